This is an optimization exercise on Yosys and OpenROAD, whose aim is small area, not a production implementation. RTL that was checked went through simulation tests only; none was proved equivalent to the original. The runs stand in the order in which they began. Some may have run side by side, so a run need not build on the results above it, and the first need not be the original design. The series may have gaps, and a smaller design here may also do less where the tests do not look. Function not checked in run 6: the RTL went through the layout flow alone.

File: design/flow/config.mk
export PLATFORM = sky130hd
export DESIGN_NAME = top
export DESIGN_NICKNAME = top
export VERILOG_FILES = /design/flow/design.v
export SDC_FILE = /design/flow/constraint.sdc
export NUM_CORES = 4
export LEC_CHECK = 0
export CAP_MARGIN = 20
export CORE_MARGIN = 2
export CORE_UTILIZATION = 40
export SLEW_MARGIN = 20
File: design/flow/run.sh
#!/bin/bash
# synth_recipe.tcl (not shown) runs the flow's synth.tcl, then flattens the netlist and writes it again
# the make line also repeats each setting of config.mk as NAME=value (left out here)
make -C /OpenROAD-flow-scripts/flow DESIGN_CONFIG=/design/flow/config.mk WORK_HOME=/design/flow/orfs CLKGATE_MAP_FILE= SYNTH_SCRIPT=/design/flow/synth_recipe.tcl finish
File: design/flow/design.v
module clock_divider #(
    parameter WIDTH = 27,
    parameter BIT   = 26
)(
    input  wire        clk,
    input  wire        reset,
    output wire        slow_clk,
    output wire        tick
);
    reg [WIDTH-1:0] cnt;
    always @(posedge clk or posedge reset) begin
        if (reset)   cnt <= {WIDTH{1'b0}};
        else         cnt <= cnt + 1'b1;
    end
    assign slow_clk = cnt[BIT];
    assign tick     = ~cnt[BIT] & (&cnt[BIT-1:0]);
endmodule
module debounced #(parameter N = 19)(   
    input  wire clk,
    input  wire rst,
    input  wire raw,    
    output reg  q       
);
    reg [N-1:0] cnt;
    reg state;
    always @(posedge clk or posedge rst) begin
        if (rst) begin cnt<=0; state<=0; q<=0; end
        else begin
            if (raw==state) cnt<=0;
            else if (cnt==(1<<N)-1) begin
                state <= raw;
                q     <= raw;
                cnt   <= 0;
            end else cnt <= cnt + 1;
        end
    end
endmodule
`timescale 1ns/1ps
module simon_fsm_hard #(
    parameter N        = 10,     
    parameter LED_HOLD = 96      
)(
    input  wire        clk,
    input  wire        tick,         
    input  wire        reset,
    input  wire        btn_valid,
    input  wire [1:0]  btn_val,
    output reg  [3:0]  led,
    output reg         error_led,
    output reg  [2:0]  state,
    output wire [3:0]  init_cnt
);
    localparam [2:0]
        S_INIT  = 3'd0,
        S_PLAY  = 3'd1,
        S_WAIT  = 3'd2,
        S_CHECK = 3'd3,
        S_ERROR = 3'd4;
    reg [3:0] init_idx, play_idx, input_idx, round_cnt;
    reg [6:0] hold_cnt;                 
    reg [1:0] latched_btn;              
    localparam [19:0] PATTERN = {2'd3, 2'd1, 2'd0, 2'd3, 2'd2,
                                 2'd0, 2'd1, 2'd3, 2'd1, 2'd2};
    wire [1:0] play_pat  = PATTERN[2*play_idx  +: 2];
    wire [1:0] input_pat = PATTERN[2*input_idx +: 2];
    assign init_cnt = init_idx;         
    always @(posedge clk or posedge reset) begin
        if (reset) begin
            state       <= S_INIT;
            init_idx    <= 0;
            play_idx    <= 0;
            input_idx   <= 0;
            round_cnt   <= 0;
            hold_cnt    <= 0;
            latched_btn <= 0;
            led         <= 0;
            error_led   <= 0;
        end
        else if (tick) begin
            case (state)
            S_INIT : begin
                if (init_idx < N)
                    init_idx <= init_idx + 1;             
                else begin
                    round_cnt <= 1;
                    play_idx  <= 0;
                    hold_cnt  <= 0;
                    state     <= S_PLAY;
                end
            end
            S_PLAY : begin
                if (hold_cnt != 0) begin                  
                    hold_cnt <= hold_cnt - 1;
                end
                else if (play_idx < round_cnt) begin
                    led      <= 4'b0001 << play_pat;
                    play_idx <= play_idx + 1;
                    hold_cnt <= LED_HOLD - 1;
                end
                else begin
                    led       <= 0;
                    input_idx <= 0;
                    state     <= S_WAIT;
                end
            end
            S_WAIT : begin
                led <= 0;
                if (btn_valid) begin
                    latched_btn <= btn_val;               
                    state       <= S_CHECK;
                end
            end
            S_CHECK : begin
                if (latched_btn == input_pat) begin
                    input_idx <= input_idx + 1;
                    if (input_idx + 1 == round_cnt) begin
                        if (round_cnt < N) begin          
                            round_cnt <= round_cnt + 1;
                            play_idx  <= 0;
                            hold_cnt  <= 0;
                            state     <= S_PLAY;
                        end else begin                    
                            state <= S_INIT;
                        end
                    end else begin
                        state <= S_WAIT;                  
                    end
                end else begin
                    error_led <= 1;
                    led       <= 0;
                    state     <= S_ERROR;
                end
            end
            S_ERROR : begin
                led <= 0;
                if (btn_valid) begin                      
                    error_led   <= 0;
                    round_cnt   <= 1;
                    play_idx    <= 0;
                    hold_cnt    <= 0;
                    state       <= S_PLAY;
                end
            end
            default: state <= S_INIT;
            endcase
        end  
    end  
endmodule
`timescale 1ns/1ps
module debug_display(
    input  wire [3:0] hex,   
    output reg  [6:0] seg,   
    output wire [3:0] an     
);
  assign an = 4'b1110;
  always @(*) begin
    case (hex)
      4'h0: seg = 7'b1000000;  
      4'h1: seg = 7'b1111001;  
      4'h2: seg = 7'b0100100;  
      4'h3: seg = 7'b0110000;  
      4'h4: seg = 7'b0011001;  
      4'h5: seg = 7'b0010010;  
      4'h6: seg = 7'b0000010;  
      4'h7: seg = 7'b1111000;  
      4'h8: seg = 7'b0000000;  
      4'h9: seg = 7'b0010000;  
      4'hA: seg = 7'b0001000;  
      4'hB: seg = 7'b0000011;  
      4'hC: seg = 7'b1000110;  
      4'hD: seg = 7'b0100001;  
      4'hE: seg = 7'b0000110;  
      4'hF: seg = 7'b0001110;  
      default: seg = 7'b1111111;  
    endcase
  end
endmodule
`timescale 1ns/1ps
module top(
    input  wire       clk,         
    input  wire       reset,       
    input  wire [3:0] btn,         
    output wire [3:0] led,         
    output wire       error_led,   
    output wire [6:0] seg,         
    output wire [3:0] an           
);
  wire        btn_valid;
  wire [1:0]  btn_val;
  wire [2:0]  fsm_state;
  wire [3:0]  init_cnt;
  wire btn_clk;    
  wire btn_tick;   
  clock_divider #(.WIDTH(8), .BIT(7)) btn_clk_gen (
    .clk      (clk),
    .reset    (reset),
    .slow_clk (btn_clk),
    .tick     (btn_tick)
  );
  wire [3:0] clean_btn;       
  genvar k;
  generate
    for (k=0; k<4; k=k+1) begin : DEB
        debounced #(.N(7)) db (
            .clk (clk),
            .rst (reset),
            .raw (btn[k]),
            .q   (clean_btn[k])
        );
    end
  endgenerate
  reg  [3:0] btn_s1, btn_s2;
  always @(posedge clk or posedge reset) begin
     if (reset) begin btn_s1<=0; btn_s2<=0; end
     else if (btn_tick) begin btn_s1<=clean_btn; btn_s2<=btn_s1; end
  end
  wire [3:0] btn_rise = btn_s1 & ~btn_s2;    
  reg       btn_valid_r;
  reg [1:0] btn_val_r;
  always @(*) begin
      casex (btn_rise)
          4'b0001: begin btn_valid_r = 1'b1; btn_val_r = 2'd0; end    
          4'b0010: begin btn_valid_r = 1'b1; btn_val_r = 2'd1; end    
          4'b0100: begin btn_valid_r = 1'b1; btn_val_r = 2'd2; end    
          4'b1000: begin btn_valid_r = 1'b1; btn_val_r = 2'd3; end    
          default: begin btn_valid_r = 1'b0; btn_val_r = 2'd0; end
      endcase
  end
  assign btn_valid = btn_valid_r;
  assign btn_val   = btn_val_r;
  simon_fsm_hard #(.N(10)) fsm (
    .clk       (clk),
    .tick      (btn_tick),
    .reset     (reset),
    .btn_valid (btn_valid),
    .btn_val   (btn_val),
    .led       (led),
    .error_led (error_led),
    .state     (fsm_state),
    .init_cnt  (init_cnt)
  );
  wire [3:0] debug_nibble = (fsm_state == 3'd0)
                            ? init_cnt
                            : {1'b0, fsm_state};
  debug_display dbg (
    .hex(debug_nibble),
    .seg(seg),
    .an (an )
  );
endmodule
File: design/flow/constraint.sdc
create_clock -name core_clock -period 10.0 [get_ports {clk}]
set_input_delay 2.0000 -clock core_clock [delete_from_list [all_inputs] [get_ports {clk}]]
set_output_delay 2.0000 -clock core_clock [all_outputs]
set_load 0.01 [all_outputs]
==> metrics.cfg, run 1 <==
[outcome]
status=no timing/DRC/antenna violations

[floorplanning]
placementRows=39
die_w_um=111
core_area_um2=11400
fp.dieH_um=111
ios=22
start_util_pct=40.7
die_area_um2=12400

[synthesis]
post_synth.cell_area_avg_um2=9.45
synth_cell_types=68
synth_area_leader_cell=dfrtp_1
async_flop_share_pct=100
synthCells=489
synth-edff-count=0
synth_top_area_share_pct=43.9
synth_seq_cells=81
synthFlopType=dfrtp_1
netlist_area_um2=4620
yosysWarnings=5
seq_area_frac_synth_pct=43.9
synth_area_leaders=dfrtp_1 44%, ha_1 6.2%, nand2_1 5.1%

[timing]
skew_ns=0.00812
fin_worst_hold_slack_ns=0.465
rsz0062_at_grt=false
finalSetupViolCount=0
maxSlewHeadroom_pct=41.4
fin_crit_sh_pct=50.5
slew_viol_final=0
min_period_ns=5.05
setup_slack_ns=4.95
hold_viol_final=0
max_freq_mhz=198
tightest_slew_ns=0.876
tns_ns=0

[route]
viasPerCell=5.36
first_iter_violations=171
route.vias.total=3498
dr_wl_met3_um=194
top_layer=met4
antenna_left=0
wl_per_cell_um=13.9
wl_met2_um=4460
wirelength_um=9100
wl_met1_um=4380
first_pass_iters=4
drc=0

[clock_network]
postCtsHoldBufs=0
path_clk_slew_ns=0.06
cts_root_buf=clkbuf_16
cts_max_level=3
clockBufferDepth=2
cts-buffers-inserted=9
post_cts_buffers=0
cts_sinks=81
cts_resized=0
clkLatencyLatePin_ns=0.34
tritoncts=yes

[worst_hold_path]
min_from=DEB[0].db.cnt[0]
hold_class=flip-flop to flip-flop

[global_routing]
grt_usage_pct=15.8
overflow=0
grt_pass1_wl_um=16300
grt_pass1_vias=3444
antenna_found_initial=0
grt_max_degree=82

[layout]
final_cell_mix=81 x dfrtp_1, 63 x nand2_1, 61 x nor2_1, 23 x xnor2_1, 23 x ha_1
area_growth_pct=13.2
final.fill_count=1098
diodes=0
drive_gt1_share_pct=8.04
final_common_cell=dfrtp_1
finalNetCount=534

[critical_path]
arrival_ns=3.05
crit_start=fsm.state[1]
critPathCaptureType=output pin
critPathRequiredTime_ns=8.00
critPathLaunchType=flip-flop
r2r_start=fsm.input_idx[0]
path_max_fanout=16
worst-setup-path-type=flip-flop to output pin

[placed_design]
globalplace.congestion=0.827
port_buffers=17
dp_slack_ns=5.30
dp_hpwl_um=6460

[run]
max_cap_viol_count=0

[worst max-delay path, cell delays in order, from the launching register on]
cell and delay [ns]:
dfrtp_1 0.64, nor2_1 0.18, a21oi_1 0.53, inv_1 0.13, ha_1 0.26, mux4_2 0.47
clkdlybuf4s50_1 0.49
[layout make-up]
type	count	area, um^2	area share, %
clock inverters	6	73.8	1.41
flip-flops and latches	81	2030	38.8
multi-input cells	376	2460	47.0
repair buffers	18	181	3.47
inverters	19	72.6	1.39
well taps	143	179	3.42
clock buffers	10	239	4.57
[cells by family (layout without fill, tap and decap cells)]
kind of cell / Yosys count / after routing / share of synthesized area, %
AO/OA/AOI/OAI: 85 / 85 / 13.4
other: 2 / 4 / 0.162
flip-flops: 81 / 81 / 43.9
buffers and inverters: 34 / 53 / 3.14
multiplexers: 16 / 16 / 4.09
XOR/XNOR: 39 / 39 / 7.39
AND/OR/NAND/NOR: 209 / 209 / 21.8
adder cells (fa/ha/maj): 23 / 23 / 6.23
[worst paths after layout]
kind | endpoint | slack [ns] | cells past startpoint
min in group asynchronous | DEB[2].db.cnt[3] | 2.17 | 3
setup / recovery | seg[3] | 4.95 | 6
max in group asynchronous | DEB[0].db.cnt[3] | 7.33 | 3
setup reg to reg | fsm.round_cnt[0] | 7.26 | 8
hold reg to reg | DEB[0].db.cnt[0] | 0.46 | 1
hold / removal | DEB[0].db.cnt[0] | 0.46 | 1
[metrics by stage]
stage	cells	cell area (um^2)	util, %
after global placement	637	4910	43.2
after detailed placement	637	4910	43.2
final	653	5230	46.0
after global routing	653	5230	46.0
after CTS	653	5230	46.0
after floorplan	491	4630	-
[per-layer routing]
metal	GRT usage [%]	up-vias
met5	0	-
met4	5.19	0
met3	2.89	6
met2	26.4	34
met1	21.0	1706
li1	-	1752
[cell usage after synthesis (all sizes together) (5+ instances only)]
cell type,count
nor3,11
mux2i,5
a21oi,12
nand2b,9
nand3,22
inv,19
or3,8
xor2,16
xnor2,23
dfrtp,81
o21ai,22
nor2,61
mux2,10
o31ai,7
clkbuf,8
and3,6
nand2,63
buf,7
ha,23
[registers in the layout, indices dropped and copies added (netlist names)]
name	flops
DEB.db.cnt	28
btn_clk_gen.cnt	8
fsm.hold_cnt	7
DEB.db.q	4
btn_s1	4
btn_s2	4
fsm.init_idx	4
fsm.input_idx	4
fsm.led	4
fsm.play_idx	4
fsm.round_cnt	4
fsm.state	3
fsm.latched_btn	2
fsm.error_led	1
Power of run 1 is not shown: the default activity estimate is doubtful for this run.
==> inputs of run 2 (changes only) <==
==> design/flow/design.v (replaced) <==
module clock_divider (
    input  wire clk,
    input  wire reset,
    output wire tick
);
    reg [7:0] cnt;
    always @(posedge clk or posedge reset) begin
        if (reset) cnt <= 8'd0;
        else       cnt <= cnt + 1'b1;
    end
    assign tick = ~cnt[7] & (&cnt[6:0]);
endmodule
module debounced (
    input  wire clk,
    input  wire rst,
    input  wire raw,    
    output reg  q       
);
    reg  [6:0] c;
    wire       d    = raw ^ q;            
    wire       z    = ~|c[5:0];
    wire       fb   = c[6] ^ c[5] ^ z;
    always @(posedge clk or posedge rst) begin
        if (rst) begin
            c <= 7'd0;
            q <= 1'b0;
        end else begin
            c <= d ? {c[5:0], fb} : 7'd0;
            if (d & c[6] & z) q <= raw;
        end
    end
endmodule
module simon_fsm_hard (
    input  wire        clk,
    input  wire        tick,
    input  wire        reset,
    input  wire [3:0]  rise,       
    output wire [3:0]  led,
    output wire        error_led,
    output wire [6:0]  seg
);
    localparam [2:0]
        S_INIT  = 3'd0,
        S_PLAY  = 3'd1,
        S_WAIT  = 3'd2,
        S_CKOK  = 3'd3,
        S_ERROR = 3'd4,
        S_CKBAD = 3'd7;
    reg [2:0] st;
    reg [6:0] hc;
    reg [3:0] idx, rnd;
    reg [3:0] pat;
    always @(*) begin
        case (idx)
          4'd0: pat = 4'b0100;
          4'd1: pat = 4'b0010;
          4'd2: pat = 4'b1000;
          4'd3: pat = 4'b0010;
          4'd4: pat = 4'b0001;
          4'd5: pat = 4'b0100;
          4'd6: pat = 4'b1000;
          4'd7: pat = 4'b0001;
          4'd8: pat = 4'b0010;
          4'd9: pat = 4'b1000;
          default: pat = 4'b0000;
        endcase
    end
    wire valid = (rise == 4'b0001) | (rise == 4'b0010) |
                 (rise == 4'b0100) | (rise == 4'b1000);
    wire ok    = |(rise & pat);
    wire [3:0] inc  = idx + 1'b1;
    wire       last = (inc == rnd);
    wire       hcz  = (hc == 7'd0);
    always @(posedge clk or posedge reset) begin
        if (reset) begin
            st <= S_INIT;
            hc <= 7'd10;
        end else if (tick) begin
            case (st)
            S_INIT:  if (hcz) st <= S_PLAY;
                     else     hc <= hc - 1'b1;
            S_PLAY:  if (!hcz)     hc <= hc - 1'b1;
                     else if (last) st <= S_WAIT;
                     else           hc <= 7'd95;
            S_WAIT:  if (valid) st <= ok ? S_CKOK : S_CKBAD;
            S_CKOK:  if (!last)          st <= S_WAIT;
                     else if (rnd == 4'd10) st <= S_INIT;
                     else                 st <= S_PLAY;
            S_CKBAD: st <= S_ERROR;
            S_ERROR: if (valid) st <= S_PLAY;
            default: st <= S_INIT;
            endcase
        end
    end
    always @(posedge clk) begin
        if (tick) begin
            case (st)
            S_INIT:  begin idx <= 4'd15; rnd <= 4'd1; end
            S_PLAY:  if (hcz) idx <= last ? 4'd0 : inc;
            S_CKOK:  if (!last) idx <= inc;
                     else begin idx <= 4'd15; rnd <= rnd + 1'b1; end
            S_ERROR: begin idx <= 4'd15; rnd <= 4'd1; end
            default: ;
            endcase
        end
    end
    assign led       = (st == S_PLAY) ? pat : 4'b0000;
    assign error_led = (st == S_ERROR);
    debug_display dbg (
        .in_init (st == S_INIT),
        .cnt     (hc[3:0]),
        .num     (st),
        .seg     (seg)
    );
endmodule
module debug_display (
    input  wire       in_init,
    input  wire [3:0] cnt,     
    input  wire [2:0] num,     
    output reg  [6:0] seg
);
    always @(*) begin
        if (in_init) begin
            case (cnt)
              4'd10: seg = 7'b1000000;  
              4'd9:  seg = 7'b1111001;  
              4'd8:  seg = 7'b0100100;  
              4'd7:  seg = 7'b0110000;  
              4'd6:  seg = 7'b0011001;  
              4'd5:  seg = 7'b0010010;  
              4'd4:  seg = 7'b0000010;  
              4'd3:  seg = 7'b1111000;  
              4'd2:  seg = 7'b0000000;  
              4'd1:  seg = 7'b0010000;  
              default: seg = 7'b0001000;  
            endcase
        end else begin
            case (num)
              3'd1:    seg = 7'b1111001;  
              3'd2:    seg = 7'b0100100;  
              3'd4:    seg = 7'b0011001;  
              default: seg = 7'b0110000;  
            endcase
        end
    end
endmodule
`timescale 1ns/1ps
module top(
    input  wire       clk,         
    input  wire       reset,       
    input  wire [3:0] btn,         
    output wire [3:0] led,         
    output wire       error_led,   
    output wire [6:0] seg,         
    output wire [3:0] an           
);
  wire tick;
  clock_divider btn_clk_gen (.clk(clk), .reset(reset), .tick(tick));
  wire [3:0] clean_btn;
  genvar k;
  generate
    for (k = 0; k < 4; k = k + 1) begin : DEB
      debounced db (.clk(clk), .rst(reset), .raw(btn[k]), .q(clean_btn[k]));
    end
  endgenerate
  reg [3:0] btn_s1, btn_s2;
  always @(posedge clk) begin
    if (tick) begin btn_s1 <= clean_btn; btn_s2 <= btn_s1; end
  end
  simon_fsm_hard fsm (
    .clk       (clk),
    .tick      (tick),
    .reset     (reset),
    .rise      (btn_s1 & ~btn_s2),
    .led       (led),
    .error_led (error_led),
    .seg       (seg)
  );
  assign an = 4'b1110;
endmodule
==> run 2 against run 1 <==
Still clean on timing, DRC and antenna. Synthesized area fell by 23%. Sequential cell count is 11 lower. Maximum frequency increased by 18%. Synthesized cell count decreased by 31%. Cell area shrank 23%. Global-route usage is 1.8 points lower. Die area shrank 23%. Routed wire length shrank 30%. Worst setup slack improved by 0.76 ns. Clock-buffer cell count rose by 3. Critical path type unchanged.
==> metrics.cfg, run 2 <==
[clock_network]
postCtsHoldBufs=0  ; unchanged
post_cts_buffers=0  ; unchanged
cts_resized=0  ; unchanged
cts_sinks=70  ; -14%
path_clk_slew_ns=0.07  ; about the same
clockBufferDepth=2  ; unchanged
tritoncts=yes
cts-buffers-inserted=9  ; unchanged
clkLatencyLatePin_ns=0.34  ; about the same
cts_max_level=3  ; unchanged
cts_root_buf=clkbuf_8

[timing]
hold_viol_final=0  ; unchanged
tns_ns=0  ; unchanged
finalSetupViolCount=0  ; unchanged
tightest_slew_ns=0.838  ; -0.0381 ns
min_period_ns=4.29  ; -0.763 ns
fin_crit_sh_pct=42.9  ; -7.6 points
rsz0062_at_grt=false
skew_ns=0.00804  ; -0.0000808 ns
maxSlewHeadroom_pct=44.0  ; +2.7 points
slew_viol_final=0  ; unchanged
max_freq_mhz=233  ; +18%

[synthesis]
post_synth.cell_area_avg_um2=10.5  ; +11%
synth-edff-count=16  ; +16
async_flop_share_pct=71.4  ; -29 points
netlist_area_um2=3540  ; -23%
synthFlopType=dfrtp_1
synth_cell_types=55  ; -19%
yosysMostFrequentCell=dfrtp_1
synth_top_area_share_pct=33.9  ; -10 points
synth_area_leaders=dfrtp_1 34%, edfxtp_1 14%, ha_1 4.6%
synthCells=337  ; -31%
yosysWarnings=5  ; unchanged
netlist_top_cells_count=48 x dfrtp_1, 26 x nor2_1, 24 x and2_1
synth_seq_cells=70  ; -14%
seq_area_frac_synth_pct=51.2  ; +7.3 points
synth_area_leader_cell=dfrtp_1

[critical_path]
cpPeakStageDelay_ns=0.58  ; -0.06 ns
crit_chain=inv_1 > ha_1 > mux2_2 > a21oi_1 > nor3_1 > clkdlybuf4s50_1
r2r_start=fsm.hc[0]
crit_start=fsm.hc[1]
critPathCaptureType=output pin
path_max_fanout=6  ; -10
critPathRequiredTime_ns=8.00  ; about the same
critPathBufInv=2  ; unchanged
arrival_ns=2.29  ; -0.76 ns
cpMaxStageDelayCell=dfstp_2
critPathLaunchType=flip-flop
worst-setup-path-type=flip-flop to output pin
crit_family=flip-flops

[layout]
final.fill_count=823  ; -25%
area_growth_pct=13.0
largest_register_ffs=28  ; unchanged
final_cell_mix=48 x dfrtp_1, 26 x nor2_1, 24 x and2_1, 23 x nand2_1, 17 x clkdlybuf4s50_1
regMostFlops=DEB.db.c
drive_gt1_share_pct=8.89  ; +0.85 points
final_common_cell=dfrtp_1
finalNetCount=374  ; -30%
reg_top3=DEB.db.c x28, btn_clk_gen.cnt x8, fsm.hc x7
diodes=0  ; unchanged

[route]
wirelength_um=6330  ; -30%
antenna_left=0  ; unchanged
route.vias.total=2414  ; -31%
wl_per_cell_um=13.5  ; -2.9%
first_iter_violations=71  ; -58%
viasPerCell=5.16  ; -3.7%
first_pass_iters=5  ; +1
drc=0  ; unchanged

[global_routing]
grt_max_degree=51  ; -38%
grt_pass1_wl_um=11000  ; -33%
overflow=0  ; unchanged
grt_usage_pct=14.1  ; -1.8 points
grt_pass1_vias=2322  ; -33%
antenna_found_initial=0  ; unchanged

[floorplanning]
placementRows=34  ; -13%
start_util_pct=41.0  ; +0.38 points
die_w_um=98.1  ; -12%
die_area_um2=9630  ; -23%
fp.dieH_um=98.1  ; -12%
ios=22  ; unchanged
core_area_um2=8640  ; -24%

[placed_design]
port_buffers=17  ; unchanged
dp_hpwl_um=4500  ; -30%
globalplace.congestion=0.826  ; -0.15%

[worst_hold_path]
hold_class=flip-flop to flip-flop
min_from=btn_s1[3]

[run]
max_cap_viol_count=0  ; unchanged

[outcome]
status=no timing/DRC/antenna violations

==> run 2: cell count changes after synthesis, moves of 13 or more <==
cell / change
nand3_1: -13
nor2_1: -35
dfrtp_1: -33
nand2_1: -40
edfxtp_1: +16
and2_1: +21
==> run 2: layer usage <==
metal	vias up	global-route usage, %	wire, um
li1	1206	-	-
met1	1150	18.5	2960
met5	-	0	0
met2	52	22.3	3030
met4	0	3.95	44
met3	6	4.72	302
==> run 2: path summary, 6_finish.rpt <==
path | to | cells after the start | slack, ns
setup / recovery | seg[6] | 6 | 5.71
hold / removal | btn_s2[3] | 0 | 0.45
setup reg to reg | fsm.pat[2] | 8 | 6.98
hold reg to reg | btn_s2[3] | 0 | 0.45
max in group asynchronous | fsm.hc[4] | 2 | 7.38
min in group asynchronous | DEB[0].db.c[2] | 2 | 2.12
==> run 2: cell type report <==
type / instances / area [um^2] / share of cell area, %
Multi-Input combinational cell: 238 / 1590 / 39.8
Sequential cell: 70 / 1810 / 45.3
Clock inverter: 3 / 22.5 / 0.563
Tap cell: 108 / 135 / 3.38
Clock buffer: 13 / 190 / 4.75
Inverter: 18 / 68.8 / 1.72
Timing Repair Buffer: 18 / 178 / 4.44
==> run 2: cells by family (layout without fill, tap and decap cells) <==
| family | Yosys count | count (layout) | share of synthesized area, % |
|---|---|---|---|
| and+or+nand+nor | 132 | 132 | 20.4 |
| DFF | 70 | 70 | 51.2 |
| other | 2 | 4 | 0.212 |
| AOI/OAI and AO/OA | 56 | 56 | 10.5 |
| muxes | 9 | 9 | 2.75 |
| buffers and inverters | 31 | 52 | 4.03 |
| adders and majority gates | 13 | 13 | 4.59 |
| xor gates and xnor gates | 24 | 24 | 6.36 |
==> run 2: stage by stage <==
| step | hold WS [ns] | instances | instance area [um^2] | util (%) | setup slack (ns) |
|---|---|---|---|---|---|
| global route | 0.472 | 468 | 4000 | 46.3 | 5.53 |
| finish | 0.448 | 468 | 4000 | 46.3 | 5.71 |
| global placement | 0.431 | 452 | 3790 | 43.9 | 6.09 |
| floorplan | 0.418 | 339 | 3550 | - | 6.53 |
| CTS | 0.454 | 468 | 4000 | 46.3 | 5.69 |
| detailed placement | 0.436 | 452 | 3790 | 43.9 | 6.07 |
Power of run 2 is not shown: the default activity estimate is doubtful for this run.
==> inputs of run 3 (changes only) <==
--- a/design/flow/config.mk
+++ b/design/flow/config.mk
@@ -7,5 +7,8 @@
 export LEC_CHECK = 0
 export CAP_MARGIN = 20
 export CORE_MARGIN = 2
-export CORE_UTILIZATION = 40
+export CORE_UTILIZATION = 70
+export CTS_BUF_LIST = sky130_fd_sc_hd__clkbuf_4
+export CTS_CLUSTER_DIAMETER = 100
+export CTS_CLUSTER_SIZE = 30
 export SLEW_MARGIN = 20
==> run 3 against run 2 <==
Sequential share of layout area up 1.9 points. Clock skew up 0.013 ns. Core utilization up 33 points. Final cell count down 9.0%. Still clean on timing, DRC and antenna. Non-clock buffer count down 1. Worst hold slack better by 0.0073 ns. Critical path depth unchanged. Register-to-register slack better by 0.05 ns. Critical path type unchanged. Die area down 41%.
==> metrics.cfg, run 3 <==
[timing]
finalSetupViolCount=0  ; unchanged
tns_ns=0  ; unchanged
min_period_ns=4.42  ; +0.131 ns
slew_viol_final=0  ; unchanged
skew_ns=0.0213  ; +0.0132 ns
hold_viol_final=0  ; unchanged
rsz0062_at_grt=false
maxSlewHeadroom_pct=42.5  ; -1.6 points
max_freq_mhz=226  ; -3.0%
tightest_slew_ns=0.856  ; +0.0179 ns
fin_crit_sh_pct=44.2  ; +1.3 points

[route]
wl_per_cell_um=14.2  ; +5.2%
first_iter_violations=162  ; +130%
viasPerCell=5.74  ; +11%
drc=0  ; unchanged
antenna_left=0  ; unchanged
first_pass_iters=4  ; -1
wirelength_um=6060  ; -4.2%
route.vias.total=2444  ; +1.2%

[floorplanning]
placementRows=25  ; -26%
fp.dieH_um=75.1  ; -23%
die_w_um=75.1  ; -23%
start_util_pct=73.6  ; +33 points
core_area_um2=4820  ; -44%
ios=22  ; unchanged
die_area_um2=5650  ; -41%

[synthesis]
synthMuxAreaShare_pct=2.75  ; unchanged
synth_xor_area_share_pct=6.36  ; unchanged
seq_area_frac_synth_pct=51.2  ; unchanged
synthAdderAreaFrac_pct=4.59  ; unchanged
synth_simple_gate_area_share_pct=20.4  ; unchanged
synth-edff-count=16  ; unchanged
synth_top_family_by_area=simple AND/OR/NAND/NOR gates
synth_seq_cells=70  ; unchanged
async_flop_share_pct=71.4  ; unchanged
netlist_top_cells_count=48 x dfrtp_1, 26 x nor2_1, 24 x and2_1
post_synth.cell_area_avg_um2=10.5  ; unchanged
yosysMostFrequentCell=dfrtp_1
synth_area_leader_cell=dfrtp_1
synthCells=337  ; unchanged
synth_top_area_share_pct=33.9  ; unchanged
yosysWarnings=5  ; unchanged
synthFlopType=dfrtp_1
synth_compound_area_share_pct=10.5  ; unchanged
netlist_area_um2=3540  ; unchanged
synth_area_leaders=dfrtp_1 34%, edfxtp_1 14%, ha_1 4.6%
synth_cell_types=55  ; unchanged

[global_routing]
antenna_found_initial=0  ; unchanged
grtUsageMet2_pct=40.4  ; +18 points
grt_max_degree=51  ; unchanged
use_met3_pct=6.96  ; +2.2 points
met1_usage_pct=30.3  ; +12 points
overflow=0  ; unchanged
grt-busiest-layer=met2
grt_pass1_vias=2309  ; -0.56%
grt_usage_pct=24.5  ; +10 points
grt_pass1_wl_um=10100  ; -7.9%

[critical_path]
worst-setup-path-type=flip-flop to output pin
arrival_ns=2.42  ; +0.13 ns
path_max_fanout=6  ; unchanged
critPathLaunchType=flip-flop
critPathCaptureType=output pin
critPathRequiredTime_ns=8.00  ; about the same
reg2reg_depth=10  ; +2

[clock_network]
tritoncts=yes
path_clk_slew_ns=0.12  ; +0.05 ns
cts_max_level=3  ; unchanged
postCtsHoldBufs=0  ; unchanged
cts_sinks=70  ; unchanged
cts_root_buf=clkbuf_4
cts_resized=0  ; unchanged
post_cts_buffers=0  ; unchanged
cts-buffers-inserted=9  ; unchanged
clkLatencyLatePin_ns=0.42  ; +0.08 ns
clockBufferDepth=2  ; unchanged

[layout]
final_cell_mix=48 x dfrtp_1, 26 x nor2_1, 24 x and2_1, 23 x nand2_1, 17 x clkdlybuf4s50_1
finalNetCount=373  ; -0.27%
drive_gt1_share_pct=8.08  ; -0.81 points
multiInputGateArea_um2=1590  ; unchanged
regMostFlops=DEB.db.c
final_common_cell=dfrtp_1
area_growth_pct=8.37
diodes=0  ; unchanged
area.sequential_um2=1810  ; unchanged
final.fill_count=352  ; -57%
reg_top3=DEB.db.c x28, btn_clk_gen.cnt x8, fsm.hc x7
largest_register_ffs=28  ; unchanged

[outcome]
status=no timing/DRC/antenna violations

[run]
max_cap_viol_count=0  ; unchanged

[placed_design]
globalplace.congestion=0.861  ; +4.3%
dp_hpwl_um=4350  ; -3.3%
port_buffers=17  ; unchanged

[worst_hold_path]
min_path_cells=0  ; unchanged
hold_class=flip-flop to flip-flop

run 3: worst max-delay path, cell delays in order, from the launching register on:
cell and delay [ns]:
dfstp_2 0.60, inv_1 0.10, ha_1 0.32, mux2_2 0.15, a21oi_1 0.06, nor3_1 0.20, clkdlybuf4s50_1 0.58
run 3: cells by family (layout without fill, tap and decap cells):
family                   Yosys count  after routing
AND/OR/NAND/NOR                  132            132
flip-flops                        70             70
AO/OA/AOI/OAI                     56             56
buffers and inverters             31             51
XOR/XNOR                          24             24
adder cells (fa/ha/maj)           13             13
multiplexers                       9              9
other                              2              4
run 3: layout make-up:
type,instances,area share (%)
Clock buffer,11,2.15
Multi-Input combinational cell,238,41.5
Sequential cell,70,47.2
Tap cell,67,2.18
Clock inverter,5,0.684
Inverter,18,1.79
Timing Repair Buffer,17,4.43
run 3: worst paths after layout:
path,from,to,slack (ns)
min reg2reg,btn_s1[0],btn_s2[0],0.46
min,btn_s1[0],btn_s2[0],0.46
min in group asynchronous,reset,btn_clk_gen.cnt[5],2.04
max,fsm.hc[1],seg[6],5.58
max reg2reg,fsm.idx[0],fsm.pat[2],7.03
max in group asynchronous,reset,DEB[0].db.c[4],7.46
run 3: metal layers:
metal | up-vias | part of all wire, % | wire length (um)
li1 | 1215 | - | -
met1 | 1166 | 46 | 2780
met2 | 52 | 49 | 2950
met3 | 11 | 3.7 | 227
met4 | 0 | 1.8 | 110
met5 | - | 0 | 0
run 3: through the flow:
stage	std cells	hold WS (ns)	area (um^2)	worst slack [ns]	util [%]
3_3_place_gp	410	0.433	3730	6.10	77.4
4_1_cts	426	0.461	3840	5.56	79.7
2_1_floorplan	339	0.418	3550	6.53	-
6_report	426	0.456	3840	5.58	79.7
5_1_grt	426	0.478	3840	5.46	79.7
3_5_place_dp	410	0.436	3730	6.04	77.4
Power of run 3 is not shown: the default activity estimate is doubtful for this run.
==> inputs of run 4 (changes only) <==
==> design/flow/design.v (replaced) <==
module clock_divider (
    input  wire clk,
    input  wire reset,
    output wire tick
);
    reg [7:0] cnt;
    always @(posedge clk or posedge reset) begin
        if (reset) cnt <= 8'd0;
        else       cnt <= cnt + 1'b1;
    end
    assign tick = ~cnt[7] & (&cnt[6:0]);
endmodule
module debounced (
    input  wire clk,
    input  wire rst,
    input  wire raw,
    output reg  q
);
    localparam [6:0] INV = 7'b0101010;
    reg  [6:0] s;
    wire [6:0] c  = s ^ INV;
    wire       d  = (raw ^ q) & ~rst;
    wire       z  = ~|c[5:0];
    wire       fb = c[6] ^ c[5] ^ z;
    always @(posedge clk) s <= (d ? {c[5:0], fb} : 7'd0) ^ INV;
    always @(posedge clk or posedge rst) begin
        if (rst) q <= 1'b0;
        else if (d & c[6] & z) q <= raw;
    end
endmodule
module simon_fsm_hard (
    input  wire        clk,
    input  wire        tick,
    input  wire        reset,
    input  wire [3:0]  rise,       
    output wire [3:0]  led,
    output wire        error_led,
    output wire [3:0]  digit       
);
    reg [2:0] st;
    reg [6:0] hc;
    reg [3:0] idx, rnd;
    wire s_init  = ~(st[2] | st[1] | st[0]);
    wire s_play  = ~st[1] & st[0];
    wire s_wait  = st[1] & ~st[0];
    wire s_ckok  = ~st[2] & st[1] & st[0];
    wire s_ckbad = st[2] & st[1];
    wire s_error = st[2] & ~st[1];
    wire [3:0] pat;
    assign pat[0] = (~idx[0] & idx[1] & ~idx[3]) | (~idx[0] & idx[2] & ~idx[3]);
    assign pat[1] = (idx[0] & ~idx[1] & ~idx[2]) | (~idx[1] & ~idx[2] & idx[3]);
    assign pat[2] = (idx[0] & idx[2]) | (~idx[1] & idx[2] & idx[3]);
    assign pat[3] = (~idx[0] & ~idx[1] & ~idx[2] & ~idx[3]) | (idx[0] & idx[1]) | (idx[1] & ~idx[2] & idx[3]);
    wire valid = (rise == 4'b0001) | (rise == 4'b0010) |
                 (rise == 4'b0100) | (rise == 4'b1000);
    wire ok    = |(rise & pat);
    wire [3:0] inc  = {idx[2:0], ~(idx[3] ^ idx[0])};     
    wire [3:0] rinc = {rnd[2:0], ~(rnd[3] ^ rnd[0])};    
    wire       last = (inc == rnd);
    wire       hce  = (hc == 7'd10);
    wire       r10  = (rnd[1] & rnd[2]);    
    always @(posedge clk or posedge reset) begin
        if (reset) begin
            st <= 3'b000;
            hc <= 7'd0;
        end else if (tick) begin
            if (s_init ? ~hce : (s_play & ~(hce & last)))
                hc <= (hc + 1'b1) | {1'b0, hce, 5'b0};
            if (s_init) begin
                if (hce) st <= 3'b001;
            end else if (s_play) begin
                if (hce & last) st <= 3'b010;
            end else if (s_wait) begin
                if (valid) st <= ok ? 3'b011 : 3'b111;
            end else if (s_ckok) begin
                st <= ~last ? 3'b010 : r10 ? 3'b000 : 3'b001;
            end else if (s_ckbad) begin
                st <= 3'b100;
            end else begin  
                if (valid) st <= 3'b001;
            end
        end
    end
    always @(posedge clk) begin
        if (tick) begin
            if (s_init | s_error) begin
                idx <= 4'd14;
                rnd <= 4'd8;
            end else if (s_play) begin
                if (hce) idx <= last ? 4'd12 : inc;
            end else if (s_ckok) begin
                if (!last) idx <= inc;
                else begin idx <= 4'd14; rnd <= rinc; end
            end
        end
    end
    assign led       = s_play ? pat : 4'b0000;
    assign error_led = s_error;
    assign digit = {s_init & hc[3],
                    (st[2] & ~st[1]) | (s_init & hc[2]),
                    st[1] | (s_init & hc[1]),
                    st[0] | (s_init & hc[0])};
endmodule
module debug_display(
    input  wire [3:0] hex,
    output reg  [6:0] seg
);
  always @(*) begin
    case (hex)
      4'h0: seg = 7'b1000000;
      4'h1: seg = 7'b1111001;
      4'h2: seg = 7'b0100100;
      4'h3: seg = 7'b0110000;
      4'h4: seg = 7'b0011001;
      4'h5: seg = 7'b0010010;
      4'h6: seg = 7'b0000010;
      4'h7: seg = 7'b1111000;
      4'h8: seg = 7'b0000000;
      4'h9: seg = 7'b0010000;
      default: seg = 7'b0001000;  
    endcase
  end
endmodule
`timescale 1ns/1ps
module top(
    input  wire       clk,         
    input  wire       reset,       
    input  wire [3:0] btn,         
    output wire [3:0] led,         
    output wire       error_led,   
    output wire [6:0] seg,         
    output wire [3:0] an           
);
  wire tick;
  clock_divider btn_clk_gen (.clk(clk), .reset(reset), .tick(tick));
  wire [3:0] clean_btn;
  genvar k;
  generate
    for (k = 0; k < 4; k = k + 1) begin : DEB
      debounced db (.clk(clk), .rst(reset), .raw(btn[k]), .q(clean_btn[k]));
    end
  endgenerate
  reg [3:0] btn_s1, btn_s2;
  always @(posedge clk) begin
    if (tick) begin btn_s1 <= clean_btn; btn_s2 <= btn_s1; end
  end
  wire [3:0] digit;
  simon_fsm_hard fsm (
    .clk       (clk),
    .tick      (tick),
    .reset     (reset),
    .rise      (btn_s1 & ~btn_s2),
    .led       (led),
    .error_led (error_led),
    .digit     (digit)
  );
  debug_display dbg (.hex(digit), .seg(seg));
  assign an = 4'b1110;
endmodule
==> design/flow/flow/run.sh (new file) <==
#!/bin/bash
# Own layout flow: the standard synthesis, its combinational logic re-mapped
# for area (registers untouched, proven equal), then the standard layout
# with port buffers of the smallest buffer cell.
set -euo pipefail
W=$(pwd)
F=$W/flow
R=$W/orfs/results/$FLOW_PLATFORM/top/base
YOSYS=$(readlink -f "$FLOW_HOME/../tools/install/yosys/bin/yosys")
export REMAP_LIB=$FLOW_HOME/platforms/$FLOW_PLATFORM/lib/sky130_fd_sc_hd__tt_025C_1v80.lib
export REMAP_TOP=$FLOW_TOP
export REMAP_SCRIPT=$F/area.abc

bash standard.sh synth > $W/synth.log 2>&1
cp $R/1_2_yosys.v $W/std_1_2_yosys.v
export REMAP_IN=$W/std_1_2_yosys.v
export REMAP_OUT=$W/remap_1_2_yosys.v
if "$YOSYS" -c $F/remap.tcl > $W/remap.log 2>&1 && \
   "$YOSYS" -c $F/equiv.tcl > $W/equiv.log 2>&1; then
  cp $REMAP_OUT $R/1_2_yosys.v
  rm -f $R/1_synth.odb $R/1_synth.sdc
  echo "using re-mapped netlist" > $W/remap_status.txt
else
  echo "re-map failed; using the standard netlist" > $W/remap_status.txt
fi

export BUFFER_PORTS_ARGS="-buffer_cell sky130_fd_sc_hd__buf_1"
bash standard.sh finish > $W/finish.log 2>&1
==> design/flow/flow/area.abc (new file) <==
strash
&get -n
&st
&syn2
&dch -f
&nf -R 1000
&put
topo
dnsize
==> design/flow/flow/equiv.tcl (new file) <==
# Prove the re-mapped netlist equal to the standard one (registers paired by name).
set lib $::env(REMAP_LIB)
yosys read_liberty -ignore_miss_func $lib
yosys read_verilog $::env(REMAP_IN)
yosys rename $::env(REMAP_TOP) gold
yosys read_verilog $::env(REMAP_OUT)
yosys rename $::env(REMAP_TOP) gate
yosys flatten
yosys async2sync
yosys opt_clean
yosys equiv_make gold gate eq
yosys hierarchy -top eq
yosys equiv_simple -seq 2
yosys equiv_induct
yosys equiv_status -assert
==> design/flow/flow/remap.tcl (new file) <==
# Re-map the combinational logic of the standard synthesis netlist for area.
# Flip-flops (and tie cells) are kept as they are, with their names and cells.
set lib $::env(REMAP_LIB)
yosys read_liberty -ignore_miss_func $lib
yosys read_verilog -noautowire $::env(REMAP_IN)
yosys hierarchy -top $::env(REMAP_TOP)
yosys setattr -mod -set keep_hierarchy 1 sky130_fd_sc_hd__df* sky130_fd_sc_hd__edf* sky130_fd_sc_hd__sdf* sky130_fd_sc_hd__conb_1
yosys flatten
yosys opt_clean
yosys abc -liberty $lib -script $::env(REMAP_SCRIPT) -dont_use sky130_fd_sc_hd__probe* -dont_use sky130_fd_sc_hd__lpflow_*
yosys opt_clean -purge
yosys select $::env(REMAP_TOP)
yosys write_verilog -noattr -nohex -nodec -selected $::env(REMAP_OUT)
==> design/flow/standard.sh (new file) <==
#!/bin/bash
# synth_recipe.tcl (not shown) runs the flow's synth.tcl, then flattens the netlist and writes it again
# the make line also repeats each setting of config.mk as NAME=value (left out here)
make -C /OpenROAD-flow-scripts/flow DESIGN_CONFIG=/design/flow/config.mk WORK_HOME=/design/flow/orfs CLKGATE_MAP_FILE= SYNTH_SCRIPT=/design/flow/synth_recipe.tcl "${@:-finish}"
removed: design/flow/run.sh
==> run 4 against run 3 <==
Synthesized area is 24% lower. Non-clock buffer count is 2 higher. Worst setup slack worse by 0.12 ns. Critical path depth is 1 higher. First-iteration DRC count is 49% lower. Still clean. Core utilization is 0.51 points higher. Critical path type unchanged. Die area is 23% lower.
==> metrics.cfg, run 4 <==
[outcome]
status=no timing/DRC/antenna violations

[route]
route.vias.total=1912  ; -22%
wl_per_cell_um=13.5  ; -5.4%
first_pass_iters=4  ; unchanged
viasPerCell=5.57  ; -2.8%
antenna_left=0  ; unchanged
first_iter_violations=83  ; -49%
wirelength_um=4620  ; -24%
drc=0  ; unchanged

[clock_network]
clockBufferDepth=2  ; unchanged
postCtsHoldBufs=0  ; unchanged
clkLatencyLatePin_ns=0.39  ; -0.03 ns
tritoncts=yes
cts-buffers-inserted=9  ; unchanged
cts_max_level=3  ; unchanged
cts_root_buf=clkbuf_4
post_cts_buffers=0  ; unchanged
path_clk_slew_ns=0.11  ; about the same
cts_resized=0  ; unchanged
cts_sinks=66  ; -5.7%

[floorplanning]
core_area_um2=3690  ; -23%
ios=22  ; unchanged
fp.dieH_um=66.1  ; -12%
die_w_um=66.1  ; -12%
die_area_um2=4370  ; -23%
placementRows=22  ; -12%
start_util_pct=73.3  ; -0.29 points

[timing]
tightest_slew_ns=0.925  ; +0.0689 ns
fin_crit_sh_pct=45.3  ; +1.2 points
hold_viol_final=0  ; unchanged
max_freq_mhz=221  ; -2.6%
tns_ns=0  ; unchanged
finalSetupViolCount=0  ; unchanged
min_period_ns=4.53  ; +0.117 ns
rsz0062_at_grt=false
slew_viol_final=0  ; unchanged
skew_ns=0.0144  ; -0.00686 ns
maxSlewHeadroom_pct=38.0  ; -4.5 points

[placed_design]
port_buffers=17  ; unchanged
globalplace.congestion=0.786  ; -8.8%
dp_hpwl_um=3360  ; -23%

[synthesis]
synthCells=258  ; -23%
yosysWarnings=5  ; unchanged
netlist_area_um2=2700  ; -24%
post_synth.cell_area_avg_um2=10.5  ; -0.37%

[critical_path]
r2r_setup_slack_ns=7.42  ; +0.39 ns
path_max_fanout=13  ; +7
reg2reg_depth=5  ; -5
critPathRequiredTime_ns=8.00  ; about the same
r2r_start=fsm.idx[3]
critPathLaunchType=flip-flop
arrival_ns=2.53  ; +0.11 ns
critPathCaptureType=output pin
r2r_end=fsm.rnd[0]
worst-setup-path-type=flip-flop to output pin

[layout]
regMostFlops=DEB.db.s
area.sequential_um2=1590  ; -12%
diodes=0  ; unchanged
final.fill_count=237  ; -33%
reg_top3=DEB.db.s x28, btn_clk_gen.cnt x8, fsm.hc x7
largest_register_ffs=28  ; unchanged
final_cell_mix=30 x nand2_1, 29 x nor2_1, 28 x dfxtp_1, 22 x dfrtp_1, 17 x buf_1
finalNetCount=296  ; -21%
drive_gt1_share_pct=5.76  ; -2.3 points
area_growth_pct=9.49
multiInputGateArea_um2=1100  ; -31%
final_common_cell=nand2_1

[global_routing]
grt_max_degree=33  ; -35%
antenna_found_initial=0  ; unchanged
grt_pass1_vias=1846  ; -20%
grt_usage_pct=23.8  ; -0.70 points
grt_pass1_wl_um=7710  ; -24%
overflow=0  ; unchanged

[run]
max_cap_viol_count=0  ; unchanged

[worst_hold_path]
min_to=DEB[1].db.s[3]
min_from=DEB[1].db.s[2]
hold_class=flip-flop to flip-flop
min_path_cells=1  ; +1

==> run 4: routing by layer <==
layer	track usage, %	wire [um]
met4	11.0	58
met2	39.3	2260
met3	7.50	156
met1	28.5	2140
met5	0	0
==> run 4: layout make-up <==
class / instances / area share, %
clock buffer: 12 / 3.04
clock inverter: 4 / 0.677
inverter: 4 / 0.507
multi-input combinational: 190 / 37.3
sequential: 66 / 53.8
tap: 48 / 2.03
timing repair buffer: 19 / 2.66
==> run 4: per-stage QoR <==
| step | hold slack [ns] | cells | util, % | worst slack [ns] | cell area [um^2] |
|---|---|---|---|---|---|
| floorplan | 0.353 | 260 | - | 6.24 | 2710 |
| global placement | 0.357 | 327 | 77.2 | 5.97 | 2850 |
| detailed placement | 0.370 | 327 | 77.2 | 5.91 | 2850 |
| CTS | 0.382 | 343 | 80.2 | 5.48 | 2960 |
| global route | 0.391 | 343 | 80.2 | 5.17 | 2960 |
| finish | 0.378 | 343 | 80.2 | 5.47 | 2960 |
==> run 4: worst max-delay path, cell delays in order, from the launching register on <==
cell,delay (ns)
dfrtp_1,0.52
nor2b_1,0.20
nor2_1,0.43
o21ai_0,0.34
nand2_1,0.20
nor3_1,0.06
a221o_1,0.27
buf_1,0.13
==> run 4: worst max-delay path by stage <==
stage,endpoint,start,depth (start not counted)
2_1_floorplan,seg[3],fsm.st[0],6
3_3_place_gp,seg[3],fsm.st[0],7
3_5_place_dp,seg[3],fsm.st[0],7
4_1_cts,seg[3],fsm.st[0],7
5_1_grt,seg[3],fsm.st[0],7
6_report,seg[3],fsm.st[0],7
Power of run 4 is not shown: the default activity estimate is doubtful for this run.
==> inputs of run 5 (changes only) <==
--- a/design/flow/config.mk
+++ b/design/flow/config.mk
@@ -9,6 +9,6 @@
 export CORE_MARGIN = 2
 export CORE_UTILIZATION = 70
 export CTS_BUF_LIST = sky130_fd_sc_hd__clkbuf_4
-export CTS_CLUSTER_DIAMETER = 100
-export CTS_CLUSTER_SIZE = 30
+export CTS_CLUSTER_DIAMETER = 300
+export CTS_CLUSTER_SIZE = 60
 export SLEW_MARGIN = 20
==> run 5 against run 4 <==
Worst setup slack unchanged. Register-to-register slack barely moved. First-iteration DRC count unchanged. Global-route usage unchanged. Synthesized cell count unchanged. Highest routed layer unchanged. Clock-buffer cell count is the same. Worst hold slack unchanged. Critical endpoint unchanged. Non-clock buffer count unchanged.
==> metrics.cfg, run 5 <==
[timing]
setup_slack_ns=5.47  ; unchanged
tightest_slew_ns=0.925  ; unchanged
tns_ns=0  ; unchanged
rsz0062_at_grt=false
slew_viol_final=0  ; unchanged
skew_ns=0.0144  ; unchanged
finalSetupViolCount=0  ; unchanged
min_period_ns=4.53  ; unchanged
fin_crit_sh_pct=45.3  ; unchanged
fin_worst_hold_slack_ns=0.378  ; unchanged
hold_viol_final=0  ; unchanged
maxSlewHeadroom_pct=38.0  ; unchanged
max_freq_mhz=221  ; unchanged

[synthesis]
post_synth.cell_area_avg_um2=10.5  ; unchanged
yosysWarnings=5  ; unchanged
netlist_area_um2=2700  ; unchanged
synthCells=258  ; unchanged

[clock_network]
post_cts_buffers=0  ; unchanged
clkLatencyLatePin_ns=0.39  ; about the same
cts_resized=0  ; unchanged
cts-buffers-inserted=9  ; unchanged
cts_max_level=3  ; unchanged
tritoncts=yes
postCtsHoldBufs=0  ; unchanged
clockBufferDepth=2  ; unchanged
path_clk_slew_ns=0.11  ; about the same
cts_sinks=66  ; unchanged
cts_root_buf=clkbuf_4

[worst_hold_path]
hold_class=flip-flop to flip-flop
min_path_cells=1  ; unchanged
min_to=DEB[1].db.s[3]
min_from=DEB[1].db.s[2]

[layout]
diodes=0  ; unchanged
largest_register_ffs=28  ; unchanged
area_growth_pct=9.49  ; unchanged
finalNetCount=296  ; unchanged
final.fill_count=237  ; unchanged
drive_gt1_share_pct=5.76  ; unchanged
reg_top3=DEB.db.s x28, btn_clk_gen.cnt x8, fsm.hc x7
regMostFlops=DEB.db.s
final_common_cell=nand2_1
final_cell_mix=30 x nand2_1, 29 x nor2_1, 28 x dfxtp_1, 22 x dfrtp_1, 17 x buf_1

[placed_design]
dp_hpwl_um=3360  ; unchanged
port_buffers=17  ; unchanged
dp_slack_ns=5.91  ; unchanged
globalplace.congestion=0.786  ; unchanged

[route]
wirelength_um=4620  ; unchanged
first_pass_iters=4  ; unchanged
route.vias.total=1912  ; unchanged
drc=0  ; unchanged
viasPerCell=5.57  ; unchanged
wl_per_cell_um=13.5  ; unchanged
antenna_left=0  ; unchanged
first_iter_violations=83  ; unchanged

[global_routing]
antenna_found_initial=0  ; unchanged
overflow=0  ; unchanged
grt_usage_pct=23.8  ; unchanged
grt_pass1_wl_um=7710  ; unchanged
grt_pass1_vias=1846  ; unchanged
grt_max_degree=33  ; unchanged

[critical_path]
critPathLaunchType=flip-flop
arrival_ns=2.53  ; about the same
critPathCaptureType=output pin
critPathBufInv=1  ; unchanged
crit_family=simple AND/OR/NAND/NOR gates
r2r_start=fsm.idx[3]
path_max_fanout=13  ; unchanged
r2r_setup_slack_ns=7.42  ; about the same
r2r_end=fsm.rnd[0]
worst-setup-path-type=flip-flop to output pin
reg2reg_depth=5  ; unchanged
cpMaxStageDelayCell=dfrtp_1
cpPeakStageDelay_ns=0.52  ; about the same
crit_chain=nor2b_1 > nor2_1 > o21ai_0 > nand2_1 > nor3_1 > a221o_1 > buf_1
critPathRequiredTime_ns=8.00  ; about the same

[floorplanning]
ios=22  ; unchanged
placementRows=22  ; unchanged
fp.dieH_um=66.1  ; unchanged
die_area_um2=4370  ; unchanged
die_w_um=66.1  ; unchanged
start_util_pct=73.3  ; unchanged
core_area_um2=3690  ; unchanged

[outcome]
status=no timing/DRC/antenna violations

[run]
max_cap_viol_count=0  ; unchanged

==> run 5: how the worst max path moves through the flow <==
| stage | startpoint | to | slack [ns] | cells past startpoint |
|---|---|---|---|---|
| floorplan | fsm.st[0] | seg[3] | 6.24 | 6 |
| global placement | fsm.st[0] | seg[3] | 5.97 | 7 |
| detailed placement | fsm.st[0] | seg[3] | 5.91 | 7 |
| CTS | fsm.st[0] | seg[3] | 5.48 | 7 |
| global route | fsm.st[0] | seg[3] | 5.17 | 7 |
| finish | fsm.st[0] | seg[3] | 5.47 | 7 |
==> run 5: final cells by class <==
class                   count  area, um^2  share of cell area (%)
flip-flops and latches     66        1590                    53.8
clock inverters             4        20.0                   0.677
well taps                  48        60.1                    2.03
repair buffers             19        78.8                    2.66
multi-input cells         190        1100                    37.3
clock buffers              12        90.1                    3.04
inverters                   4        15.0                   0.507
==> run 5: per-stage QoR <==
stage | cell area [um^2] | utilization (%) | instances
after floorplan | 2710 | - | 260
after global placement | 2850 | 77.2 | 327
after detailed placement | 2850 | 77.2 | 327
after CTS | 2960 | 80.2 | 343
after global routing | 2960 | 80.2 | 343
final | 2960 | 80.2 | 343
==> run 5: worst register-to-register path, cell delays in order (launching register included) <==
cell,delay [ns]
edfxtp_1,0.46
xnor2_1,0.17
or3_1,0.31
a211oi_1,0.79
a21oi_1,0.21
nor2_1,0.31
==> run 5: per-layer routing <==
layer	vias to the layer above	routed length (um)	track usage, %	part of all wire (%)
li1	966	-	-	-
met5	-	0	0	0
met1	921	2140	28.5	46
met3	4	156	7.50	3.4
met4	0	58	11.0	1.3
met2	21	2260	39.3	49
Power of run 5 is not shown: the default activity estimate is doubtful for this run.
==> inputs of run 6 (changes only) <==
--- a/design/flow/design.v
+++ b/design/flow/design.v
@@ -1,15 +1,19 @@
+`timescale 1ns/1ps
 module clock_divider (
     input  wire clk,
     input  wire reset,
     output wire tick
 );
-    reg [7:0] cnt;
-    always @(posedge clk or posedge reset) begin
-        if (reset) cnt <= 8'd0;
-        else       cnt <= cnt + 1'b1;
+    reg  [7:0] c;
+    wire       z  = ~|c[6:0];
+    wire       fb = c[7] ^ c[5] ^ c[4] ^ c[3] ^ z;
+    always @(posedge clk) begin
+        if (reset) c <= 8'b1100_0101;
+        else       c <= {c[6:0], fb};
     end
-    assign tick = ~cnt[7] & (&cnt[6:0]);
+    assign tick = c[7] & z;
 endmodule
+`timescale 1ns/1ps
 module debounced (
     input  wire clk,
     input  wire rst,
@@ -28,11 +32,14 @@
         else if (d & c[6] & z) q <= raw;
     end
 endmodule
+`timescale 1ns/1ps
 module simon_fsm_hard (
     input  wire        clk,
     input  wire        tick,
     input  wire        reset,
-    input  wire [3:0]  rise,       
+    input  wire        ev_v,       
+    input  wire [1:0]  ev_b,       
+    output wire        ev_hold,    
     output wire [3:0]  led,
     output wire        error_led,
     output wire [3:0]  digit       
@@ -43,17 +50,16 @@
     wire s_init  = ~(st[2] | st[1] | st[0]);
     wire s_play  = ~st[1] & st[0];
     wire s_wait  = st[1] & ~st[0];
-    wire s_ckok  = ~st[2] & st[1] & st[0];
-    wire s_ckbad = st[2] & st[1];
-    wire s_error = st[2] & ~st[1];
+    wire s_check = st[1] & st[0];
+    wire s_error = st[2];
     wire [3:0] pat;
     assign pat[0] = (~idx[0] & idx[1] & ~idx[3]) | (~idx[0] & idx[2] & ~idx[3]);
     assign pat[1] = (idx[0] & ~idx[1] & ~idx[2]) | (~idx[1] & ~idx[2] & idx[3]);
     assign pat[2] = (idx[0] & idx[2]) | (~idx[1] & idx[2] & idx[3]);
     assign pat[3] = (~idx[0] & ~idx[1] & ~idx[2] & ~idx[3]) | (idx[0] & idx[1]) | (idx[1] & ~idx[2] & idx[3]);
-    wire valid = (rise == 4'b0001) | (rise == 4'b0010) |
-                 (rise == 4'b0100) | (rise == 4'b1000);
-    wire ok    = |(rise & pat);
+    wire valid = ev_v;
+    wire ok    = pat[ev_b];
+    assign ev_hold = s_wait & ev_v;
     wire [3:0] inc  = {idx[2:0], ~(idx[3] ^ idx[0])};     
     wire [3:0] rinc = {rnd[2:0], ~(rnd[3] ^ rnd[0])};    
     wire       last = (inc == rnd);
@@ -71,11 +77,9 @@
             end else if (s_play) begin
                 if (hce & last) st <= 3'b010;
             end else if (s_wait) begin
-                if (valid) st <= ok ? 3'b011 : 3'b111;
-            end else if (s_ckok) begin
-                st <= ~last ? 3'b010 : r10 ? 3'b000 : 3'b001;
-            end else if (s_ckbad) begin
-                st <= 3'b100;
+                if (valid) st <= 3'b011;
+            end else if (s_check) begin
+                st <= ~ok ? 3'b100 : ~last ? 3'b010 : r10 ? 3'b000 : 3'b001;
             end else begin  
                 if (valid) st <= 3'b001;
             end
@@ -88,7 +92,7 @@
                 rnd <= 4'd8;
             end else if (s_play) begin
                 if (hce) idx <= last ? 4'd12 : inc;
-            end else if (s_ckok) begin
+            end else if (s_check & ok) begin
                 if (!last) idx <= inc;
                 else begin idx <= 4'd14; rnd <= rinc; end
             end
@@ -97,10 +101,11 @@
     assign led       = s_play ? pat : 4'b0000;
     assign error_led = s_error;
     assign digit = {s_init & hc[3],
-                    (st[2] & ~st[1]) | (s_init & hc[2]),
+                    st[2] | (s_init & hc[2]),
                     st[1] | (s_init & hc[1]),
                     st[0] | (s_init & hc[0])};
 endmodule
+`timescale 1ns/1ps
 module debug_display(
     input  wire [3:0] hex,
     output reg  [6:0] seg
@@ -140,16 +145,29 @@
       debounced db (.clk(clk), .rst(reset), .raw(btn[k]), .q(clean_btn[k]));
     end
   endgenerate
-  reg [3:0] btn_s1, btn_s2;
+  reg  [3:0] btn_s1;
+  reg        ev_v;
+  reg  [1:0] ev_b;
+  wire       ev_hold;
+  wire [3:0] rise = clean_btn & ~btn_s1;
   always @(posedge clk) begin
-    if (tick) begin btn_s1 <= clean_btn; btn_s2 <= btn_s1; end
+    if (tick) begin
+      btn_s1 <= clean_btn;
+      if (!ev_hold) begin
+        ev_v <= (rise == 4'b0001) | (rise == 4'b0010) |
+                (rise == 4'b0100) | (rise == 4'b1000);
+        ev_b <= {rise[3] | rise[2], rise[3] | rise[1]};
+      end
+    end
   end
   wire [3:0] digit;
   simon_fsm_hard fsm (
     .clk       (clk),
     .tick      (tick),
     .reset     (reset),
-    .rise      (btn_s1 & ~btn_s2),
+    .ev_v      (ev_v),
+    .ev_b      (ev_b),
+    .ev_hold   (ev_hold),
     .led       (led),
     .error_led (error_led),
     .digit     (digit)
--- a/design/flow/flow/run.sh
+++ b/design/flow/flow/run.sh
@@ -25,4 +25,5 @@
 fi
 
 export BUFFER_PORTS_ARGS="-buffer_cell sky130_fd_sc_hd__buf_1"
+export CTS_ARGS="-sink_clustering_enable -repair_clock_nets -sink_clustering_size 30 -sink_clustering_max_diameter 100 -buf_list sky130_fd_sc_hd__clkbuf_4 -dont_use_dummy_load"
 bash standard.sh finish > $W/finish.log 2>&1
--- a/design/flow/config.mk
+++ b/design/flow/config.mk
@@ -9,6 +9,6 @@
 export CORE_MARGIN = 2
 export CORE_UTILIZATION = 70
 export CTS_BUF_LIST = sky130_fd_sc_hd__clkbuf_4
-export CTS_CLUSTER_DIAMETER = 300
-export CTS_CLUSTER_SIZE = 60
+export CTS_CLUSTER_DIAMETER = 100
+export CTS_CLUSTER_SIZE = 30
 export SLEW_MARGIN = 20
==> run 6 against run 5 <==
First-iteration DRC count is 59% higher. Largest cell class unchanged. Maximum frequency rose by 8.8%. Register-to-register slack better by 0.14 ns. Synthesized cell count grew 3.9%. Routed wire length increased by 2.7%. Clock skew rose by 0.0082 ns. Clock-buffer cell count decreased by 3. Still clean on timing, DRC and antenna. Sequential share of layout area fell by 0.40 points.
==> metrics.cfg, run 6 <==
[outcome]
status=no timing/DRC/antenna violations

[clock_network]
cts_resized=0  ; unchanged
path_clk_slew_ns=0.10  ; about the same
cts_max_level=3  ; unchanged
clockBufferDepth=2  ; unchanged
cts_sinks=65  ; -1.5%
post_cts_buffers=0  ; unchanged
tritoncts=yes
cts-buffers-inserted=9  ; unchanged
postCtsHoldBufs=0  ; unchanged
cts_root_buf=clkbuf_4
clkLatencyLatePin_ns=0.38  ; about the same

[route]
first_iter_violations=132  ; +59%
wl_met1_um=2140  ; +0.14%
viasPerCell=5.78  ; +3.7%
first_pass_iters=4  ; unchanged
drc=0  ; unchanged
wirelength_um=4740  ; +2.7%
route.vias.total=1995  ; +4.3%
wl_per_cell_um=13.7  ; +2.1%
antenna_left=0  ; unchanged
top_layer=met4
dr_wl_met3_um=282  ; +81%
wl_met2_um=2270  ; about the same

[layout]
final.fill_count=231  ; -2.5%
drive_gt1_share_pct=3.37  ; -2.4 points
finalNetCount=305  ; +3.0%
area.sequential_um2=1520  ; -4.4%
regMostFlops=DEB.db.s
area_growth_pct=7.81
multiInputGateArea_um2=1110  ; +0.34%
diodes=0  ; unchanged
largest_register_ffs=28  ; unchanged
final_common_cell=dfxtp_1
reg_top3=DEB.db.s x28, btn_clk_gen.c x8, fsm.hc x7
final_util_pct=78.4  ; -1.8 points
final_cell_mix=36 x dfxtp_1, 34 x nand2_1, 34 x nor2_1, 19 x a21oi_1, 17 x buf_1
post-route-cell-area_um2=2850  ; -3.7%

[floorplanning]
core_area_um2=3630  ; -1.5%
die_area_um2=4280  ; -2.0%
placementRows=22  ; unchanged
fp.dieH_um=65.5  ; -1.0%
start_util_pct=72.8  ; -0.51 points
die_w_um=65.5  ; -1.0%
ios=22  ; unchanged

[timing]
tns_ns=0  ; unchanged
slew_viol_final=0  ; unchanged
finalSetupViolCount=0  ; unchanged
maxSlewHeadroom_pct=53.4  ; +15 points
fin_worst_hold_slack_ns=0.377  ; -0.000910 ns
skew_ns=0.0226  ; +0.00818 ns
fin_crit_sh_pct=41.7  ; -3.7 points
hold_viol_final=0  ; unchanged
rsz0062_at_grt=false
max_freq_mhz=240  ; +8.8%
min_period_ns=4.17  ; -0.368 ns
tightest_slew_ns=0.694  ; -0.231 ns

[synthesis]
netlist_area_um2=2640  ; -2.2%
synthCells=268  ; +3.9%
post_synth.cell_area_avg_um2=9.86  ; -5.8%
yosysWarnings=5  ; unchanged

[critical_path]
crit_family=compound AO/OA/AOI/OAI gates
critPathRequiredTime_ns=8.00  ; about the same
crit_start=fsm.st[1]
cpPeakStageDelay_ns=0.54  ; +0.02 ns
cpMaxStageDelayCell=dfrtp_1
crit_end=seg[3]
path_max_fanout=12  ; -1
r2r_start=fsm.idx[0]
critPathBufInv=2  ; +1
critPathLaunchType=flip-flop
critPathCaptureType=output pin
r2r_setup_slack_ns=7.56  ; +0.14 ns
crit_chain=nor2_1 > a21oi_1 > clkinv_1 > o311ai_0 > buf_1
r2r_end=fsm.rnd[1]
worst-setup-path-type=flip-flop to output pin
arrival_ns=2.17  ; -0.36 ns
cp_num_cells=5  ; -2
reg2reg_depth=8  ; +3

[global_routing]
overflow=0  ; unchanged
grt_usage_pct=26.0  ; +2.2 points
grt_max_degree=24  ; -27%
grt_pass1_wl_um=8230  ; +6.7%
antenna_found_initial=0  ; unchanged
grt_pass1_vias=1895  ; +2.7%

[placed_design]
placed_area_um2=2780  ; -2.3%
port_buffers=17  ; unchanged
dp_hpwl_um=3530  ; +4.8%
globalplace.congestion=0.860  ; +9.4%

[worst_hold_path]
hold_class=flip-flop to flip-flop

[run]
max_cap_viol_count=0  ; unchanged

## run 6: worst reg2reg max path, stage by stage, from the launching register on
cell and delay [ns]:
edfxtp_1 0.49, nor2_1 0.18, a21oi_1 0.19, a21oi_1 0.05, o21ai_0 0.16, a31oi_1 0.08
nor2_1 0.19, nand2_1 0.10, a211oi_1 0.63
## run 6: worst min path at each step
stage                     slack, ns  depth (start not counted)        endpoint            from
after floorplan                0.35                          1  DEB[0].db.s[5]  DEB[0].db.s[4]
after global placement         0.36                          1  DEB[2].db.s[5]  DEB[2].db.s[4]
after detailed placement       0.36                          1  DEB[0].db.s[5]  DEB[0].db.s[4]
after CTS                      0.38                          1  DEB[2].db.s[5]  DEB[2].db.s[4]
after global routing           0.39                          1  DEB[2].db.s[5]  DEB[2].db.s[4]
final                          0.38                          1  DEB[2].db.s[5]  DEB[2].db.s[4]
## run 6: area by class of cell
cell class / count / share of cell area [%]
inverters: 6 / 0.790
multi-input cells: 199 / 38.8
flip-flops and latches: 65 / 53.4
well taps: 48 / 2.11
clock buffers: 9 / 2.37
repair buffers: 18 / 2.50
## run 6: per-stage QoR
| step | setup WS [ns] | instances |
|---|---|---|
| after floorplan | 6.42 | 270 |
| after global placement | 6.07 | 336 |
| after detailed placement | 6.00 | 336 |
| after CTS | 5.85 | 345 |
| after global routing | 5.67 | 345 |
| final | 5.83 | 345 |
## run 6: per-layer routing
metal  vias to the layer above  GRT usage [%]
met5                         -              0
met4                         0           13.0
met3                         6           8.39
met2                        74           39.8
met1                       922           33.3
li1                        993              -
Power of run 6 is not shown: the default activity estimate is doubtful for this run.
==> inputs of run 7 (changes only) <==
--- a/design/flow/design.v
+++ b/design/flow/design.v
@@ -17,19 +17,20 @@
 module debounced (
     input  wire clk,
     input  wire rst,
-    input  wire raw,
-    output reg  q
+    input  wire raw,    
+    output reg  q       
 );
     localparam [6:0] INV = 7'b0101010;
     reg  [6:0] s;
     wire [6:0] c  = s ^ INV;
-    wire       d  = (raw ^ q) & ~rst;
-    wire       z  = ~|c[5:0];
-    wire       fb = c[6] ^ c[5] ^ z;
+    wire       d  = (raw ^ q) & ~rst;        
+    wire       zl = ~|c[4:0];
+    wire       z  = ~c[5] & zl;              
+    wire       fb = c[6] ^ (c[5] | zl);      
     always @(posedge clk) s <= (d ? {c[5:0], fb} : 7'd0) ^ INV;
     always @(posedge clk or posedge rst) begin
-        if (rst) q <= 1'b0;
-        else if (d & c[6] & z) q <= raw;
+        if (rst)                q <= 1'b0;
+        else if (d & c[6] & z)  q <= raw;
     end
 endmodule
 `timescale 1ns/1ps
==> run 7 against run 6 <==
Clock-buffer cell count stayed put. Worst hold slack better by 0.0059 ns. Die area is 0.21% lower. Critical path type unchanged. Critical endpoint is now seg[4]. Worst setup slack worse by 0.092 ns. First-iteration DRC count is 5.3% higher. Still clean on timing, DRC and antenna. Maximum frequency is 2.2% lower.
==> metrics.cfg, run 7 <==
[outcome]
status=no timing/DRC/antenna violations

[route]
wl_per_cell_um=13.5  ; -1.7%
wirelength_um=4730  ; -0.27%
route.vias.total=1975  ; -1.0%
drc=0  ; unchanged
antenna_left=0  ; unchanged
dr_wl_met3_um=201  ; -29%
first_iter_violations=139  ; +5.3%
first_pass_iters=4  ; unchanged
wl_met1_um=2160  ; +0.65%
top_layer=met4
wl_met2_um=2230  ; -1.5%
viasPerCell=5.64  ; -2.4%

[layout]
reg_top3=DEB.db.s x28, btn_clk_gen.c x8, fsm.hc x7
multiInputGateArea_um2=1100  ; -0.23%
drive_gt1_share_pct=3.31  ; -0.056 points
regMostFlops=DEB.db.s
largest_register_ffs=28  ; unchanged
area.sequential_um2=1520  ; unchanged
finalNetCount=310  ; +1.6%
final.fill_count=248  ; +7.4%
area_growth_pct=7.83  ; about the same
final_common_cell=nand2_1
final_cell_mix=43 x nand2_1, 36 x dfxtp_1, 32 x nor2_1, 18 x a21oi_1, 17 x buf_1
diodes=0  ; unchanged

[clock_network]
tritoncts=yes
clockBufferDepth=2  ; unchanged
cts_root_buf=clkbuf_4
clkLatencyLatePin_ns=0.41  ; +0.03 ns
post_cts_buffers=0  ; unchanged
cts_resized=0  ; unchanged
cts-buffers-inserted=9  ; unchanged
cts_sinks=65  ; unchanged
postCtsHoldBufs=0  ; unchanged
cts_max_level=3  ; unchanged
path_clk_slew_ns=0.09  ; about the same

[timing]
tightest_slew_ns=0.681  ; -0.0129 ns
hold_viol_final=0  ; unchanged
max_freq_mhz=235  ; -2.2%
tns_ns=0  ; unchanged
min_period_ns=4.26  ; +0.0917 ns
finalSetupViolCount=0  ; unchanged
fin_crit_sh_pct=42.6  ; +0.92 points
slew_viol_final=0  ; unchanged
rsz0062_at_grt=false
setup_slack_ns=5.74  ; -0.0917 ns
maxSlewHeadroom_pct=54.3  ; +0.86 points
skew_ns=0.0265  ; +0.00391 ns

[global_routing]
grt_max_degree=23  ; -4.2%
grt_pass1_vias=1920  ; +1.3%
grt_pass1_wl_um=8320  ; +1.1%
overflow=0  ; unchanged
grt_usage_pct=26.0  ; about the same
antenna_found_initial=0  ; unchanged

[synthesis]
synthCells=273  ; +1.9%
post_synth.cell_area_avg_um2=9.66  ; -2.1%
yosysWarnings=5  ; unchanged
netlist_area_um2=2640  ; -0.24%

[floorplanning]
core_area_um2=3630  ; unchanged
die_area_um2=4280  ; -0.21%
placementRows=22  ; unchanged
fp.dieH_um=65.4  ; -0.11%
ios=22  ; unchanged
start_util_pct=72.6  ; -0.17 points
die_w_um=65.4  ; -0.11%

[critical_path]
critPathRequiredTime_ns=8.00  ; about the same
cpMaxStageDelayCell=dfrtp_1
r2r_setup_slack_ns=7.33  ; -0.23 ns
cpPeakStageDelay_ns=0.54  ; about the same
critPathCaptureType=output pin
critPathLaunchType=flip-flop
crit_chain=nor2_1 > a21oi_1 > clkinv_1 > o21ai_0 > a21boi_0 > buf_1
path_max_fanout=12  ; unchanged
arrival_ns=2.26  ; +0.09 ns
worst-setup-path-type=flip-flop to output pin

[placed_design]
dp_hpwl_um=3360  ; -4.6%
globalplace.congestion=0.773  ; -10%
port_buffers=17  ; unchanged
dp_slack_ns=6.16  ; +0.164 ns

[worst_hold_path]
hold_class=flip-flop to flip-flop

[run]
max_cap_viol_count=0  ; unchanged

run 7: worst paths after layout:
path                                 from             end  depth (start not counted)
hold reg to reg            DEB[3].db.s[4]  DEB[3].db.s[5]                          1
min in group asynchronous           reset       fsm.hc[6]                          2
setup / recovery                fsm.st[1]          seg[4]                          6
max in group asynchronous           reset       fsm.st[2]                          2
setup reg to reg               fsm.idx[0]      fsm.rnd[3]                          6
hold / removal             DEB[3].db.s[4]  DEB[3].db.s[5]                          1
run 7: cell type report:
type / count / area share (%)
Clock buffer: 9 / 2.38
Tap cell: 48 / 2.11
Sequential cell: 65 / 53.5
Inverter: 5 / 0.660
Multi-Input combinational cell: 205 / 38.8
Timing Repair Buffer: 18 / 2.51
run 7: routing by layer:
layer  vias to the layer above  global-route usage (%)
met5                         -                       0
met4                         0                    14.8
met3                        15                    5.82
met2                        42                    40.9
met1                       917                    33.2
li1                       1001                       -
run 7: stage by stage:
stage / utilization, % / instances / hold WS [ns] / area (um^2)
after CTS: 78.3 / 350 / 0.385 / 2840
after global placement: 76.4 / 341 / 0.365 / 2780
final: 78.3 / 350 / 0.383 / 2840
after detailed placement: 76.4 / 341 / 0.368 / 2780
after global routing: 78.3 / 350 / 0.391 / 2840
after floorplan: - / 275 / 0.353 / 2650
run 7: critical path: cells and delay by family, from the launching register on:
family | cells | cell delay (ns)
AO/OA/AOI/OAI | 3 | 0.82
flip-flops | 1 | 0.54
AND/OR/NAND/NOR | 1 | 0.15
buffers and inverters | 2 | 0.35
Power of run 7 is not shown: the default activity estimate is doubtful for this run.
==> inputs of run 8 (changes only) <==
--- a/design/flow/design.v
+++ b/design/flow/design.v
@@ -7,7 +7,7 @@
     reg  [7:0] c;
     wire       z  = ~|c[6:0];
     wire       fb = c[7] ^ c[5] ^ c[4] ^ c[3] ^ z;
-    always @(posedge clk) begin
+    always @(posedge clk or posedge reset) begin
         if (reset) c <= 8'b1100_0101;
         else       c <= {c[6:0], fb};
     end
@@ -23,14 +23,18 @@
     localparam [6:0] INV = 7'b0101010;
     reg  [6:0] s;
     wire [6:0] c  = s ^ INV;
-    wire       d  = (raw ^ q) & ~rst;        
+    wire       d  = raw ^ q;                 
     wire       zl = ~|c[4:0];
     wire       z  = ~c[5] & zl;              
     wire       fb = c[6] ^ (c[5] | zl);      
-    always @(posedge clk) s <= (d ? {c[5:0], fb} : 7'd0) ^ INV;
     always @(posedge clk or posedge rst) begin
-        if (rst)                q <= 1'b0;
-        else if (d & c[6] & z)  q <= raw;
+        if (rst) begin
+            s <= INV;
+            q <= 1'b0;
+        end else begin
+            s <= (d ? {c[5:0], fb} : 7'd0) ^ INV;
+            if (d & c[6] & z) q <= raw;
+        end
     end
 endmodule
 `timescale 1ns/1ps
==> run 8 against run 7 <==
Clock-buffer cell count stayed put. Core utilization increased by 1.6 points. Register-to-register slack improved by 0.05 ns. Largest cell class unchanged. Critical path depth grew 1. Routed wire length is 1.2% higher. Highest routed layer unchanged. Still clean.
==> metrics.cfg, run 8 <==
[critical_path]
worst-setup-path-type=flip-flop to output pin
cpMostUsedCell=nor2_1
path_max_fanout=10  ; -2
arrival_ns=2.16  ; -0.10 ns
critPathRequiredTime_ns=8.00  ; about the same
cpMaxStageDelayCell=dfrtp_1
crit_chain=nor2_1 > a21oi_1 > nor2_1 > o21ai_0 > a21o_1 > nand3_1 > buf_1
cpPeakStageDelay_ns=0.50  ; -0.04 ns
critPathCaptureType=output pin
critPathLaunchType=flip-flop

[synthesis]
synthCells=255  ; -6.6%
yosysWarnings=5  ; unchanged
netlist_area_um2=2780  ; +5.5%
post_synth.cell_area_avg_um2=10.9  ; +13%

[timing]
tightest_slew_ns=0.803  ; +0.122 ns
min_period_ns=4.16  ; -0.0970 ns
skew_ns=0.0287  ; +0.00220 ns
tns_ns=0  ; unchanged
max_freq_mhz=240  ; +2.3%
slew_viol_final=0  ; unchanged
rsz0062_at_grt=false
fin_crit_sh_pct=41.6  ; -0.97 points
hold_viol_final=0  ; unchanged
maxSlewHeadroom_pct=46.4  ; -7.9 points
finalSetupViolCount=0  ; unchanged

[global_routing]
overflow=0  ; unchanged
grt_usage_pct=24.7  ; -1.2 points
antenna_found_initial=0  ; unchanged
grt_pass1_vias=1837  ; -4.3%
grt_max_degree=51  ; +120%
grt_pass1_wl_um=7860  ; -5.6%

[layout]
area_growth_pct=7.46
diodes=0  ; unchanged
drive_gt1_share_pct=9.51  ; +6.2 points
reg_top3=DEB.db.s x28, btn_clk_gen.c x8, fsm.hc x7
final_cell_mix=34 x dfrtp_1, 32 x nand2_1, 31 x nor2_1, 17 x buf_1
final_common_cell=dfrtp_1
largest_register_ffs=28  ; unchanged
regMostFlops=DEB.db.s
finalNetCount=292  ; -5.8%

[route]
drc=0  ; unchanged
route.vias.total=1951  ; -1.2%
first_pass_iters=4  ; unchanged
antenna_left=0  ; unchanged
wl_per_cell_um=14.4  ; +6.7%
wirelength_um=4790  ; +1.2%
viasPerCell=5.88  ; +4.1%
first_iter_violations=166  ; +19%

[clock_network]
cts_max_level=3  ; unchanged
post_cts_buffers=0  ; unchanged
path_clk_slew_ns=0.07  ; -0.02 ns
postCtsHoldBufs=0  ; unchanged
cts_root_buf=clkbuf_4
cts_resized=0  ; unchanged
clockBufferDepth=2  ; unchanged
tritoncts=yes
cts-buffers-inserted=9  ; unchanged
cts_sinks=65  ; unchanged
clkLatencyLatePin_ns=0.40  ; about the same

[placed_design]
globalplace.congestion=0.848  ; +9.7%
dp_hpwl_um=3410  ; +1.5%
port_buffers=17  ; unchanged

[outcome]
status=no timing/DRC/antenna violations

[floorplanning]
start_util_pct=74.3  ; +1.7 points
ios=22  ; unchanged
core_area_um2=3740  ; +3.0%
die_area_um2=4500  ; +5.2%
placementRows=22  ; unchanged
die_w_um=67.1  ; +2.5%
fp.dieH_um=67.1  ; +2.5%

[worst_hold_path]
hold_class=flip-flop to flip-flop

[run]
max_cap_viol_count=0  ; unchanged

[run 8: critical path, delay by kind of cell (launching register included)]
family,cells,cell delay [ns]
AND/OR/NAND/NOR,3,0.33
flip-flops,1,0.50
AO/OA/AOI/OAI,3,0.83
buffers and inverters,1,0.13
[run 8: worst paths after layout]
path	startpoint	endpoint	slack [ns]	cells after the start
setup / recovery	fsm.st[1]	seg[3]	5.84	7
hold / removal	btn_clk_gen.c[6]	btn_clk_gen.c[7]	0.37	0
setup reg to reg	btn_clk_gen.c[5]	fsm.hc[6]	7.38	8
hold reg to reg	btn_clk_gen.c[6]	btn_clk_gen.c[7]	0.37	0
max in group asynchronous	reset	btn_clk_gen.c[4]	7.78	2
min in group asynchronous	reset	DEB[3].db.s[2]	1.70	2
[run 8: through the flow]
step	utilization [%]	setup WS [ns]	std cells	hold slack (ns)	area, um^2
floorplan	-	6.61	257	0.351	2790
global placement	78.0	6.42	323	0.354	2920
detailed placement	78.0	6.27	323	0.358	2920
CTS	79.8	5.86	332	0.371	2990
global route	79.9	5.63	332	0.380	2990
finish	79.9	5.84	332	0.369	2990
[run 8: per-layer routing]
metal | global-route usage, % | vias to the layer above | wire [um]
met5 | 0 | - | 0
met4 | 11.5 | 0 | 103
met1 | 30.9 | 939 | 2010
li1 | - | 939 | -
met2 | 39.9 | 62 | 2400
met3 | 7.09 | 11 | 270
[run 8: layout make-up]
class	count	area, um^2
Fill cell	236	753
Clock buffer	9	67.6
Timing Repair Buffer	18	71.3
Tap cell	48	60.1
Sequential cell	65	1720
Multi-Input combinational cell	184	1040
Inverter	8	31.3
Power of run 8 is not shown: the default activity estimate is doubtful for this run.
==> inputs of run 9 (changes only) <==
--- a/design/flow/design.v
+++ b/design/flow/design.v
@@ -7,7 +7,7 @@
     reg  [7:0] c;
     wire       z  = ~|c[6:0];
     wire       fb = c[7] ^ c[5] ^ c[4] ^ c[3] ^ z;
-    always @(posedge clk or posedge reset) begin
+    always @(posedge clk) begin
         if (reset) c <= 8'b1100_0101;
         else       c <= {c[6:0], fb};
     end
@@ -23,18 +23,14 @@
     localparam [6:0] INV = 7'b0101010;
     reg  [6:0] s;
     wire [6:0] c  = s ^ INV;
-    wire       d  = raw ^ q;                 
+    wire       d  = (raw ^ q) & ~rst;        
     wire       zl = ~|c[4:0];
     wire       z  = ~c[5] & zl;              
     wire       fb = c[6] ^ (c[5] | zl);      
+    always @(posedge clk) s <= (d ? {c[5:0], fb} : 7'd0) ^ INV;
     always @(posedge clk or posedge rst) begin
-        if (rst) begin
-            s <= INV;
-            q <= 1'b0;
-        end else begin
-            s <= (d ? {c[5:0], fb} : 7'd0) ^ INV;
-            if (d & c[6] & z) q <= raw;
-        end
+        if (rst)                q <= 1'b0;
+        else if (d & c[6] & z)  q <= raw;
     end
 endmodule
 `timescale 1ns/1ps
==> design/flow/flow/area.abc (replaced) <==
strash
&get -n
&st
&syn2
&dch -f
&nf -R 1000 -p
&put
topo
dnsize
==> run 9 against run 8 <==
Still clean. Via count up 0.21%. Register-to-register slack better by 0.06 ns. First-iteration DRC count down 4.2%. Worst hold slack gained 0.0029 ns. Critical path depth is 2 lower. Largest cell class unchanged.
==> metrics.cfg, run 9 <==
[floorplanning]
die_w_um=65.3  ; -2.7%
ios=22  ; unchanged
core_area_um2=3630  ; -2.9%
fp.dieH_um=65.3  ; -2.7%
start_util_pct=72.3  ; -2.1 points
die_area_um2=4260  ; -5.3%
placementRows=22  ; unchanged

[route]
drc=0  ; unchanged
first_pass_iters=4  ; unchanged
viasPerCell=5.65  ; -3.8%
route.vias.total=1955  ; +0.21%
antenna_left=0  ; unchanged
wl_per_cell_um=12.6  ; -13%
first_iter_violations=159  ; -4.2%
wirelength_um=4350  ; -9.0%

[critical_path]
path_max_fanout=12  ; +2
arrival_ns=2.54  ; +0.38 ns
cpMaxStageDelayCell=o21bai_1
critPathCaptureType=output pin
critPathLaunchType=flip-flop
critPathBufInv=1  ; unchanged
worst-setup-path-type=flip-flop to output pin
critPathRequiredTime_ns=8.00  ; about the same
crit_family=compound AO/OA/AOI/OAI gates
crit_chain=o21bai_1 > o21ai_0 > nand2b_1 > a21boi_0 > buf_1
cpPeakStageDelay_ns=0.59  ; +0.09 ns

[layout]
finalNetCount=306  ; +4.8%
area_growth_pct=7.86
regMostFlops=DEB.db.s
diodes=0  ; unchanged
drive_gt1_share_pct=3.36  ; -6.2 points
final.fill_count=257  ; +8.9%
reg_top3=DEB.db.s x28, btn_clk_gen.c x8, fsm.hc x7
final_common_cell=nand2_1
largest_register_ffs=28  ; unchanged
final_cell_mix=40 x nand2_1, 36 x dfxtp_1, 30 x nor2_1, 19 x a21oi_1, 17 x buf_1

[run]
max_cap_viol_count=0  ; unchanged

[timing]
skew_ns=0.0222  ; -0.00646 ns
tns_ns=0  ; unchanged
hold_viol_final=0  ; unchanged
min_period_ns=4.54  ; +0.374 ns
max_freq_mhz=221  ; -8.2%
slew_viol_final=0  ; unchanged
tightest_slew_ns=0.727  ; -0.0765 ns
finalSetupViolCount=0  ; unchanged
maxSlewHeadroom_pct=51.2  ; +4.9 points
fin_crit_sh_pct=45.4  ; +3.7 points
rsz0062_at_grt=false

[synthesis]
netlist_area_um2=2630  ; -5.6%
synthCells=269  ; +5.5%
yosysWarnings=5  ; unchanged
post_synth.cell_area_avg_um2=9.76  ; -11%

[clock_network]
cts_resized=0  ; unchanged
clkLatencyLatePin_ns=0.39  ; about the same
clockBufferDepth=2  ; unchanged
post_cts_buffers=0  ; unchanged
path_clk_slew_ns=0.09  ; +0.02 ns
cts_max_level=3  ; unchanged
cts_sinks=65  ; unchanged
postCtsHoldBufs=0  ; unchanged
tritoncts=yes
cts-buffers-inserted=9  ; unchanged
cts_root_buf=clkbuf_4

[worst_hold_path]
hold_class=flip-flop to flip-flop

[global_routing]
grt_max_degree=23  ; -55%
antenna_found_initial=0  ; unchanged
grt_usage_pct=22.7  ; -2.1 points
grt_pass1_vias=1753  ; -4.6%
overflow=0  ; unchanged
grt_pass1_wl_um=7360  ; -6.3%

[placed_design]
dp_hpwl_um=3070  ; -10%
globalplace.congestion=0.864  ; +1.9%
port_buffers=17  ; unchanged

[outcome]
status=no timing/DRC/antenna violations

run 9: cell types whose count changed in the layout (fill, tap and decap cells not counted), sizes merged, moves of 4 or more:
cell	change
nand2	+8
nor2b	+11
dfstp	-16
and2	+4
dfxtp	+36
dfrtp	-20
xnor2	-10
clkinv	-4
or4	+4
nor4	-4
run 9: through the flow:
step / utilization (%) / std cells / cell area, um^2 / setup WS (ns) / hold WS (ns)
floorplan: - / 271 / 2630 / 6.29 / 0.353
global route: 78.0 / 346 / 2830 / 5.19 / 0.400
global placement: 76.1 / 337 / 2770 / 6.00 / 0.360
finish: 78.0 / 346 / 2830 / 5.46 / 0.372
detailed placement: 76.1 / 337 / 2770 / 5.90 / 0.364
CTS: 78.0 / 346 / 2830 / 5.47 / 0.382
run 9: final timing paths:
kind,end,from,cells past startpoint,slack (ns)
setup reg to reg,fsm.rnd[2],fsm.idx[0],7,7.44
hold reg to reg,DEB[2].db.s[3],DEB[2].db.s[2],1,0.37
min in group asynchronous,fsm.hc[1],reset,2,1.86
max in group asynchronous,fsm.st[0],reset,2,7.78
setup / recovery,seg[4],fsm.st[1],5,5.46
hold / removal,DEB[2].db.s[3],DEB[2].db.s[2],1,0.37
run 9: final cells by class:
class	count	area, um^2	share of cell area [%]
multi-input combinational	202	1100	38.7
clock buffer	9	67.6	2.39
sequential	65	1520	53.7
inverter	4	15.0	0.530
tap	48	60.1	2.12
timing repair buffer	18	71.3	2.52
run 9: metal layers:
layer | share of wire [%] | up-vias | global-route usage [%]
li1 | - | 988 | -
met1 | 47 | 888 | 29.3
met2 | 45 | 69 | 35.2
met3 | 5.5 | 10 | 4.97
met4 | 2.0 | 0 | 13.3
met5 | 0 | - | 0
run 9: worst reg2reg max path, cell delays in order, from the launching register on:
cell      delay [ns]
edfxtp_1        0.49
nor2_1          0.35
o21ai_0         0.20
o32ai_1         0.15
o21ai_0         0.21
nand2b_1        0.23
nor2b_1         0.14
nor3_1          0.43
Power of run 9 is not shown: the default activity estimate is doubtful for this run.

-- static timing again, ports no longer ideal --
The results above use ideal ports. As a check the final layouts listed here were re-extracted and re-timed, cells and wires unchanged. Step 1 sets driving cells, clkbuf_16 on the clock port and buf_2 on the other inputs (assumed; they add their load-dependent delay and slew). Step 2 times the ports against the registers' clock, not the clock port: input delays grow and output delays shrink by t, the midpoint of the rising clock arrivals with the driver on. Three values: ideal, step 1, step 2; two values: the first two.
| run | t (ns) | slack for setup (ns) | slew at the worst register clock pin (ns) |
|---|---|---|---|
| run 1 | 0.372 | 4.950 / 4.914 / 5.286 | 0.06 / 0.06 |
| run 2 | 0.363 | 5.713 / 5.685 / 6.048 | 0.08 / 0.08 |
| run 3 | 0.430 | 5.582 / 5.557 / 5.988 | 0.12 / 0.12 |
| run 4 | 0.406 | 5.465 / 5.439 / 5.845 | 0.11 / 0.11 |
| run 5 | 0.406 | 5.465 / 5.439 / 5.845 | 0.11 / 0.11 |
| run 6 | 0.386 | 5.833 / 5.812 / 6.056 | 0.10 / 0.10 |
| run 7 | 0.420 | 5.742 / 5.718 / 6.139 | 0.10 / 0.10 |
| run 8 | 0.416 | 5.839 / 5.811 / 6.227 | 0.10 / 0.10 |
| run 9 | 0.400 | 5.465 / 5.441 / 5.841 | 0.09 / 0.09 |
After both steps setup and hold are still met in every run listed.
